Context: an optimization exercise on an open-source flow, tuned for a short achievable clock period and few clock cycles. The choices shown serve that exercise and are no tape-out recipe.
Only simulation tests tie the RTL to the original design; equivalence was not proved.
The runs stand in the order in which they began. Some may have run side by side, so a run need not build on the results above it, and the first need not be the original design.
Some runs may be left out. An edit can pass the tests and still lose a function that they never use.
Power is estimated from default activity; no workload was simulated.

==> design.v <==
module Add4 (
    input [31:0] in,
    output logic [31:0] out
);
always_comb begin
    out = in + 32'd4;
end
endmodule
module Add_1_1 (
    input [31:0] in1,
    input [31:0] in2,
    output logic [31:0] out
);
always_comb begin
    out = in1 + in2;
end
endmodule
module ALU_Control (
    input [6:0] funct7,
    input [2:0] funct3,
    input [6:0] opcode,
    output logic [4:0] alu_ctrl
);
parameter [4:0] alu_nop = 5'd0,
                alu_add = 5'd1,
                alu_sub = 5'd2,
                alu_slts = 5'd3,
                alu_sltu = 5'd4,
                alu_slu = 5'd5,
                alu_srs = 5'd6,
                alu_sru = 5'd7,
                alu_and = 5'd8,
                alu_or = 5'd9,
                alu_xor = 5'd10,
                alu_beq = 5'd11,
                alu_bne = 5'd12,
                alu_blts = 5'd13,
                alu_bltu = 5'd14,
                alu_bges = 5'd15,
                alu_bgeu = 5'd16;
always_comb begin
    case({funct3, opcode})
        {3'b000, 7'b0110011},
        {3'b010, 7'b0000011},
        {3'b000, 7'b0010011},
        {3'b000, 7'b0000011},
        {3'b000, 7'b1100111},
        {3'b010, 7'b0100011},
        {3'b000, 7'b0100011}: begin
            if(funct7[5] == 1'b1 && opcode == 7'b0110011)
                alu_ctrl = alu_sub;    
            else 
                alu_ctrl = alu_add;
        end
        {3'b001, 7'b0110011},
        {3'b001, 7'b0010011}: begin
            alu_ctrl = alu_slu;    
        end
        {3'b010, 7'b0110011},
        {3'b010, 7'b0010011}: begin
            alu_ctrl = alu_slts;    
        end
        {3'b011, 7'b0110011},
        {3'b011, 7'b0010011}: begin
            alu_ctrl = alu_sltu;    
        end
        {3'b100, 7'b0110011},
        {3'b100, 7'b0010011}: begin
            alu_ctrl = alu_xor;    
        end
        {3'b101, 7'b0110011},
        {3'b101, 7'b0010011}: begin
            if(funct7[5] == 1'b0)
                alu_ctrl = alu_sru;    
            else 
                alu_ctrl = alu_srs;
        end
        {3'b110, 7'b0110011},
        {3'b110, 7'b0010011}: begin
            alu_ctrl = alu_or;    
        end
        {3'b111, 7'b0110011},
        {3'b111, 7'b0010011}: begin
            alu_ctrl = alu_and;    
        end
        {3'b000, 7'b1100011}: begin
            alu_ctrl = alu_beq;
        end
        {3'b001, 7'b1100011}: begin
            alu_ctrl = alu_bne;
        end
        {3'b100, 7'b1100011}: begin
            alu_ctrl = alu_blts;
        end
        {3'b101, 7'b1100011}: begin
            alu_ctrl = alu_bges;
        end
        {3'b110, 7'b1100011}: begin
            alu_ctrl = alu_bltu;
        end
        {3'b111, 7'b1100011}: begin
            alu_ctrl = alu_bgeu;
        end
        default: 
            alu_ctrl = alu_nop;
    endcase
end
endmodule
module ALU (
    input [4:0] alu_ctrl,
    input [31:0] alu_in1,
    input [31:0] alu_in2,
    output logic [31:0] alu_out,
    output logic branch_flag
);
parameter [4:0] alu_nop = 5'd0,
                alu_add = 5'd1,
                alu_sub = 5'd2,
                alu_slts = 5'd3,
                alu_sltu = 5'd4,
                alu_slu = 5'd5,
                alu_srs = 5'd6,
                alu_sru = 5'd7,
                alu_and = 5'd8,
                alu_or = 5'd9,
                alu_xor = 5'd10,
                alu_beq = 5'd11,
                alu_bne = 5'd12,
                alu_blts = 5'd13,
                alu_bltu = 5'd14,
                alu_bges = 5'd15,
                alu_bgeu = 5'd16;
always_comb begin
    case(alu_ctrl)
        alu_nop: begin
            alu_out = alu_in2;
            branch_flag = 1'b0;
        end 
        alu_add: begin
            alu_out = alu_in1 + alu_in2;
            branch_flag = 1'b0;
        end
        alu_sub: begin
            alu_out = alu_in1 - alu_in2;
            branch_flag = 1'b0;
        end 
        alu_slts: begin
            alu_out = ($signed(alu_in1) < $signed(alu_in2)) ? 1 : 0;
            branch_flag = 1'b0;
        end
        alu_sltu: begin
            alu_out = (alu_in1 < alu_in2) ? 1 : 0;
            branch_flag = 1'b0;
        end
        alu_slu: begin
            alu_out = alu_in1 << alu_in2[4:0];
            branch_flag = 1'b0;
        end 
        alu_srs: begin
            alu_out = $signed(alu_in1) >>> alu_in2[4:0];
            branch_flag = 1'b0;
        end 
        alu_sru: begin
            alu_out = alu_in1 >> alu_in2[4:0];
            branch_flag = 1'b0;
        end 
        alu_and: begin
            alu_out = alu_in1 & alu_in2;
            branch_flag = 1'b0;
        end 
        alu_or: begin
            alu_out = alu_in1 | alu_in2;
            branch_flag = 1'b0;
        end 
        alu_xor: begin
            alu_out = alu_in1 ^ alu_in2;
            branch_flag = 1'b0;
        end 
        alu_beq: begin
            alu_out = 32'd0;
            branch_flag = (alu_in1 == alu_in2) ? 1'b1 : 1'b0;
        end 
        alu_bne: begin
            alu_out = 32'd0;
            branch_flag = (alu_in1 != alu_in2) ? 1'b1 : 1'b0;
        end 
        alu_blts: begin
            alu_out = 32'd0;
            branch_flag = ($signed(alu_in1) < $signed(alu_in2)) ? 1'b1 : 1'b0;
        end
        alu_bltu: begin
            alu_out = 32'd0;
            branch_flag = (alu_in1 < alu_in2) ? 1'b1 : 1'b0;
        end
        alu_bges: begin
            alu_out = 32'd0;
            branch_flag = ($signed(alu_in1) >= $signed(alu_in2)) ? 1'b1 : 1'b0;
        end
        alu_bgeu: begin
            alu_out = 32'd0;
            branch_flag = (alu_in1 >= alu_in2) ? 1'b1 : 1'b0;
        end
        default: begin
            alu_out = 32'd0;
            branch_flag = 1'b0;
        end
    endcase
end
endmodule
module Branch_Control (
    input [6:0] opcode,
    input branch_flag,
    output logic [1:0] branch_ctrl
);
always_comb begin
    if(branch_flag == 1'b1 || opcode == 7'b1101111)
        branch_ctrl = 2'b10;
    else if(opcode == 7'b1100111) 
        branch_ctrl = 2'b01;
    else 
        branch_ctrl = 2'b00;
end
endmodule
module Control_Unit (
    input [6:0] opcode,
    output logic rd_src,  
    output logic alu_in2_sel,
    output logic pc_src,
    output logic wb_sel,
    output logic imm_sel,
    output logic reg_w,
    output logic mem_r,
    output logic mem_w,
    output logic disable_stall
);
always_comb begin
    case (opcode)
        7'b0110011:  begin
            rd_src = 1'b1;          
            alu_in2_sel = 1'b0;     
            pc_src = 1'b0;          
            wb_sel = 1'b0;          
            imm_sel = 1'b0;        
            reg_w = 1'b1;          
            mem_r = 1'b0;          
            mem_w = 1'b0;
            disable_stall = 1'b0;
        end 
        7'b0010011: begin
            rd_src = 1'b1;          
            alu_in2_sel = 1'b1;     
            pc_src = 1'b0;          
            wb_sel = 1'b0;          
            imm_sel = 1'b1;
            reg_w = 1'b1;
            mem_r = 1'b0;
            mem_w = 1'b0;
            disable_stall = 1'b0;
        end  
        7'b0000011: begin
            rd_src = 1'b1;          
            alu_in2_sel = 1'b1;     
            pc_src = 1'b0;          
            wb_sel = 1'b1;          
            imm_sel = 1'b1;
            reg_w = 1'b1;
            mem_r = 1'b1;
            mem_w = 1'b0;
            disable_stall = 1'b1;
        end 
        7'b1100111: begin
            rd_src = 1'b0;          
            alu_in2_sel = 1'b1;     
            pc_src = 1'b0;          
            wb_sel = 1'b0;          
            imm_sel = 1'b1;        
            reg_w = 1'b1;
            mem_r = 1'b0;
            mem_w = 1'b0;  
            disable_stall = 1'b0;
        end
        7'b0100011: begin
            rd_src = 1'b1;          
            alu_in2_sel = 1'b1;     
            pc_src = 1'b0;          
            wb_sel = 1'b0;          
            imm_sel = 1'b1;
            reg_w = 1'b0;
            mem_r = 1'b0;
            mem_w = 1'b1;  
            disable_stall = 1'b0;
        end
        7'b1100011: begin
            rd_src = 1'b0;          
            alu_in2_sel = 1'b0;     
            pc_src = 1'b1;          
            wb_sel = 1'b0;          
            imm_sel = 1'b1;
            reg_w = 1'b0;
            mem_r = 1'b0;
            mem_w = 1'b0;  
            disable_stall = 1'b0;
        end
        7'b0010111: begin
            rd_src = 1'b0;          
            alu_in2_sel = 1'b0;     
            pc_src = 1'b1;          
            wb_sel = 1'b0;          
            imm_sel = 1'b1;
            reg_w = 1'b1;
            mem_r = 1'b0;
            mem_w = 1'b0;
            disable_stall = 1'b0;
        end 
        7'b0110111: begin
            rd_src = 1'b1;          
            alu_in2_sel = 1'b1;     
            pc_src = 1'b0;          
            wb_sel = 1'b0;          
            imm_sel = 1'b1;
            reg_w = 1'b1;
            mem_r = 1'b0;
            mem_w = 1'b0; 
            disable_stall = 1'b0;
        end
        7'b1101111: begin
            rd_src = 1'b0;          
            alu_in2_sel = 1'b1;     
            pc_src = 1'b0;          
            wb_sel = 1'b0;          
            imm_sel = 1'b1;
            reg_w = 1'b1;
            mem_r = 1'b0;
            mem_w = 1'b0;    
            disable_stall = 1'b0;
        end 
        default: begin
            rd_src = 1'b0;         
            alu_in2_sel = 1'b0;    
            pc_src = 1'b0;         
            wb_sel = 1'b0;         
            imm_sel = 1'b0;
            reg_w = 1'b0;
            mem_r = 1'b0;
            mem_w = 1'b0;
            disable_stall = 1'b0;
        end 
    endcase
end
endmodule
module DM_Read_Gen (
    input [2:0] funct3,
    input [31:0] pc,
    input [31:0] data,
    input mem_r,
    output logic [31:0] read_data
);
always_comb begin
    if(mem_r) begin
        if(funct3 == 3'b000) begin
            case (pc[1:0])
                2'b00: begin
                    read_data = {{24{data[7]}}, data[7:0]};
                end
                2'b01: begin
                    read_data = {{24{data[15]}}, data[15:8]};
                end
                2'b10: begin
                    read_data = {{24{data[23]}}, data[23:16]};
                end
                2'b11: begin
                    read_data = {{24{data[31]}}, data[31:24]};
                end 
            endcase
        end
        else begin
            read_data = data;
        end
    end
    else begin
        read_data = 32'd0;
    end
end
endmodule
module DM_Write_Gen (
    input [2:0] funct3,
    input [31:0] alu,
    input [31:0] data,
    input mem_w,
    output logic [3:0] write_en,
    output logic [31:0] write_data
);
always_comb begin
    if(mem_w) begin
        if(funct3 == 3'b000) begin
            case (alu[1:0])
                2'b00: begin
                    write_en = 4'b1110;
                    write_data = {24'd0, data[7:0]};
                end
                2'b01: begin
                    write_en = 4'b1101;
                    write_data = {16'd0, data[7:0], 8'd0};
                end
                2'b10: begin
                    write_en = 4'b1011;
                    write_data = {8'd0, data[7:0], 16'd0};
                end
                2'b11: begin
                    write_en = 4'b0111;
                    write_data = {data[7:0], 24'd0};
                end 
            endcase
        end
        else begin
            write_en = 4'd0;
            write_data = data;
        end
    end
    else begin
        write_en = 4'b1111;
        write_data = 32'd0;
    end
end
endmodule
module EX_MEM_reg (
    input clk,
    input rst,
    input EX_MEM_stall,
    input EX_MEM_flush,
    input rd_src_in,
    input wb_sel_in,
    input reg_w_in,
    input mem_r_in,
    input mem_w_in,
    input disable_stall_in,
    input [31:0] pc_in,
    input [31:0] alu_in,
    input [4:0] rr2_addr_in,
    input [31:0] rr2_data_in,
    input [4:0] wr_addr_in,
    input [6:0] opcode_in,
    input [2:0] funct3_in,
    input branch_flag_in,
    input [31:0] pc_add_imm_in,
    output logic rd_src_out,
    output logic wb_sel_out,
    output logic reg_w_out,
    output logic mem_r_out,
    output logic mem_w_out,
    output logic disable_stall_out,
    output logic [31:0] pc_out,
    output logic [31:0] alu_out,
    output logic [4:0] rr2_addr_out,
    output logic [31:0] rr2_data_out,
    output logic [4:0] wr_addr_out,
    output logic [6:0] opcode_out,
    output logic [2:0] funct3_out,
    output logic branch_flag_out,
    output logic [31:0] pc_add_imm_out
);
always_ff @(posedge clk, posedge rst) begin
    if(rst) begin
        rd_src_out <= 1'b0;
        wb_sel_out <= 1'b0;
        reg_w_out <= 1'b0;
        mem_r_out <= 1'b0;
        mem_w_out <= 1'b0;
        disable_stall_out <= 1'b0;
        pc_out <= 32'd0;
        alu_out <= 32'd0;
        rr2_addr_out <= 5'd0;
        rr2_data_out <= 32'd0;
        wr_addr_out <= 5'd0;
        opcode_out <= 7'd0;
        funct3_out <= 3'd0;
        branch_flag_out <= 1'b0;
        pc_add_imm_out <= 32'd0;
    end
    else if(EX_MEM_flush) begin
    	rd_src_out <= 1'b0;
        wb_sel_out <= 1'b0;
        reg_w_out <= 1'b0;
        mem_r_out <= 1'b0;
        mem_w_out <= 1'b0;
        disable_stall_out <= 1'b0;
        pc_out <= 32'd0;
        alu_out <= 32'd0;
        rr2_addr_out <= 5'd0;
        rr2_data_out <= 32'd0;
        wr_addr_out <= 5'd0;
        opcode_out <= 7'd0;
        funct3_out <= 3'd0;
        branch_flag_out <= 1'b0;
        pc_add_imm_out <= 32'd0;
    end
    else if(EX_MEM_stall) begin
        disable_stall_out <= 1'd0;
    end
    else begin
        rd_src_out <= rd_src_in;
        wb_sel_out <= wb_sel_in;
        reg_w_out <= reg_w_in;
        mem_r_out <= mem_r_in;
        mem_w_out <= mem_w_in;
        disable_stall_out <= disable_stall_in;
        pc_out <= pc_in;
        alu_out <= alu_in;
        rr2_addr_out <= rr2_addr_in;
        rr2_data_out <= rr2_data_in;
        wr_addr_out <= wr_addr_in;
        opcode_out <= opcode_in;
        funct3_out <= funct3_in;
        branch_flag_out <= branch_flag_in;
        pc_add_imm_out <= pc_add_imm_in;
    end
end
endmodule
module Forward_Control (
    input [4:0] EX_MEM_wr_addr,
    input [4:0] MEM_WB_wr_addr,
    input [4:0] ID_EX_rr1_addr,
    input [4:0] ID_EX_rr2_addr,
    input [4:0] EX_MEM_rr2_addr,
    input EX_MEM_reg_w,
    input MEM_WB_reg_w,
    input EX_MEM_mem_w,
    output logic [1:0] forward_alu_in1,
    output logic [1:0] forward_alu_in2,
    output logic forward_data_memory
);
always_comb begin
    if(EX_MEM_reg_w && (EX_MEM_wr_addr != 5'b0) && (EX_MEM_wr_addr == ID_EX_rr1_addr))
       forward_alu_in1 = 2'b10;
    else if(MEM_WB_reg_w && (MEM_WB_wr_addr != 5'b0) && (MEM_WB_wr_addr == ID_EX_rr1_addr))
        forward_alu_in1 = 2'b01;
    else 
        forward_alu_in1 = 2'b00;
    if(EX_MEM_reg_w && (EX_MEM_wr_addr != 5'b0) && (EX_MEM_wr_addr == ID_EX_rr2_addr))
       forward_alu_in2 = 2'b10;
    else if(MEM_WB_reg_w && (MEM_WB_wr_addr != 5'b0) && (MEM_WB_wr_addr == ID_EX_rr2_addr))
        forward_alu_in2 = 2'b01;
    else 
       forward_alu_in2 = 2'b00;
    if(MEM_WB_reg_w && EX_MEM_mem_w && (MEM_WB_wr_addr != 5'b0) && (EX_MEM_rr2_addr == MEM_WB_wr_addr))
        forward_data_memory = 1'b1;
    else 
        forward_data_memory = 1'b0;
end
endmodule
module Hazard_Control (
    input [1:0] branch_ctrl,
    input EX_MEM_mem_r,
    input EX_MEM_reg_disable_stall,
    output logic PC_stall,
    output logic IM_stall,
    output logic IF_ID_stall,
    output logic ID_EX_stall,
    output logic EX_MEM_stall,
    output logic MEM_WB_stall,
    output logic IM_flush,
    output logic IF_ID_flush,
    output logic ID_EX_flush,
    output logic EX_MEM_flush
);
always_comb begin
    PC_stall = 1'b0;
    IM_stall = 1'b0;
    IF_ID_stall = 1'b0;
    ID_EX_stall = 1'b0;
    EX_MEM_stall = 1'b0;
    MEM_WB_stall = 1'b0;
    IM_flush = 1'b0;
    IF_ID_flush = 1'b0;
    ID_EX_flush = 1'b0;
    EX_MEM_flush = 1'b0;
    if(EX_MEM_mem_r) begin 
        PC_stall = EX_MEM_reg_disable_stall;
        IM_stall = 1'b1;
        IF_ID_stall = EX_MEM_reg_disable_stall;
        ID_EX_stall = EX_MEM_reg_disable_stall;
        EX_MEM_stall = EX_MEM_reg_disable_stall;
        MEM_WB_stall = EX_MEM_reg_disable_stall;
    end
    else begin
        PC_stall = 1'b0;
        IM_stall = 1'b0;
        IF_ID_stall = 1'b0;
        ID_EX_stall = 1'b0;
        EX_MEM_stall = 1'b0;
        MEM_WB_stall = 1'b0;
    end
    if(branch_ctrl != 2'b00) begin
        IM_flush = 1'b1;
        IF_ID_flush = 1'b1;
        ID_EX_flush = 1'b1;
        EX_MEM_flush = 1'b1;
    end
    else begin
        IM_flush = 1'b0;
        IF_ID_flush = 1'b0;
        ID_EX_flush = 1'b0;
        EX_MEM_flush = 1'b0;
    end
end
endmodule
module ID_EX_reg (
    input clk,
    input rst,
    input ID_EX_stall,
    input ID_EX_flush,
    input rd_src_in,
    input alu_in2_sel_in,
    input pc_src_in,
    input wb_sel_in,
    input reg_w_in,
    input mem_r_in,
    input mem_w_in,
    input disable_stall_in,
    input [31:0] pc_in,
    input [31:0] rr1_data_in,
    input [31:0] rr2_data_in,
    input [4:0] rr1_addr_in,
    input [4:0] rr2_addr_in,
    input [4:0] wr_addr_in,
    input [4:0] alu_ctrl_in,
    input [31:0] imm_in,
    input [6:0] opcode_in,
    input [2:0] funct3_in,
    output logic rd_src_out,
    output logic alu_in2_sel_out,
    output logic pc_src_out,
    output logic wb_sel_out,
    output logic reg_w_out,
    output logic mem_r_out,
    output logic mem_w_out,
    output logic disable_stall_out,
    output logic [31:0] pc_out,
    output logic [31:0] rr1_data_out,
    output logic [31:0] rr2_data_out,
    output logic [4:0] rr1_addr_out,
    output logic [4:0] rr2_addr_out,
    output logic [4:0] wr_addr_out,
    output logic [4:0] alu_ctrl_out,
    output logic [31:0] imm_out,
    output logic [6:0] opcode_out,
    output logic [2:0] funct3_out
);
logic flush_second_time;
always_ff @(posedge clk, posedge rst) begin
    if(rst) begin
        rd_src_out <= 1'd0;
        alu_in2_sel_out <= 1'd0;
        pc_src_out <= 1'd0;
        wb_sel_out <= 1'd0;
        reg_w_out <= 1'd0;
        mem_r_out <= 1'd0;
        mem_w_out <= 1'd0;
        disable_stall_out <= 1'd0;
        pc_out <= 32'd0;
        rr1_data_out <= 32'd0;
        rr2_data_out <= 32'd0;
        rr1_addr_out <= 5'd0;
        rr2_addr_out <= 5'd0;
        wr_addr_out <= 5'd0;
        alu_ctrl_out <= 5'd0;
        imm_out <= 32'd0;
        opcode_out <= 7'd0;
        funct3_out <= 3'd0;
        flush_second_time <= 1'b0;
    end
    else if (ID_EX_flush || flush_second_time) begin
        rd_src_out <= 1'd0;
        alu_in2_sel_out <= 1'd0;
        pc_src_out <= 1'd0;
        wb_sel_out <= 1'd0;
        reg_w_out <= 1'd0;
        mem_r_out <= 1'd0;
        mem_w_out <= 1'd0;
        disable_stall_out <= 1'd0;
        pc_out <= 32'd0;
        rr1_data_out <= 32'd0;
        rr2_data_out <= 32'd0;
        rr1_addr_out <= 5'd0;
        rr2_addr_out <= 5'd0;
        wr_addr_out <= 5'd0;
        alu_ctrl_out <= 5'd0;
        imm_out <= 32'd0;
        opcode_out <= 7'd0;
        funct3_out <= 3'd0;
        flush_second_time <= !flush_second_time;
    end
    else if(!ID_EX_stall) begin
        rd_src_out <= rd_src_in;
        alu_in2_sel_out <= alu_in2_sel_in;
        pc_src_out <= pc_src_in;
        wb_sel_out <= wb_sel_in;
        reg_w_out <= reg_w_in;
        mem_r_out <= mem_r_in;
        mem_w_out <= mem_w_in;
        disable_stall_out <= disable_stall_in;
        pc_out <= pc_in;
        rr1_data_out <= rr1_data_in;
        rr2_data_out <= rr2_data_in;
        rr1_addr_out <= rr1_addr_in;
        rr2_addr_out <= rr2_addr_in;
        wr_addr_out <= wr_addr_in;
        alu_ctrl_out <= alu_ctrl_in;
        imm_out <= imm_in;
        opcode_out <= opcode_in;
        funct3_out <= funct3_in;
    end
end
endmodule
module IF_ID_reg (
    input clk,
    input rst,
    input IF_ID_stall,
    input IF_ID_flush,
    input [31:0] pc_in,
    input [31:0] instr_in,
    output logic [31:0] pc_out,
    output logic [31:0] instr_out
);
always_ff @(posedge clk, posedge rst) begin
    if(rst) begin
        pc_out <= 32'd0;
        instr_out <= 32'd0;
    end
    else if(IF_ID_flush) begin
	pc_out <= 32'd0;
	instr_out <= 32'd0;
    end
    else if(!IF_ID_stall) begin
        pc_out <= pc_in; 
        instr_out <= instr_in;  
    end
    else begin
        instr_out <= instr_in;  
    end
end
endmodule
module IM_Mux (
    input [31:0] instr_1,
    input [31:0] instr_2,
    input IM_stall,
    input IM_flush,
    output logic [31:0] instr_out
);
always_comb begin
    if(IM_flush) begin
        instr_out = 32'd0;
    end
    else if(IM_stall) begin
        instr_out = instr_2;
    end
    else begin
        instr_out = instr_1;
    end
end
endmodule
module Imm_Gen (
    input imm_sel,
    input [31:0] imm_in,
    output logic [31:0] imm_out
);
always_comb begin
   if (imm_sel) begin
       if (imm_in[6:0] == 7'b0000011 || imm_in[6:0] == 7'b0010011 || imm_in[6:0] == 7'b1100111) begin
           if (imm_in[14:12] == 3'b001 && imm_in[14:12] == 3'b101) begin
               imm_out = {27'd0, imm_in[4:0]};
           end
           else begin
               imm_out = {{20{imm_in[31]}}, imm_in[31:20]};
           end
       end
       else if (imm_in[6:0] == 7'b0100011) begin
           imm_out = {{20{imm_in[31]}}, imm_in[31:25], imm_in[11:7]};
       end
       else if (imm_in[6:0] == 7'b1100011) begin
           imm_out = {{20{imm_in[31]}}, imm_in[7], imm_in[30:25], imm_in[11:8], 1'd0};
       end
       else if (imm_in[6:0] == 7'b0010111 || imm_in[6:0] == 7'b0110111) begin
           imm_out = {imm_in[31:12], 12'd0};
       end
       else if (imm_in[6:0] == 7'b1101111) begin
           imm_out = {{12{imm_in[31]}}, imm_in[19:12], imm_in[20], imm_in[30:21], 1'd0};
       end
       else begin
           imm_out = 32'd0;
       end
   end
   else begin
       imm_out = 32'd0;
   end 
end
endmodule
module MEM_WB_reg (
    input clk,
    input rst,
    input MEM_WB_stall,
    input wb_sel_in,
    input reg_w_in,
    input [31:0] rd_data_in,
    input [31:0] rb_data_in,
    input [4:0] wr_addr_in,
    output logic wb_sel_out,
    output logic reg_w_out,
    output logic [31:0] rd_data_out,
    output logic [31:0] rb_data_out,
    output logic [4:0] wr_addr_out
);
always_ff @(posedge clk, posedge rst) begin
    if(rst) begin
        wb_sel_out <= 1'b0;
        reg_w_out <= 1'b0;
        rd_data_out <= 32'd0;
        rb_data_out <= 32'd0;
        wr_addr_out <= 5'd0;
    end
    else if(!MEM_WB_stall) begin
        wb_sel_out <= wb_sel_in;
        reg_w_out <= reg_w_in;
        rd_data_out <= rd_data_in;
        rb_data_out <= rb_data_in;
        wr_addr_out <= wr_addr_in;
    end
end
endmodule
module Mux_2_1 (
    input [31:0] in1,
    input [31:0] in2,
    input sel,
    output logic [31:0] out
);
always_comb begin
    case (sel)
        1'b0:
            out = in1;
        1'b1:
            out = in2;
    endcase
end 
endmodule
module Mux_3_1 (
    input [31:0] in1,
    input [31:0] in2,
    input [31:0] in3,
    input [1:0] sel,
    output logic [31:0] out
);
always_comb begin
    case (sel)
        2'b00:
            out = in1;
        2'b01:
            out = in2;
        2'b10:
            out = in3;
        default: 
            out = 32'd0;
    endcase
end
endmodule
module PC (
    input clk,
    input rst,
    input PC_stall,
    input [31:0] pc_in,
    output logic [31:0] pc_out
);
logic stall_after;
always_ff @(posedge clk, posedge rst) begin
    if (rst) begin
        pc_out <= 32'd0;
        stall_after <= 1'd0;
    end
    else if(!PC_stall) 
        pc_out <= pc_in;
end
endmodule
module Register (
    input clk,
    input rst,
    input [4:0] rr1_addr,
    input [4:0] rr2_addr,
    input [4:0] wr_addr,
    input [31:0] wd,
    input reg_w, 
    output logic [31:0] rr1_data,
    output logic [31:0] rr2_data
);
logic [31:0] reg_data [0:31];
assign rr1_data[31:0] = (wr_addr == rr1_addr && wr_addr != 5'd0 && reg_w) ? wd : reg_data[rr1_addr];
assign rr2_data[31:0] = (wr_addr == rr2_addr && wr_addr != 5'd0 && reg_w) ? wd : reg_data[rr2_addr];
always_ff @(posedge clk, posedge rst) begin
    if (rst) begin
        for (int i = 0; i < 32; i = i + 1) begin
            reg_data[i] <= 32'd0;
        end
    end
    else if (reg_w) begin
        if(wr_addr != 5'd0)
            reg_data[wr_addr] <= wd;
    end
end
endmodule
module cpu_add #(parameter int W = 32, parameter int L = 5) (
    input  [W-1:0] a,
    input  [W-1:0] b,
    input          cin,
    output [W-1:0] s,
    output         cout
);
    logic [W-1:0] g [0:L];
    logic [W-1:0] p [0:L];
    assign g[0] = (a & b) | {{(W-1){1'b0}}, (a[0] ^ b[0]) & cin};
    assign p[0] = a ^ b;
    for (genvar l = 0; l < L; l++) begin : lv
        for (genvar i = 0; i < W; i++) begin : bt
            if (i >= (1 << l)) begin : c
                assign g[l+1][i] = g[l][i] | (p[l][i] & g[l][i - (1 << l)]);
                assign p[l+1][i] = p[l][i] & p[l][i - (1 << l)];
            end else begin : n
                assign g[l+1][i] = g[l][i];
                assign p[l+1][i] = p[l][i];
            end
        end
    end
    assign s = p[0] ^ {g[L][W-2:0], cin};
    assign cout = g[L][W-1];
endmodule
module cpu_addoff #(parameter int LW = 13) (
    input  [31:0]   a,
    input  [LW-1:0] off,
    output [31:0]   s
);
    logic c;
    logic [31-LW:0] hi, hi_p1, hi_m1;
    cpu_add #(.W(LW), .L(LW > 16 ? 5 : 4)) lo (.a(a[LW-1:0]), .b(off), .cin(1'b0), .s(s[LW-1:0]), .cout(c));
    assign hi    = a[31:LW];
    assign hi_p1 = hi + 1'b1;
    assign hi_m1 = hi - 1'b1;
    assign s[31:LW] = off[LW-1] ? (c ? hi : hi_m1) : (c ? hi_p1 : hi);
endmodule
module cpu_ltu32 (
    input  [31:0] a,
    input  [31:0] b,
    output        lt
);
    logic [31:0] g [0:5];
    logic [31:0] p [0:5];
    assign g[0] = a & ~b;
    assign p[0] = ~(a ^ b);
    for (genvar l = 0; l < 5; l++) begin : lv
        localparam int N = 32 >> (l + 1);
        for (genvar i = 0; i < N; i++) begin : bt
            assign g[l+1][i] = g[l][2*i+1] | (p[l][2*i+1] & g[l][2*i]);
            assign p[l+1][i] = p[l][2*i+1] & p[l][2*i];
        end
        for (genvar i = N; i < 32; i++) begin : z
            assign g[l+1][i] = 1'b0;
            assign p[l+1][i] = 1'b0;
        end
    end
    assign lt = ~(g[5][0] | p[5][0]);
endmodule
module cpu_next #(parameter int C = 0) (
    input         t_d, t_f, a_d, a_f,
    input         x_valid, x_jalr, x_br, x_jal, x_pred, x_t4, x_bwd,
    input         dvalid, d_haz, d_pd, dpred,
    input  [31:0] x_t, x_pc4, fseq, pcd, pcd4, d_pdt,
    output [31:0] fn,
    output        dvn, fpn, gon, insn, drpn
);
    logic hd, hf, exr, exs, uk, dv, kill;
    logic [31:0] dflt;
    assign hd   = C ? t_d : a_d;
    assign hf   = C ? t_f : a_f;
    assign exr  = x_valid & (x_jalr | (x_br & ~hd & ~hf));
    assign exs  = x_valid & x_br & ~hd & hf;
    assign uk   = x_valid & x_br & hd & ~dvalid;
    assign dv   = dvalid | uk;
    assign kill = exr | exs;
    assign gon  = dv & ~d_haz & ~kill;
    assign insn = x_valid & ~x_pred & ~x_t4 & ((x_br & (C == 1)) | x_jal);
    assign drpn = x_valid & x_pred & x_br & (C == 0) & ~x_bwd;
    assign dflt = uk ? pcd4 : fseq;
    logic sel_pd, quiet;
    logic [31:0] other;
    assign quiet  = exs | ~dv;        
    assign sel_pd = ~exr & ~quiet & ~d_haz & d_pd & ~dpred;
    assign other  = exr ? (C ? x_t : x_pc4) : (quiet ? fseq : (d_haz ? pcd : dflt));
    assign fn     = sel_pd ? d_pdt : other;
    assign fpn    = ~exr & (quiet | (~d_haz & ~(d_pd & ~dpred) & ~uk));
    assign dvn    = fpn;
endmodule
module CPU (
    input clk,
    input rst,
    input [31:0] im_data_out,
    input [31:0] dm_data_out,
    output [13:0] im_addr,
    output [3:0] dm_write_en,
    output [13:0] dm_addr,
    output [31:0] dm_data_in
);
localparam [6:0] OP_LUI   = 7'b0110111,
                 OP_AUIPC = 7'b0010111,
                 OP_JAL   = 7'b1101111,
                 OP_JALR  = 7'b1100111,
                 OP_BR    = 7'b1100011,
                 OP_LD    = 7'b0000011,
                 OP_ST    = 7'b0100011,
                 OP_IMM   = 7'b0010011,
                 OP_OP    = 7'b0110011;
logic [31:0] F;
logic [31:0] pcd;
logic        dvalid;
logic        dpred;                
logic [2:0]  dpidx;
logic        x_valid;
logic [31:0] x_pc4, x_t, x_pre;
logic [31:0] x_a, x_b, x_op2;     
logic [31:0] x_an, x_bn, x_op2n;
logic [4:0]  x_rd;
logic        x_wrnz, x_ld, x_st, x_br, x_jalr;
logic        x_beq, x_bne, x_blt, x_bge, x_bltu, x_bgeu;
logic        x_sb;
logic        x_pred, x_bwd, x_jal, x_t4;
logic [2:0]  x_pidx;
logic        x_r_add, x_r_sll, x_r_slt, x_r_sltu, x_r_xor, x_r_srl, x_r_or, x_r_and;
logic        x_r_sub, x_sra;
logic        x_r_t;                
logic        x_ldnz, m_ldnz;       
logic [31:0] m_res;
logic [4:0]  m_rd;
logic        m_wrnz, m_ld;         
logic        m_lb;
logic [1:0]  m_off;
logic        m_jr;                 
logic [31:0] m_jt;
logic [4:0]  w_rd;
logic        w_wrnz, w_ld, w_lb;
logic [1:0]  w_off;
logic [13:0] o_dm_addr;
logic [3:0]  o_we_n;
logic [31:0] o_wdata;
logic [31:0] rf [1:31];
logic [31:0] x_result, ld_data;
logic [15:2] f_out;
assign im_addr     = f_out;
assign dm_addr     = o_dm_addr;
assign dm_write_en = o_we_n;
assign dm_data_in  = o_wdata;
logic [31:0] F4, pcd4;
assign F4   = F + 32'd4;
assign pcd4 = pcd + 32'd4;
logic [31:0] inst;
assign inst = im_data_out;
logic [6:0] opc;
logic [4:0] rd, rs1, rs2;
logic [2:0] f3;
assign opc = inst[6:0];
assign rd  = inst[11:7];
assign rs1 = inst[19:15];
assign rs2 = inst[24:20];
assign f3  = inst[14:12];
logic d_lui, d_auipc, d_jal, d_jalr, d_br, d_ld, d_st, d_imm, d_op;
assign d_lui   = (opc == OP_LUI);
assign d_auipc = (opc == OP_AUIPC);
assign d_jal   = (opc == OP_JAL);
assign d_jalr  = (opc == OP_JALR);
assign d_br    = (opc == OP_BR);
assign d_ld    = (opc == OP_LD);
assign d_st    = (opc == OP_ST);
assign d_imm   = (opc == OP_IMM);
assign d_op    = (opc == OP_OP);
logic d_use1, d_use2, d_wr;
assign d_use1 = d_jalr | d_br | d_ld | d_st | d_imm | d_op;
assign d_use2 = d_br | d_st | d_op;
assign d_wr   = d_lui | d_auipc | d_jal | d_jalr | d_ld | d_imm | d_op;
logic [31:0] imm_i, imm_s, imm_b, imm_u, imm_j;
assign imm_i = {{20{inst[31]}}, inst[31:20]};
assign imm_s = {{20{inst[31]}}, inst[31:25], inst[11:7]};
assign imm_b = {{20{inst[31]}}, inst[7], inst[30:25], inst[11:8], 1'b0};
assign imm_u = {inst[31:12], 12'd0};
assign imm_j = {{12{inst[31]}}, inst[19:12], inst[20], inst[30:21], 1'b0};
logic [31:0] t_b, t_j, t_u, t_jf;
cpu_addoff #(.LW(13)) add_tb (.a(pcd), .off(imm_b[12:0]), .s(t_b));
cpu_addoff #(.LW(21)) add_tj (.a(pcd), .off(imm_j[20:0]), .s(t_j));
cpu_add    #(.W(20), .L(5))  add_tu (.a(pcd[31:12]), .b(imm_u[31:12]), .cin(1'b0), .s(t_u[31:12]), .cout());
assign t_u[11:0] = pcd[11:0];
cpu_addoff #(.LW(12)) add_tjf (.a(x_pre), .off(imm_i[11:0]), .s(t_jf));
logic [31:0] d_aimm;
assign d_aimm = d_st ? imm_s : imm_i;
logic [31:0] d_pre;
assign d_pre = ({32{d_lui}} & imm_u) | ({32{d_auipc}} & t_u) |
               ({32{d_jal | d_jalr}} & pcd4);
logic [31:1] dec1, dec2;
logic [31:0] rv1, rv2;
logic xm1, xm2, mm1, mm2, lm1, lm2;
assign xm1 = x_valid & x_wrnz & (x_rd == rs1);
assign xm2 = x_valid & x_wrnz & (x_rd == rs2);
assign mm1 = m_wrnz & (m_rd == rs1);
assign mm2 = m_wrnz & (m_rd == rs2);
assign lm1 = w_wrnz & w_ld & (w_rd == rs1);
assign lm2 = w_wrnz & w_ld & (w_rd == rs2);
logic d_haz;
assign d_haz = (d_use1 & ((x_ldnz & (x_rd == rs1)) | (m_ldnz & (m_rd == rs1)))) |
               (d_use2 & ((x_ldnz & (x_rd == rs2)) | (m_ldnz & (m_rd == rs2))));
logic d_useimm;
assign d_useimm = ~(d_op | d_br);
logic s1x, s1m, s1l, s1r, s2x, s2m, s2l, s2r;
assign s1x = xm1;
assign s1m = ~xm1 & mm1;
assign s1l = ~xm1 & ~mm1 & lm1;
assign s1r = ~xm1 & ~mm1 & ~lm1;
assign s2x = xm2;
assign s2m = ~xm2 & mm2;
assign s2l = ~xm2 & ~mm2 & lm2;
assign s2r = ~xm2 & ~mm2 & ~lm2;
always_comb begin
    rv1 = 32'd0;
    rv2 = 32'd0;
    for (int i = 1; i < 32; i++) begin
        dec1[i] = (rs1 == 5'(i));
        dec2[i] = (rs2 == 5'(i));
        rv1 = rv1 | ({32{dec1[i]}} & rf[i]);
        rv2 = rv2 | ({32{dec2[i]}} & rf[i]);
    end
end
logic [31:0] fa, fb, fo;
assign fa = ({32{s1r}} & rv1) | ({32{s1x}} & x_result) |
            ({32{s1m}} & m_res) | ({32{s1l}} & ld_data);
assign fb = ({32{s2r}} & rv2) | ({32{s2x}} & x_result) |
            ({32{s2m}} & m_res) | ({32{s2l}} & ld_data);
assign fo = d_useimm ? d_aimm : fb;
logic d_jf, d_pd;
logic [31:0] d_pdt;
assign d_jf  = d_jalr & xm1 & x_r_t;
assign d_pd  = (d_jal & ~(inst[31:12] == 20'h00400)) | (d_br & inst[31]) | d_jf;
assign d_pdt = d_jf ? t_jf : (d_jal ? t_j : t_b);
logic [31:0] a, b, op2;           
logic [31:0] ac, bc, o2c;           
assign a   = x_a;
assign b   = x_b;
assign op2 = x_op2;
assign ac  = ~x_an;
assign bc  = ~x_bn;
assign o2c  = ~x_op2n;
logic [31:0] sum;
logic [31:0] dif;
cpu_add #(.W(32)) add_x (.a(a), .b(op2), .cin(1'b0), .s(sum), .cout());
cpu_add #(.W(32)) sub_x (.a(a), .b(~op2), .cin(1'b1), .s(dif), .cout());
logic [31:0] sll_r, srl_r;
logic [32:0] sr33;
assign sll_r = ac << o2c[4:0];
assign sr33  = $signed({x_sra & ac[31], ac}) >>> o2c[4:0];
assign srl_r = sr33[31:0];
logic lt_u, lt_s;
cpu_ltu32 cmp_alu (.a(ac), .b(o2c), .lt(lt_u));
assign lt_s = (ac[31] ^ o2c[31]) ? ac[31] : lt_u;
logic [31:0] x_other;
assign x_other = ({32{x_r_sll}}  & sll_r) |
                 ({32{x_r_slt}}  & {31'd0, lt_s}) |
                 ({32{x_r_sltu}} & {31'd0, lt_u}) |
                 ({32{x_r_xor}}  & (ac ^ o2c)) |
                 ({32{x_r_srl}}  & srl_r) |
                 ({32{x_r_or}}   & (ac | o2c)) |
                 ({32{x_r_and}}  & (ac & o2c)) |
                 x_pre;
assign x_result = x_r_add ? sum : (x_r_sub ? dif : x_other);
logic beq, bltu, blt, cond;
assign beq = (ac == bc);
cpu_ltu32 cmp_br (.a(ac), .b(bc), .lt(bltu));
assign blt = (ac[31] ^ bc[31]) ? ac[31] : bltu;
assign cond = (x_beq & beq) | (x_bne & ~beq) | (x_blt & blt) | (x_bge & ~blt) |
              (x_bltu & bltu) | (x_bgeu & ~bltu);
localparam int NB = 8;
logic [NB-1:0]  bv;
logic [13:0]    btag [NB];
logic [31:0]    btgt [NB];
logic [2:0]     bptr;
logic [NB-1:0]  bh;
logic           bhit;
logic [31:0]    bt;
logic [2:0]     bidx;
always_comb begin
    bt = 32'd0;
    bidx = 3'd0;
    for (int i = 0; i < NB; i++) begin
        bh[i] = bv[i] & (btag[i] == F[15:2]);
        bt = bt | ({32{bh[i]}} & btgt[i]);
        bidx = bidx | ({3{bh[i]}} & 3'(i));
    end
end
assign bhit = |bh;
logic [31:0] fseq;
assign fseq = bhit ? bt : F4;
logic        u_ins, u_drop;
logic [13:0] u_tag;
logic [31:0] u_tgt;
logic [2:0]  u_idx;
logic t_d, t_f, a_d, a_f;
assign t_d = (x_t[31:2] == pcd[31:2]);
assign t_f = (x_t[31:2] == F[31:2]);
assign a_d = (x_pc4[31:2] == pcd[31:2]);
assign a_f = (x_pc4[31:2] == F[31:2]);
logic [31:0] Fn   [2];
logic        dvn  [2];
logic        fpn  [2];
logic        gon  [2];
logic        insn [2];
logic        drpn [2];
for (genvar c = 0; c < 2; c++) begin : outc
    cpu_next #(.C(c)) nx (
        .t_d(t_d), .t_f(t_f), .a_d(a_d), .a_f(a_f),
        .x_valid(x_valid), .x_jalr(x_jalr), .x_br(x_br), .x_jal(x_jal),
        .x_pred(x_pred), .x_t4(x_t4), .x_bwd(x_bwd),
        .dvalid(dvalid), .d_haz(d_haz), .d_pd(d_pd), .dpred(dpred),
        .x_t(x_t), .x_pc4(x_pc4), .fseq(fseq), .pcd(pcd),
        .pcd4(pcd4), .d_pdt(d_pdt),
        .fn(Fn[c]), .dvn(dvn[c]), .fpn(fpn[c]), .gon(gon[c]),
        .insn(insn[c]), .drpn(drpn[c])
    );
end
logic [31:0] F_next;
logic        dvalid_next, fpred, go, bt_ins, bt_drop;
always_comb begin
    if (m_jr) begin
        F_next = m_jt; dvalid_next = 1'b0; fpred = 1'b0; go = 1'b0;
    end else begin
        F_next      = cond ? Fn[1]  : Fn[0];
        dvalid_next = cond ? dvn[1] : dvn[0];
        fpred       = cond ? fpn[1] : fpn[0];    
        go          = cond ? gon[1] : gon[0];
    end
end
assign bt_ins  = cond ? insn[1] : insn[0];
assign bt_drop = cond ? drpn[1] : drpn[0];
logic [3:0]  st_we_n;
logic [31:0] st_data;
assign st_data = x_sb ? {4{b[7:0]}} : b;
assign st_we_n = x_sb ? ~(4'b0001 << sum[1:0]) : 4'b0000;
logic [7:0]  ld_byte;
always_comb begin
    case (w_off)
        2'd0: ld_byte = dm_data_out[7:0];
        2'd1: ld_byte = dm_data_out[15:8];
        2'd2: ld_byte = dm_data_out[23:16];
        default: ld_byte = dm_data_out[31:24];
    endcase
end
assign ld_data = w_lb ? {{24{ld_byte[7]}}, ld_byte} : dm_data_out;
always_ff @(posedge clk or posedge rst) begin
    if (rst) begin
        F       <= 32'd0;
        pcd     <= 32'd0;
        dvalid  <= 1'b0;
        dpred   <= 1'b0;
        dpidx   <= 3'd0;
        bv      <= '0;
        bptr    <= 3'd0;
        u_ins   <= 1'b0;
        u_drop  <= 1'b0;
        x_valid <= 1'b0;
        m_wrnz  <= 1'b0;
        m_ld    <= 1'b0;
        m_ldnz  <= 1'b0;
        x_ldnz  <= 1'b0;
        m_jr    <= 1'b0;
        w_wrnz  <= 1'b0;
        w_ld    <= 1'b0;
        o_we_n  <= 4'b1111;
    end else begin
        F       <= F_next;
        pcd     <= F;
        dvalid  <= dvalid_next;
        dpred   <= fpred & bhit;
        dpidx   <= bidx;
        u_ins   <= bt_ins;
        u_drop  <= bt_drop;
        if (u_ins) begin
            bv[bptr] <= 1'b1;
            bptr <= bptr + 3'd1;
        end else if (u_drop) begin
            bv[u_idx] <= 1'b0;
        end
        x_valid <= go;
        x_ldnz  <= go & d_ld & (rd != 5'd0);
        m_wrnz  <= x_valid & x_wrnz;
        m_ld    <= x_valid & x_ld;
        m_ldnz  <= x_valid & x_ld & x_wrnz;
        m_jr    <= x_valid & x_jalr;
        w_wrnz  <= m_wrnz;
        w_ld    <= m_ld;
        o_we_n  <= (x_valid & x_st) ? st_we_n : 4'b1111;
    end
end
always_ff @(posedge clk) begin
    f_out    <= rst ? 14'd0 : F_next[15:2];
    x_pc4    <= pcd4;
    x_t      <= d_br ? t_b : t_j;
    x_pre    <= d_pre;
    x_a      <= fa;
    x_b      <= fb;
    x_op2    <= fo;
    x_an     <= ~fa;
    x_bn     <= ~fb;
    x_op2n   <= ~fo;
    x_rd     <= rd;
    x_wrnz   <= d_wr & (rd != 5'd0);
    x_ld     <= d_ld;
    x_st     <= d_st;
    x_sb     <= (f3[1:0] == 2'b00);
    x_br     <= d_br;
    x_beq    <= (f3 == 3'b000);
    x_bne    <= (f3 == 3'b001);
    x_blt    <= (f3 == 3'b100);
    x_bge    <= (f3 == 3'b101);
    x_bltu   <= (f3 == 3'b110);
    x_bgeu   <= (f3 == 3'b111);
    x_jalr   <= d_jalr & ~d_jf;
    x_pred   <= dpred;
    x_pidx   <= dpidx;
    x_bwd    <= inst[31];
    x_jal    <= d_jal;
    x_t4     <= d_jal ? (inst[31:12] == 20'h00400) : (imm_b == 32'd4);
    x_r_sub  <= d_op & (f3 == 3'b000) & inst[30];
    x_sra    <= inst[30];
    x_r_add  <= d_ld | d_st | (d_imm & (f3 == 3'b000)) | (d_op & (f3 == 3'b000) & ~inst[30]);
    x_r_sll  <= (d_op | d_imm) & (f3 == 3'b001);
    x_r_slt  <= (d_op | d_imm) & (f3 == 3'b010);
    x_r_sltu <= (d_op | d_imm) & (f3 == 3'b011);
    x_r_xor  <= (d_op | d_imm) & (f3 == 3'b100);
    x_r_srl  <= (d_op | d_imm) & (f3 == 3'b101);
    x_r_or   <= (d_op | d_imm) & (f3 == 3'b110);
    x_r_and  <= (d_op | d_imm) & (f3 == 3'b111);
    x_r_t    <= d_auipc;
    u_tag    <= x_pc4[15:2] - 14'd1;
    u_tgt    <= x_t;
    u_idx    <= x_pidx;
    if (u_ins) begin
        btag[bptr] <= u_tag;
        btgt[bptr] <= u_tgt;
    end
    m_res    <= x_result;
    m_jt     <= {sum[31:1], 1'b0};
    m_rd     <= x_rd;
    m_lb     <= x_sb;
    m_off    <= sum[1:0];
    o_dm_addr <= sum[15:2];
    o_wdata  <= st_data;
    w_rd     <= m_rd;
    w_lb     <= m_lb;
    w_off    <= m_off;
end
always_ff @(posedge clk or posedge rst) begin
    if (rst) begin
        for (int i = 1; i < 32; i++) rf[i] <= 32'd0;
    end else begin
        for (int i = 1; i < 32; i++) begin
            if (m_wrnz && !m_ld && m_rd == 5'(i))
                rf[i] <= m_res;
            else if (w_wrnz && w_ld && w_rd == 5'(i))
                rf[i] <= ld_data;
        end
    end
end
endmodule
==> run.sh <==
#!/bin/bash
# synth_recipe.tcl (not shown) runs the flow's synth.tcl, then flattens the netlist and writes it again
# the make line also repeats each setting of config.mk as NAME=value (left out here)
make -C /OpenROAD-flow-scripts/flow DESIGN_CONFIG=/design/flow/config.mk WORK_HOME=/design/flow/orfs CLKGATE_MAP_FILE= SYNTH_SCRIPT=/design/flow/synth_recipe.tcl finish
==> config.mk <==
export PLATFORM = sky130hd
export DESIGN_NAME = CPU
export DESIGN_NICKNAME = CPU
export VERILOG_FILES = /design/flow/design.v
export SDC_FILE = /design/flow/constraint.sdc
export NUM_CORES = 4
export LEC_CHECK = 0
export CAP_MARGIN = 20
export CELL_PAD_IN_SITES_DETAIL_PLACEMENT = 1
export CELL_PAD_IN_SITES_GLOBAL_PLACEMENT = 1
export CORE_MARGIN = 2
export CORE_UTILIZATION = 25
export PLACE_DENSITY = 0.45
export SETUP_SLACK_MARGIN = 4.5
export SLEW_MARGIN = 20
==> constraint.sdc <==
create_clock -name core_clock -period 8.0 [get_ports {clk}]
set_input_delay 1.6000 -clock core_clock [delete_from_list [all_inputs] [get_ports {clk}]]
set_output_delay 1.6000 -clock core_clock [all_outputs]
set_load 0.01 [all_outputs]
==> results of run 1 <==
[state kept, by name, indices dropped and copies added (netlist names), 18 cells and up]
name,flops
x_t,32
m_jt,18
rf,992
o_wdata,32
x_an,32
u_tgt,32
x_b,32
m_res,32
x_bn,32
F,32
x_op2,32
x_a,32
pcd,32
x_pc4,31
x_op2n,32
btgt,256
btag,112
x_pre,32
[power by group through the flow]
stage	Clock [mW]	Combinational, mW	Sequential (mW)
2_1_floorplan	0	5.47	12.5
3_3_place_gp	0	8.60	14.2
3_5_place_dp	0	8.66	14.2
4_1_cts	12.0	9.82	14.1
5_1_grt	12.3	11.2	14.2
6_report	11.8	10.7	14.2
[final cells by class]
cell class,count,share of cell area (%)
Sequential cell,1949,34.64
Inverter,275,0.7945
Clock inverter,87,0.8294
Clock buffer,358,5.089
Timing Repair Buffer,1241,9.089
Antenna cell,57,0.1021
Tap cell,5757,5.156
Multi-Input combinational cell,9332,44.30
[worst max path at each step]
| stage | start | endpoint | slack (ps) | cells after the start |
|---|---|---|---|---|
| 5_1_grt | x_an[6]$_DFF_P_ | F[28]$_DFF_PP0_ | 3720 | 16 |
| 4_1_cts | x_an[24]$_DFF_P_ | F[22]$_DFF_PP0_ | 3810 | 15 |
| 2_1_floorplan | rst | F[0]$_DFF_PP0_ | 2730 | 2 |
| 6_report | x_t[7]$_DFF_P_ | f_out[15]$_SDFF_PP0_ | 3840 | 12 |
| 3_3_place_gp | im_data_out[21] | x_op2[14]$_DFF_P_ | 1360 | 13 |
| 3_5_place_dp | im_data_out[21] | x_op2[18]$_DFF_P_ | 1270 | 13 |
[worst max-delay path: stages, from the launching register on]
cell	delay, ps
dfxtp_1	760
xor2_1	190
nor4_2	310
nand4_1	240
or3_4	530
a31oi_4	200
buf_8	360
nand2_1	370
a21oi_1	240
a21oi_1	80
nor3b_1	200
a2111oi_2	330
and2_1	200
[routing by layer]
| layer | wire length [um] | up-vias | global-route usage (%) |
|---|---|---|---|
| li1 | - | 46700 | - |
| met1 | 322400 | 59800 | 44.00 |
| met2 | 332700 | 6825 | 50.74 |
| met3 | 68550 | 2011 | 7.515 |
| met4 | 51760 | 14 | 18.55 |
| met5 | 108 | - | 0 |
[cell families (layout without fill, tap and decap cells)]
logic type                 count (synthesis)  count (layout)  share of synthesized area, %
buffers and inverters                   1470            1961                         5.266
muxes                                    402             402                         4.152
other                                      0              57                             0
AOI/OAI and AO/OA                       4325            4327                         24.65
adders and majority gates                261             261                         3.017
and+or+nand+nor                         3871            3878                         15.34
xor gates and xnor gates                 464             464                         3.703
DFF                                     1949            1949                         43.87
[repair_timing]
| action | in CTS | in global routing |
|---|---|---|
| buffers inserted | 463 | 165 |
| setup endpoints to repair | 1032 | 395 |
| hold buffers | 0 | 0 |
| pin swaps | 321 | 260 |
| resized for setup | 1171 | 492 |
| gates cloned | 20 | 8 |
[cell usage after synthesis, types with 26 or more instances]
master / instances / area share [%]
a211oi_1: 63 / 0.43
a21o_1: 73 / 0.50
a21oi_1: 630 / 2.9
a221oi_1: 122 / 0.97
a222oi_1: 87 / 0.79
a22o_1: 125 / 1.0
a22oi_1: 864 / 5.9
a31oi_1: 40 / 0.23
and2_1: 41 / 0.23
and3_1: 41 / 0.23
buf_1: 96 / 0.33
buf_2: 73 / 0.33
buf_4: 26 / 0.18
clkbuf_1: 989 / 3.4
dfrtp_1: 1082 / 25
dfxtp_1: 495 / 9.0
edfxtp_1: 368 / 10
ha_1: 255 / 2.9
inv_1: 266 / 0.91
mux2_2: 36 / 0.37
mux2i_1: 327 / 3.0
mux4_2: 39 / 0.80
nand2_1: 2004 / 6.9
nand2b_1: 44 / 0.25
nand3_1: 291 / 1.3
nand4_1: 163 / 0.93
nor2_1: 845 / 2.9
nor2b_1: 26 / 0.15
nor3_1: 173 / 0.79
nor4_1: 57 / 0.32
o211ai_1: 61 / 0.42
o21a_1: 61 / 0.42
o21ai_0: 1864 / 8.5
o221ai_1: 38 / 0.30
o22ai_1: 53 / 0.30
or3_1: 41 / 0.23
or4_1: 42 / 0.29
xnor2_1: 316 / 2.5
xor2_1: 148 / 1.2
[stage by stage]
stage                     total power, mW  setup WS (ps)  util [%]  instances  hold WS, ps
final                               36.66           3842     31.93      19060        327.1
after detailed placement            22.86           1274     27.18      17900        313.5
after global routing                37.76           3717     31.90      19010        334.0
after CTS                           35.91           3806     31.09      18830        328.2
after global placement              22.81           1358     27.18      17900        315.8
after floorplan                     17.92           2730         -      12740        309.6
==> metrics.md, run 1 <==
| Metric | Value |
|---|---|
| Post-DP HPWL | 510300 um |
| Yosys reg bits | 1949 |
| Mapped Cells | 12740 |
| Clk root buf | clkbuf_16 |
| Violated checks | capacitance limit, slew limit |
| Grt total ovfl | 0 |
| Kind of critical path | reg -> reg |
| Crit Reg-Reg Endpoint | f_out[15]$_SDFF_PP0_ |
| Clock skew | 88.60 ps |
| WL final | 775600 um |
| Cell Area, Synth | 109700 um^2 |
| Worst EP arrival | 5110 ps |
| Worst setup SP type | register |
| Multi-input logic area | 61880 um^2 |
| Remaining DRCs | 0 |
| H-tree depth | 4 |
| Synth async-reset ratio | 55.72% |
| MaxCap Viol Count | 1 |
| Core ar. | 437500 um^2 |
| Worst Hold End | u_idx[0]$_DFF_P_ |
| Sequential Area | 48390 um^2 |
| Dpl cell area | 118900 um^2 |
| FF-to-FF setup slack | 3840 ps |
| Net Sw Frac | 38.72% |
| Worst slew margin | -7.501% |
| Internal power | 22.46 mW |
| Number of synthesized flops with an enable pin | 368 |
| Worst-path clk slew | 60 ps |
| Most common cell after layout, fill and taps aside | nand2_1 |
| NetSw | 14.19 mW |
| Synth-to-layout area growth | 27.29% |
| Sequential element share of the synthesized area | 43.87% |
| Placer Congestion | 0.9620 |
| Commonest cells after routing, fill and taps aside | nand2_1, o21ai_0, dfrtp_1, a22oi_1, buf_4 |
| Routed len/inst | 40.70 um |
| Layout Nets | 13370 |
| Period utilization | 51.97% |
| CP endpoint kind | register |
| Worst slew pin tran | 1611 ps |
| Final Hold Fails | 0 |
| R2r worst-path depth | 12 |
| I/O Pins | 130 |
| Maximum VDD drop | 0.2146 mV |
| Die Span Y | 666.6 um |
| Port Buffers | 129 |
| Initial DRC Count | 14600 |
| Setup TNS | 0 ps |
| DR vias | 115400 |
| Seq pwr share | 38.6% |
| Clock Tree Buf Depth | 4 |
| CTS sink cnt | 1949 |
| Yosys warning total | 27 |
| Die area | 444300 um^2 |
| Fmax | 240.5 MHz |
| Final setup fails | 0 |
| Hold Crit Depth | 0 |
| Largest net degree at the start of global routing | 142 |
| Pwr/cell area | 262.4 nW/um^2 |
| Vias per cell | 6.053 |
| RSZ-0062 raised after global routing | yes |
| Status | failed layout checks |
| CTS tree | yes |
| Syn_nets | 13070 |
| Post-DRT Antenna Nets | 0 |
| Worst Min Path Start | x_pidx[0]$_DFF_P_ |
| Layout fillers | 49590 |
| CP Max Fanout | 46 |
| Leakage | 49.73 nW |
| Design area | 139700 um^2 |
| Max Slew Vio Count | 11 |
| Hold WC Path Type | reg -> reg |
| Initial core utilization | 25.08% |
| Vias in the first global route | 112000 |
| Ys flop type | dfrtp_1 |
| Drt pass-1 iters | 7 |
| Minimum period implied by the final worst setup slack | 4158 ps |
| Share of cells above drive strength 1 | 20.11% |
| Reg-to-Reg Start | x_t[7]$_DFF_P_ |
| Num rows | 243 |
| Clock share of power | 32.3% |
| GR Util All Layers | 33.50% |
| Initial antenna violation count | 72 |
| Worst skew pair latency | 1020 ps |
| Post-synth cell types | 117 |
| Mean post-synth cell area | 8.613 um^2 |
| Logic pwr share | 29.1% |
| First-pass GRT wire length | 1027000 um |
| Die X | 666.6 um |
| Total CTS buffers | 243 |
| CP required | 8950 ps |
Testbench counts, summed over its fixed seeds: cycles 117,341.
==> run 2, diff against run 1 <==
--- a/design.v
+++ b/design.v
@@ -1048,6 +1048,7 @@
 logic [31:0] o_wdata;
 logic [31:0] rf [1:31];
 logic [31:0] x_result, ld_data;
+logic [31:0] w_res, w_data;
 logic [15:2] f_out;
 assign im_addr     = f_out;
 assign dm_addr     = o_dm_addr;
@@ -1104,8 +1105,8 @@
 assign xm2 = x_valid & x_wrnz & (x_rd == rs2);
 assign mm1 = m_wrnz & (m_rd == rs1);
 assign mm2 = m_wrnz & (m_rd == rs2);
-assign lm1 = w_wrnz & w_ld & (w_rd == rs1);
-assign lm2 = w_wrnz & w_ld & (w_rd == rs2);
+assign lm1 = w_wrnz & (w_rd == rs1);
+assign lm2 = w_wrnz & (w_rd == rs2);
 logic d_haz;
 assign d_haz = (d_use1 & ((x_ldnz & (x_rd == rs1)) | (m_ldnz & (m_rd == rs1)))) |
                (d_use2 & ((x_ldnz & (x_rd == rs2)) | (m_ldnz & (m_rd == rs2))));
@@ -1132,9 +1133,9 @@
 end
 logic [31:0] fa, fb, fo;
 assign fa = ({32{s1r}} & rv1) | ({32{s1x}} & x_result) |
-            ({32{s1m}} & m_res) | ({32{s1l}} & ld_data);
+            ({32{s1m}} & m_res) | ({32{s1l}} & w_data);
 assign fb = ({32{s2r}} & rv2) | ({32{s2x}} & x_result) |
-            ({32{s2m}} & m_res) | ({32{s2l}} & ld_data);
+            ({32{s2m}} & m_res) | ({32{s2l}} & w_data);
 assign fo = d_useimm ? d_aimm : fb;
 logic d_jf, d_pd;
 logic [31:0] d_pdt;
@@ -1253,6 +1254,7 @@
     endcase
 end
 assign ld_data = w_lb ? {{24{ld_byte[7]}}, ld_byte} : dm_data_out;
+assign w_data  = w_ld ? ld_data : w_res;
 always_ff @(posedge clk or posedge rst) begin
     if (rst) begin
         F       <= 32'd0;
@@ -1352,6 +1354,7 @@
     m_off    <= sum[1:0];
     o_dm_addr <= sum[15:2];
     o_wdata  <= st_data;
+    w_res    <= m_res;
     w_rd     <= m_rd;
     w_lb     <= m_lb;
     w_off    <= m_off;
@@ -1361,10 +1364,8 @@
         for (int i = 1; i < 32; i++) rf[i] <= 32'd0;
     end else begin
         for (int i = 1; i < 32; i++) begin
-            if (m_wrnz && !m_ld && m_rd == 5'(i))
-                rf[i] <= m_res;
-            else if (w_wrnz && w_ld && w_rd == 5'(i))
-                rf[i] <= ld_data;
+            if (w_wrnz && w_rd == 5'(i))
+                rf[i] <= w_data;
         end
     end
 end
--- a/config.mk
+++ b/config.mk
@@ -6,8 +6,6 @@
 export NUM_CORES = 4
 export LEC_CHECK = 0
 export CAP_MARGIN = 20
-export CELL_PAD_IN_SITES_DETAIL_PLACEMENT = 1
-export CELL_PAD_IN_SITES_GLOBAL_PLACEMENT = 1
 export CORE_MARGIN = 2
 export CORE_UTILIZATION = 25
 export PLACE_DENSITY = 0.45
==> run 2 against run 1 <==
Compared with the run above: the run now finishes clean; setup slack improved by 260 ps; routed wire length decreased by 19%; global-route usage decreased by 4.1 points; cell count decreased by 12%; combinational power increased by 9%; die area decreased by 9.0%; highest routed layer unchanged.
==> metrics.md, run 2 <==
| Metric | Value |
|---|---|
| Post-DRT Antenna Nets | 0 |
| Max Slew Vio Count | 0 |
| Max reg flops | 992 |
| Synth top area cells | dfrtp_1, edfxtp_1, dfxtp_1, o21ai_0, nand2_1 |
| CTS sink cnt | 1981 |
| Period utilization | 48.77% |
| Final Hold Fails | 0 |
| Share of cells above drive strength 1 | 26.66% |
| CTS tree | yes |
| Routed len/inst | 37.34 um |
| Mapped Cells | 10460 |
| XOR/XNOR Fraction of Synth Area | 4.094% |
| Multi-input logic area | 54210 um^2 |
| Simple-Gate Fraction of Synth Area | 12.93% |
| Largest area contributor in the netlist | dfrtp_1 |
| Layout fillers | 40270 |
| Top reg by flops | rf |
| Kind of critical path | in -> reg |
| Die X | 635.9 um |
| Clk root buf | clkbuf_16 |
| Initial antenna violation count | 56 |
| CP Max Fanout | 7 |
| Synth-to-layout area growth | 35.59% |
| Drt pass-1 iters | 12 |
| Post-Place Setup Slack | 717.7 ps |
| Minimum period implied by the final worst setup slack | 3901 ps |
| DR vias | 98290 |
| Cell Area, Synth | 99820 um^2 |
| Critical path origin | im_data_out[20] |
| Yosys reg bits | 1981 |
| Worst slew margin | 17.57% |
| Worst-path clk slew | 60 ps |
| Mean post-synth cell area | 9.543 um^2 |
| Largest regs | rf (992), btgt (256), btag (112) |
| Placer Congestion | 0.9762 |
| Leakage | 55.49 nW |
| I/O Pins | 130 |
| Crit path to | x_op2[28]$_DFF_P_ |
| Synth async-reset ratio | 54.82% |
| Final worst slack | 4099 ps |
| Setup TNS | 0 ps |
| RSZ-0062 raised after global routing | yes |
| Vias in the first global route | 91900 |
| CTS Hold Buffers Added | 0 |
| Die Span Y | 635.9 um |
| Commonest cells after routing, fill and taps aside | nand2_1, o21ai_0, dfrtp_1, buf_4, a22oi_1 |
| Pwr/cell area | 276.2 nW/um^2 |
| Synth cell count leaders | nand2_1, o21ai_0, dfrtp_1, clkbuf_1, a22oi_1 |
| Clock Tree Buf Depth | 4 |
| Non-Filler Instances | 16740 |
| Critical path depth in cells | 16 |
| Number of synthesized flops with an enable pin | 368 |
| First-pass GRT wire length | 825500 um |
| WL final | 625300 um |
| Worst slew pin tran | 1236 ps |
| Sequential element share of the synthesized area | 48.87% |
| Port Buffers | 129 |
| CP required | 8810 ps |
| Ys flop type | dfrtp_1 |
| H-tree depth | 4 |
| Largest family of logic cells by synthesized area | compound AO/OA/AOI/OAI gates |
| Layout Nets | 11580 |
| Fmax | 256.3 MHz |
| Hold WC Path Type | reg -> reg |
| Buffer and inverter count on the worst path | 7 |
| R2r worst-path depth | 12 |
| Largest net degree at the start of global routing | 166 |
| Remaining DRCs | 0 |
| Die area | 404300 um^2 |
| Core ar. | 398300 um^2 |
| Slowest-stage cell, CP | or4_4 |
| Synthesized-area fraction occupied by adder cells | 3.342% |
| Num rows | 232 |
| Post-synth cell types | 106 |
| Most common cell in the netlist | nand2_1 |
| Dpl cells | 15350 |
| Highest metal used | met5 |
| Synth Area in Compound Gates | 23.31% |
| Vias per cell | 5.870 |
| Most Frequent Cell on Critical Path | buf_12 |
| Clock skew | 122.1 ps |
| CP delay by family, top | simple AND/OR/NAND/NOR gates |
| Reg-to-Reg Start | F[23]$_DFF_PP0_ |
| Met1 WL | 240000 um |
| GR Util All Layers | 29.41% |
| WL met3 | 68930 um |
| FF-to-FF setup slack | 4110 ps |
| Post-DP HPWL | 384900 um |
| Sequential Area | 49010 um^2 |
| Worst skew pair latency | 1020 ps |
| Top cell type's share of synthesized area | 27.13% |
| Status | timing/DRC/antenna clean |
| Worst setup SP type | input port |
| Most common cell after layout, fill and taps aside | nand2_1 |
| Crit Reg-Reg Endpoint | f_out[5]$_SDFF_PP0_ |
| Final setup fails | 0 |
| CP cell instances | buf_16 > buf_12 > buf_12 > nand3b_1 > buf_6 > buf_12 > nor2_4 > buf_12 > buf_16 > a22o_1 > a221oi_2 > nand3_1 > or4_4 > a222oi_1 > nand2_2 > o21a_1 |
| Initial DRC Count | 14150 |
| Initial core utilization | 25.06% |
| Syn_nets | 10790 |
| Grt total ovfl | 0 |
| Total CTS buffers | 228 |
| Worst EP arrival | 4710 ps |
| Met2 WL post-DR | 263200 um |
| Yosys warning total | 27 |
| Max stage delay on crit path | 680 ps |
| CP endpoint kind | register |
| Mux contribution to synthesized area | 2.674% |
| MaxCap Viol Count | 0 |
| Maximum VDD drop | 0.2193 mV |
[run 2: worst min path at each step]
| stage | start | end | slack (ps) | depth (start not counted) |
|---|---|---|---|---|
| 2_1_floorplan | x_pidx[0]$_DFF_P_ | u_idx[0]$_DFF_P_ | 310 | 0 |
| 3_3_place_gp | x_pidx[1]$_DFF_P_ | u_idx[1]$_DFF_P_ | 310 | 0 |
| 3_5_place_dp | x_pidx[1]$_DFF_P_ | u_idx[1]$_DFF_P_ | 310 | 0 |
| 4_1_cts | x_pidx[1]$_DFF_P_ | u_idx[1]$_DFF_P_ | 290 | 0 |
| 5_1_grt | x_pidx[1]$_DFF_P_ | u_idx[1]$_DFF_P_ | 300 | 0 |
| 6_report | x_pidx[1]$_DFF_P_ | u_idx[1]$_DFF_P_ | 280 | 0 |
[run 2: area by class of cell]
cell class | count | share of cell area [%]
Clock buffer | 302 | 4.689
Tap cell | 5265 | 4.867
Sequential cell | 1981 | 36.21
Multi-Input combinational cell | 7305 | 40.05
Inverter | 329 | 0.9744
Timing Repair Buffer | 1406 | 11.80
Clock inverter | 123 | 1.341
Antenna cell | 33 | 0.06102
[run 2: layer usage]
layer / GRT usage, % / vias up
li1: - / 40100
met1: 36.50 / 49100
met2: 43.75 / 6881
met3: 9.271 / 2184
met4: 19.36 / 32
met5: 0.09453 / -
[run 2: repair_timing]
action                     4_1_cts  5_1_grt
resized for setup             1657      683
cloned                          47       16
buffers inserted               612      262
pin swaps                      459      491
setup endpoints to repair      488      509
[run 2: worst register-to-register path, stage by stage, from the launching register on]
cell	delay [ps]
dfrtp_1	590
xnor2_1	330
nand4_1	350
nor4_1	560
a41o_1	250
o21ai_1	90
buf_6	230
o21ai_1	410
buf_4	320
o2bb2ai_2	140
a221oi_2	80
a221oi_2	340
and2_1	190
[run 2: kinds of logic (layout without fill, tap and decap cells)]
family,after synthesis,in the layout
AO/OA/AOI/OAI,3486,3497
multiplexers,218,218
buffers and inverters,1193,2160
flip-flops,1981,1981
XOR/XNOR,465,465
other,0,33
AND/OR/NAND/NOR,2854,2862
adder cells (fa/ha/maj),263,263
[run 2: report_power, final]
| part | switching (mW) | internal, mW | leakage (nW) | total, mW |
|---|---|---|---|---|
| Clock | 4.88 | 6.75 | 3.95 | 11.6 |
| Sequential | 2.34 | 11.7 | 17.9 | 14.1 |
| Combinational | 7.06 | 4.62 | 33.7 | 11.7 |
[run 2: metrics by stage]
step	power, mW	hold WS [ps]	cell area (um^2)	utilization, %
finish	37.39	276.6	135300	33.98
global route	38.34	296.2	135300	33.97
CTS	36.29	285.0	129600	32.54
detailed placement	22.83	314.3	108500	27.23
global placement	22.85	312.9	108300	27.20
floorplan	18.07	309.6	99850	-
Testbench counts for the RTL of run 2, summed over its fixed seeds: cycles 117,341.
==> run 3, diff against run 2 <==
==> config.mk (replaced) <==
export PLATFORM = sky130hd
export DESIGN_NAME = CPU
export DESIGN_NICKNAME = CPU
export VERILOG_FILES = /design/flow/design.v
export SDC_FILE = /design/flow/constraint.sdc
export NUM_CORES = 4
export LEC_CHECK = 0
export CAP_MARGIN = 40
export CORE_MARGIN = 2
export CORE_UTILIZATION = 25
export PLACE_DENSITY = 0.45
export SETUP_SLACK_MARGIN = 4.2
export SLEW_MARGIN = 40
==> run 3 against run 2 <==
Compared with the run above: still clean; register-to-register slack hardly changed; via count is 3.9% lower; highest routed layer unchanged; power is 3.5% lower; non-clock buffer count is 500 lower; clock skew is 8.9 ps lower; area after synthesis stayed put; sequential power hardly changed; global-route usage is 1.7 points lower; first-iteration DRC count is 5.6% lower; die area stayed put; critical endpoint is now x_op2[12]$_DFF_P_; synthesized cell count stayed put; hold slack better by 51 ps.
==> metrics.md, run 3 <==
| Metric | Value |
|---|---|
| Grt total ovfl | 0 |
| Worst slew pin tran | 950.8 ps |
| Worst EP arrival | 4790 ps |
| Worst slew margin | 36.61% |
| DR vias | 94490 |
| Worst Min Path Start | x_pidx[0]$_DFF_P_ |
| Cell Area, Synth | 99820 um^2 |
| Worst-path clk slew | 70 ps |
| Max Slew Vio Count | 0 |
| Hold Worst Slack | 327.9 ps |
| Vias per cell | 5.823 |
| Total CTS buffers | 232 |
| Most common cell in the netlist | nand2_1 |
| Initial antenna violation count | 47 |
| CP Max Fanout | 16 |
| Core ar. | 398300 um^2 |
| Yosys reg bits | 1981 |
| CP required | 8870 ps |
| Max stage delay on crit path | 640 ps |
| Post-synth cell types | 106 |
| Largest regs | rf (992), btgt (256), btag (112) |
| Synth-to-layout area growth | 25.94% |
| Clock skew | 113.2 ps |
| Final Hold Fails | 0 |
| Layout fillers | 40930 |
| WL final | 589100 um |
| Critical path origin | im_data_out[24] |
| Sequential element share of the synthesized area | 48.87% |
| Ys flop type | dfrtp_1 |
| Share of cells above drive strength 1 | 18.78% |
| Multi-input logic area | 50840 um^2 |
| Remaining DRCs | 0 |
| Mean post-synth cell area | 9.543 um^2 |
| Clock Tree Buf Depth | 4 |
| Initial core utilization | 25.06% |
| Maximum VDD drop | 0.2419 mV |
| Most common cell after layout, fill and taps aside | nand2_1 |
| GR Util All Layers | 27.67% |
| Largest area contributor in the netlist | dfrtp_1 |
| Leakage | 51.50 nW |
| Status | timing/DRC/antenna clean |
| Reg-to-Reg Start | x_t[15]$_DFF_P_ |
| Max reg flops | 992 |
| H-tree depth | 4 |
| Vias in the first global route | 88760 |
| Clk root buf | clkbuf_16 |
| Top reg by flops | rf |
| Syn_nets | 10790 |
| Worst setup SP type | input port |
| Worst skew pair latency | 970 ps |
| Die area | 404300 um^2 |
| Kind of critical path | in -> reg |
| Period utilization | 49.04% |
| Yosys warning total | 27 |
| Die Span Y | 635.9 um |
| Commonest cells after routing, fill and taps aside | nand2_1, o21ai_0, dfrtp_1, a22oi_1, buf_4 |
| Placer Congestion | 0.9762 |
| Synth async-reset ratio | 54.82% |
| Routed len/inst | 36.30 um |
| Number of synthesized flops with an enable pin | 368 |
| CP endpoint kind | register |
| Top cell type's share of synthesized area | 27.13% |
| Mapped Cells | 10460 |
| Final setup fails | 0 |
| Post-DP HPWL | 390800 um |
| CTS tree | yes |
| Sequential Area | 48950 um^2 |
| Largest net degree at the start of global routing | 138 |
| Setup TNS | 0 ps |
| Die X | 635.9 um |
| Slowest-stage cell, CP | or4_4 |
| Post-DRT Antenna Nets | 0 |
| Pwr/cell area | 287.0 nW/um^2 |
| Drt pass-1 iters | 8 |
| Num rows | 232 |
| Synth top area cells | dfrtp_1, edfxtp_1, dfxtp_1, o21ai_0, nand2_1 |
| Fmax | 254.9 MHz |
| Port Buffers | 129 |
| Minimum period implied by the final worst setup slack | 3923 ps |
| Layout Nets | 11070 |
| CTS sink cnt | 1981 |
| CP cell instances | buf_6 > or3_4 > nor2_4 > buf_16 > buf_4 > a22o_1 > a221oi_1 > nand3_1 > or4_4 > a222oi_1 > nand2_2 > o21a_1 |
| Initial DRC Count | 13350 |
| RSZ-0062 raised after global routing | yes |
| Final core occ | 31.57% |
| I/O Pins | 130 |
| First-pass GRT wire length | 783500 um |
| Synth cell count leaders | nand2_1, o21ai_0, dfrtp_1, clkbuf_1, a22oi_1 |
| MaxCap Viol Count | 0 |
| Hold WC Path Type | reg -> reg |
run 3: cell counts after synthesis:
No cell type changed its count.
run 3: power by group:
part | switching [mW] | total, mW | internal [mW]
Combinational | 6.59 | 10.5 | 3.92
Sequential | 2.31 | 14.0 | 11.7
Clock | 4.78 | 11.5 | 6.76
run 3: worst paths after layout:
path | to | slack [ps] | depth (start not counted)
worst max-delay path | x_op2[12]$_DFF_P_ | 4080 | 12
worst min-delay path | u_idx[0]$_DFF_P_ | 330 | 0
worst max register to register | f_out[15]$_SDFF_PP0_ | 4120 | 13
worst min register to register | u_idx[0]$_DFF_P_ | 330 | 0
max in group asynchronous | rf[14][16]$_DFFE_PP0P_ | 4580 | 5
min in group asynchronous | F[26]$_DFF_PP0_ | 1450 | 2
run 3: logic make-up (layout without fill, tap and decap cells):
family	after synthesis	in the layout	synth area share, %
compound gates	3486	3487	23.31
xor+xnor	465	465	4.094
fa+ha+maj	263	263	3.342
buf+inv	1193	1664	4.778
flops	1981	1981	48.87
mux	218	218	2.674
other cells	0	29	0
simple gates	2854	2856	12.93
run 3: what timing repair did:
item | CTS | global route
hold buffers | 0 | 0
buffers inserted | 185 | 166
resized for setup | 746 | 362
pin swaps | 143 | 197
gates cloned | 4 | 16
endpoints found under the setup margin | 308 | 198
run 3: metal layers:
layer	global-route usage, %	wire, um	vias to the layer above
li1	-	-	39020
met1	35.69	235400	47510
met2	42.29	255200	6165
met3	6.886	56730	1772
met4	15.31	41600	26
met5	0	196	-
run 3: final cells by class:
type                       instances  area share (%)
sequential                      1981           38.94
timing repair buffer             906           7.768
clock buffer                     321           5.377
antenna                           29         0.05773
clock inverter                   108           1.153
multi-input combinational       7289           40.44
tap                             5265           5.240
inverter                         329           1.031
run 3: critical path, delay by kind of cell:
kind	cells	cell delay (ps)
and+or+nand+nor	5	1340
AOI/OAI and AO/OA	4	1170
buffers and inverters	3	590
run 3: metrics by stage:
stage	setup WS, ps	instances	power (mW)	instance area [um^2]
2_1_floorplan	2784	10460	18.07	99850
6_report	4077	16230	36.08	125700
3_5_place_dp	909.7	15390	22.88	109600
5_1_grt	4028	16200	37.09	125600
4_1_cts	4105	16010	35.29	122100
3_3_place_gp	317.7	15340	22.85	108300

## separate check: timing with driven ports
The results above use ideal ports. As a check the final layouts listed here were re-extracted and re-timed, cells and wires unchanged.
Step 1: set_driving_cell puts a clkbuf_16 on clk and a buf_2 on each other input, an assumption about the parent block.
Step 2 also shifts input and output timing later by t, the mid clock arrival at the registers, as if the neighbouring blocks saw the same clock.
a / b / c = ideal / step 1 / step 2; a / b = the first two.
run	t, ns	setup WS [ns]	worst setup path at the end
run 1	1.093	3.842 / 3.842 / 2.861	input to register
run 2	1.068	4.099 / 4.113 / 3.095	input to register
run 3	1.036	4.077 / 4.101 / 3.065	input to register
The setup slack of run 3, which loses most, moves by +0.024 ns with the drivers and by -1.012 ns with both steps.
